This is an optimization exercise on Yosys and OpenROAD, whose aim is small area, a short achievable clock period and few clock cycles per item, not a production implementation. In this exercise RTL edits were held to simulation tests only and were not proved equivalent to the original. The runs stand in the order in which they began. Some may have run side by side, so a run need not build on the results above it, and the first need not be the original design. Not every run is shown, and edits may drop behaviour that the tests do not exercise.

===== design.v =====
`timescale 1ns / 1ps
module msdap (
	input         clk,
	input         rst_n,
	input         in_valid,
	output        in_ready,
	input  [15:0] in_l,
	input  [15:0] in_r,
	input         flush,
	output        out_valid,
	output [39:0] out_l,
	output [39:0] out_r
);
wire        rj_write_en, h_write_en, x_write_en;
wire [3:0]  rj_write_val;
wire [6:0]  h_write_val;
wire [6:0]  x_newest;
wire [7:0]  x_count;
wire        alu_start, alu_abort;
wire        doneL, doneR;
wire [39:0] yL, yR;
wire [3:0]  rjL_rd_addr, rjR_rd_addr;
wire [7:0]  rjL_data, rjR_data;
wire [6:0]  hL_rd_addr, hR_rd_addr;
wire [7:0]  hL_data, hR_data;
wire [6:0]  xL_rd_addr, xR_rd_addr;
wire [15:0] xL_data, xR_data;
main_controller msdap_main (
	.clk(clk), .rst_n(rst_n), .in_valid(in_valid), .in_ready(in_ready), .flush(flush),
	.rj_write_en(rj_write_en), .rj_write_val(rj_write_val),
	.h_write_en(h_write_en), .h_write_val(h_write_val),
	.x_write_en(x_write_en), .x_newest(x_newest), .x_count(x_count),
	.alu_start(alu_start), .alu_abort(alu_abort),
	.doneL(doneL), .doneR(doneR), .yL(yL), .yR(yR),
	.out_valid(out_valid), .out_l(out_l), .out_r(out_r));
rj_memory rjL (.clk(clk), .write_en(rj_write_en), .write(rj_write_val), .data_in(in_l[7:0]),
	.read(rjL_rd_addr), .rj_data(rjL_data));
rj_memory rjR (.clk(clk), .write_en(rj_write_en), .write(rj_write_val), .data_in(in_r[7:0]),
	.read(rjR_rd_addr), .rj_data(rjR_data));
hcoeff_memory hL (.clk(clk), .write_en(h_write_en), .write(h_write_val), .data_in({in_l[8], in_l[6:0]}),
	.read(hL_rd_addr), .h_data(hL_data));
hcoeff_memory hR (.clk(clk), .write_en(h_write_en), .write(h_write_val), .data_in({in_r[8], in_r[6:0]}),
	.read(hR_rd_addr), .h_data(hR_data));
x_memory xL (.clk(clk), .write_en(x_write_en), .write(x_newest + 7'd1), .data_in(in_l),
	.read(xL_rd_addr), .x_data(xL_data));
x_memory xR (.clk(clk), .write_en(x_write_en), .write(x_newest + 7'd1), .data_in(in_r),
	.read(xR_rd_addr), .x_data(xR_data));
alu_channel aluL (.clk(clk), .rst_n(rst_n), .start(alu_start), .abort(alu_abort),
	.x_newest(x_newest), .x_count(x_count),
	.rj_addr(rjL_rd_addr), .rj_in(rjL_data), .h_addr(hL_rd_addr), .h_in(hL_data),
	.x_addr(xL_rd_addr), .x_in(xL_data), .done(doneL), .y(yL));
alu_channel aluR (.clk(clk), .rst_n(rst_n), .start(alu_start), .abort(alu_abort),
	.x_newest(x_newest), .x_count(x_count),
	.rj_addr(rjR_rd_addr), .rj_in(rjR_data), .h_addr(hR_rd_addr), .h_in(hR_data),
	.x_addr(xR_rd_addr), .x_in(xR_data), .done(doneR), .y(yR));
endmodule
module rj_memory (clk, write_en, write, data_in, read, rj_data);
input        clk, write_en;
input  [3:0] write, read;
input  [7:0] data_in;
output [7:0] rj_data;
reg [7:0] rj_mem [15:0];
always @(posedge clk)
	if (write_en)
		rj_mem[write] <= data_in;
assign rj_data = rj_mem[read];
endmodule
module hcoeff_memory (clk, write_en, write, data_in, read, h_data);
input        clk, write_en;
input  [6:0] write, read;
input  [7:0] data_in;
output [7:0] h_data;
reg [7:0] h_mem [127:0];
always @(posedge clk)
	if (write_en)
		h_mem[write] <= data_in;
assign h_data = h_mem[read];
endmodule
module x_memory (clk, write_en, write, data_in, read, x_data);
input         clk, write_en;
input  [6:0]  write, read;
input  [15:0] data_in;
output [15:0] x_data;
reg [15:0] x_mem [127:0];
always @(posedge clk)
	if (write_en)
		x_mem[write] <= data_in;
assign x_data = x_mem[read];
endmodule
module sign_extender (xin_data, xout_data);
input  [15:0] xin_data;
output [39:0] xout_data;
assign xout_data = {{8{xin_data[15]}}, xin_data, 16'h0000};
endmodule
module adder (clk, clr, add_sub_flag, self_add, shifted_add, x1, x2, y);
input             clk, clr, add_sub_flag, self_add, shifted_add;
input      [39:0] x1, x2;
output reg [39:0] y;
reg [39:0] temp;
always @(posedge clk)
begin
	if (clr)
	begin
		temp <= 40'b0;
		y    <= 40'b0;
	end
	else if (self_add && !add_sub_flag)
		temp <= temp + x1;
	else if (self_add && add_sub_flag)
		temp <= temp + (~x1 + 40'd1);
	else if (shifted_add)
	begin
		y    <= temp + x2;
		temp <= 40'b0;
	end
end
endmodule
module shifter (clk, clr, shift_en, shift_in, shift_out);
input             clk, clr, shift_en;
input      [39:0] shift_in;
output reg [39:0] shift_out;
always @(posedge clk)
begin
	if (clr)
		shift_out <= 40'b0;
	else if (shift_en)
		shift_out <= {shift_in[39], shift_in[39:1]};
end
endmodule
module alu_channel (clk, rst_n, start, abort, x_newest, x_count,
	rj_addr, rj_in, h_addr, h_in, x_addr, x_in, done, y);
input             clk, rst_n, start, abort;
input      [6:0]  x_newest;
input      [7:0]  x_count;
output reg [3:0]  rj_addr;
input      [7:0]  rj_in;
output reg [6:0]  h_addr;
input      [7:0]  h_in;
output     [6:0]  x_addr;
input      [15:0] x_in;
output reg        done;
output     [39:0] y;
localparam S_IDLE  = 3'b111;
localparam S_WAIT  = 3'b000;
localparam S_RJ    = 3'b001;
localparam S_H     = 3'b010;
localparam S_ADD   = 3'b011;
localparam S_SHIFT = 3'b100;
reg [2:0] compState;
reg [1:0] cnt;
reg [4:0] k;
reg [7:0] i, j;
reg       clr, self_add, add_sub_flag, shifted_add, shift_en;
reg [15:0] x_term;
wire [39:0] x_ext, sum, shifted;
wire term_ok = ({1'b0, h_in[6:0]} < x_count);
assign x_addr = x_newest - h_in[6:0];
sign_extender s_ext (.xin_data(x_term), .xout_data(x_ext));
adder add (.clk(clk), .clr(clr), .add_sub_flag(add_sub_flag), .self_add(self_add),
	.shifted_add(shifted_add), .x1(x_ext), .x2(shifted), .y(sum));
shifter shift (.clk(clk), .clr(clr), .shift_en(shift_en), .shift_in(sum), .shift_out(shifted));
assign y = shifted;
always @(*)
begin
	h_addr = i[6:0];
	rj_addr = k[3:0];
end
always @(posedge clk)
begin
	if (!rst_n || abort)
	begin
		compState    <= S_IDLE;
		cnt          <= 2'd0;
		k            <= 5'd0;
		i            <= 8'd0;
		j            <= 8'd0;
		clr          <= 1'b1;
		self_add     <= 1'b0;
		add_sub_flag <= 1'b0;
		shifted_add  <= 1'b0;
		shift_en     <= 1'b0;
		done         <= 1'b0;
	end
	else
	begin
		self_add    <= 1'b0;
		shifted_add <= 1'b0;
		shift_en    <= 1'b0;
		done        <= 1'b0;
		case (compState)
		S_IDLE:
		begin
			if (start)
			begin
				cnt       <= 2'd0;
				compState <= S_WAIT;
			end
		end
		S_WAIT:
		begin
			clr <= 1'b1;
			i   <= 8'd0;
			j   <= 8'd0;
			k   <= 5'd0;
			cnt <= cnt + 2'd1;
			if (cnt == 2'd3)
				compState <= S_RJ;
		end
		S_RJ:
		begin
			clr <= 1'b0;
			if (k < 5'd16)
			begin
				j         <= j + rj_in;
				compState <= S_H;
			end
			else
			begin
				done      <= 1'b1;
				compState <= S_IDLE;
			end
		end
		S_H:
		begin
			if (i < j)
			begin
				if (term_ok)
				begin
					self_add     <= 1'b1;
					add_sub_flag <= h_in[7];
					x_term       <= x_in;
				end
				i <= i + 8'd1;
			end
			else
				compState <= S_ADD;
		end
		S_ADD:
		begin
			shifted_add <= 1'b1;
			compState   <= S_SHIFT;
		end
		S_SHIFT:
		begin
			shift_en  <= 1'b1;
			k         <= k + 5'd1;
			compState <= S_RJ;
		end
		default:
			compState <= S_IDLE;
		endcase
	end
end
endmodule
module main_controller (clk, rst_n, in_valid, in_ready, flush,
	rj_write_en, rj_write_val, h_write_en, h_write_val,
	x_write_en, x_newest, x_count, alu_start, alu_abort,
	doneL, doneR, yL, yR, out_valid, out_l, out_r);
input             clk, rst_n, in_valid, flush;
output            in_ready;
output            rj_write_en;
output     [3:0]  rj_write_val;
output            h_write_en;
output     [6:0]  h_write_val;
output            x_write_en;
output reg [6:0]  x_newest;
output reg [7:0]  x_count;
output            alu_start;
output            alu_abort;
input             doneL, doneR;
input      [39:0] yL, yR;
output reg        out_valid;
output reg [39:0] out_l, out_r;
localparam ST_RJ   = 2'd0;
localparam ST_H    = 2'd1;
localparam ST_WAIT = 2'd2;
localparam ST_CALC = 2'd3;
reg [1:0] state;
reg [6:0] load_count;
reg       yReadyL, yReadyR;
wire load_phase = (state == ST_RJ) || (state == ST_H);
wire accept     = in_valid && in_ready && !(flush && !load_phase);
assign in_ready     = (state != ST_CALC);
assign rj_write_en  = accept && (state == ST_RJ);
assign rj_write_val = load_count[3:0];
assign h_write_en   = accept && (state == ST_H);
assign h_write_val  = load_count;
assign x_write_en   = accept && (state == ST_WAIT);
assign alu_start    = x_write_en;
assign alu_abort    = flush && !load_phase;
wire doneL_all = yReadyL || doneL;
wire doneR_all = yReadyR || doneR;
always @(posedge clk)
begin
	if (!rst_n)
	begin
		state      <= ST_RJ;
		load_count <= 7'd0;
		x_newest   <= 7'd0;
		x_count    <= 8'd0;
		yReadyL    <= 1'b0;
		yReadyR    <= 1'b0;
		out_valid  <= 1'b0;
	end
	else
	begin
		out_valid <= 1'b0;
		case (state)
		ST_RJ:
		begin
			if (accept)
			begin
				load_count <= load_count + 7'd1;
				if (load_count == 7'd15)
				begin
					load_count <= 7'd0;
					state      <= ST_H;
				end
			end
		end
		ST_H:
		begin
			if (accept)
			begin
				load_count <= load_count + 7'd1;
				if (load_count == 7'd127)
					state <= ST_WAIT;
			end
		end
		ST_WAIT:
		begin
			if (flush)
				x_count <= 8'd0;
			else if (accept)
			begin
				x_newest <= x_newest + 7'd1;
				if (x_count != 8'd128)
					x_count <= x_count + 8'd1;
				yReadyL <= 1'b0;
				yReadyR <= 1'b0;
				state   <= ST_CALC;
			end
		end
		ST_CALC:
		begin
			if (flush)
			begin
				x_count <= 8'd0;
				yReadyL <= 1'b0;
				yReadyR <= 1'b0;
				state   <= ST_WAIT;
			end
			else
			begin
				if (doneL)
				begin
					yReadyL <= 1'b1;
					out_l   <= yL;
				end
				if (doneR)
				begin
					yReadyR <= 1'b1;
					out_r   <= yR;
				end
				if (doneL_all && doneR_all)
				begin
					out_valid <= 1'b1;
					state     <= ST_WAIT;
				end
			end
		end
		endcase
	end
end
endmodule

===== run.sh =====
#!/bin/bash
# synth_recipe.tcl (not shown) runs the flow's synth.tcl, then flattens the netlist and writes it again
# the make line also repeats each setting of config.mk as NAME=value (left out here)
make -C /OpenROAD-flow-scripts/flow DESIGN_CONFIG=/design/flow/config.mk WORK_HOME=/design/flow/orfs CLKGATE_MAP_FILE= SYNTH_SCRIPT=/design/flow/synth_recipe.tcl finish

===== config.mk =====
export PLATFORM = sky130hd
export DESIGN_NAME = msdap
export DESIGN_NICKNAME = msdap
export VERILOG_FILES = /design/flow/design.v
export SDC_FILE = /design/flow/constraint.sdc
export NUM_CORES = 4
export LEC_CHECK = 0
export CAP_MARGIN = 20
export CORE_MARGIN = 2
export CORE_UTILIZATION = 40
export PLACE_DENSITY = 0.6
export SLEW_MARGIN = 20

===== constraint.sdc =====
create_clock -name core_clock -period 10.0 [get_ports {clk}]
set_input_delay 2.0000 -clock core_clock [delete_from_list [all_inputs] [get_ports {clk}]]
set_output_delay 2.0000 -clock core_clock [all_outputs]
set_load 0.01 [all_outputs]

==> results of run 1 <==
## logic make-up (layout without fill, tap and decap cells)
family / Yosys count / count (layout)
buffers and inverters: 827 / 2069
muxes: 2082 / 2082
other: 1 / 39
xor gates and xnor gates: 151 / 151
DFF: 6827 / 6827
and+or+nand+nor: 1644 / 1644
AOI/OAI and AO/OA: 969 / 969
adders and majority gates: 215 / 215
## per-stage QoR
stage / cells / util (%) / hold WS, ps / worst slack (ps)
final: 22900 / 45.8 / 432 / 1500
after global routing: 22900 / 45.8 / 459 / 1420
after CTS: 22900 / 45.7 / 438 / 1440
after detailed placement: 21600 / 42.5 / 422 / 1440
after global placement: 21600 / 42.5 / 419 / 797
after floorplan: 12700 / - / 408 / 3680
## cells in the final DEF, fill, tap and decap left out, types with 20 or more instances in the layout
cell and n:
sky130_fd_sc_hd__nor2_1 461, sky130_fd_sc_hd__nand4_1 22, sky130_fd_sc_hd__xor2_1 48, sky130_fd_sc_hd__nand2_1 572
sky130_fd_sc_hd__inv_1 140, sky130_fd_sc_hd__clkbuf_1 154, sky130_fd_sc_hd__and2_1 24, sky130_fd_sc_hd__xnor2_1 99
sky130_fd_sc_hd__inv_6 20, sky130_fd_sc_hd__dfxtp_1 298, sky130_fd_sc_hd__a211oi_1 42, sky130_fd_sc_hd__nor4_1 34
sky130_fd_sc_hd__a221o_1 32, sky130_fd_sc_hd__buf_4 518, sky130_fd_sc_hd__ha_1 205, sky130_fd_sc_hd__a31o_1 32
sky130_fd_sc_hd__diode_2 37, sky130_fd_sc_hd__nand2b_1 29, sky130_fd_sc_hd__nor3b_1 37, sky130_fd_sc_hd__o21ai_0 130
sky130_fd_sc_hd__o21bai_1 25, sky130_fd_sc_hd__clkdlybuf4s50_1 85, sky130_fd_sc_hd__nor2b_1 41, sky130_fd_sc_hd__edfxtp_1 6510
sky130_fd_sc_hd__bufinv_16 41, sky130_fd_sc_hd__o21ai_1 29, sky130_fd_sc_hd__nor3_1 44, sky130_fd_sc_hd__clkinv_1 158
sky130_fd_sc_hd__a221oi_1 30, sky130_fd_sc_hd__a21o_1 50, sky130_fd_sc_hd__a21oi_1 220, sky130_fd_sc_hd__nand3_1 122
sky130_fd_sc_hd__and3_1 20, sky130_fd_sc_hd__o22ai_1 201, sky130_fd_sc_hd__clkinv_2 112, sky130_fd_sc_hd__nor2_4 133
sky130_fd_sc_hd__clkbuf_16 688, sky130_fd_sc_hd__buf_12 58, sky130_fd_sc_hd__mux4_2 1962, sky130_fd_sc_hd__mux2i_1 114
## critical path: stages, from the launching register on
cell	delay [ps]
sky130_fd_sc_hd__dfxtp_4	870
sky130_fd_sc_hd__buf_4	480
sky130_fd_sc_hd__mux4_2	560
sky130_fd_sc_hd__mux4_2	480
sky130_fd_sc_hd__mux4_2	580
sky130_fd_sc_hd__mux2i_1	640
sky130_fd_sc_hd__inv_1	190
sky130_fd_sc_hd__fa_4	1420
sky130_fd_sc_hd__buf_12	370
sky130_fd_sc_hd__mux4_2	360
sky130_fd_sc_hd__nand2_1	80
sky130_fd_sc_hd__nand2_1	100
sky130_fd_sc_hd__o21ai_0	850
sky130_fd_sc_hd__a221o_1	800
sky130_fd_sc_hd__nor4_1	100
sky130_fd_sc_hd__a31o_1	210
## area by class of cell
| cell class | count | share of cell area, % |
|---|---|---|
| diodes | 37 | 0.0303 |
| flip-flops and latches | 6827 | 66.1 |
| clock buffers | 854 | 5.88 |
| well taps | 8909 | 3.65 |
| multi-input cells | 5063 | 21.1 |
| inverters | 142 | 0.174 |
| repair buffers | 685 | 2.05 |
| clock inverters | 388 | 1.11 |
## flip-flops by register name (all words and copies together), names as in the netlist, 16 cells and up, named ones only
signal / flops
rjR.rj_mem: 128
xL.x_mem: 2048
aluR.add.temp: 24
xR.x_mem: 2048
rjL.rj_mem: 128
aluL.x_term: 16
aluL.shift.shift_out: 39
aluR.add.y: 39
aluR.x_term: 16
aluL.add.y: 39
hR.h_mem: 1024
hL.h_mem: 1024
aluR.shift.shift_out: 39
aluL.add.temp: 24
msdap_main.out_l: 39
msdap_main.out_r: 39
## Yosys cell counts, types with 11 or more instances
library cell and number:
sky130_fd_sc_hd__edfxtp_1 6510, sky130_fd_sc_hd__mux4_2 1962, sky130_fd_sc_hd__nor2_1 601, sky130_fd_sc_hd__nand2_1 578, sky130_fd_sc_hd__clkbuf_1 444, sky130_fd_sc_hd__dfxtp_1 317
sky130_fd_sc_hd__a21oi_1 220, sky130_fd_sc_hd__ha_1 207, sky130_fd_sc_hd__o22ai_1 201, sky130_fd_sc_hd__o21ai_0 155, sky130_fd_sc_hd__inv_1 140, sky130_fd_sc_hd__nand3_1 127
sky130_fd_sc_hd__mux2i_1 114, sky130_fd_sc_hd__buf_1 111, sky130_fd_sc_hd__buf_2 111, sky130_fd_sc_hd__xnor2_1 101, sky130_fd_sc_hd__a21o_1 50, sky130_fd_sc_hd__xor2_1 50
sky130_fd_sc_hd__nor3_1 46, sky130_fd_sc_hd__a211oi_1 42, sky130_fd_sc_hd__nor2b_1 41, sky130_fd_sc_hd__nor3b_1 37, sky130_fd_sc_hd__a221oi_1 35, sky130_fd_sc_hd__nor4_1 34
sky130_fd_sc_hd__a221o_1 32, sky130_fd_sc_hd__a31o_1 32, sky130_fd_sc_hd__nand2b_1 29, sky130_fd_sc_hd__and2_1 27, sky130_fd_sc_hd__o21bai_1 25, sky130_fd_sc_hd__nand4_1 22
sky130_fd_sc_hd__and3_1 21, sky130_fd_sc_hd__o21a_1 18, sky130_fd_sc_hd__o211ai_1 17, sky130_fd_sc_hd__a22oi_1 16, sky130_fd_sc_hd__a31oi_1 16, sky130_fd_sc_hd__or3_1 16
sky130_fd_sc_hd__o31ai_1 14, sky130_fd_sc_hd__or2_2 14, sky130_fd_sc_hd__a22o_1 12, sky130_fd_sc_hd__buf_4 12, sky130_fd_sc_hd__o21ai_1 12, sky130_fd_sc_hd__nand3b_1 11
## worst max-delay path by stage
stage	endpoint	cells past startpoint
floorplan	aluR.x_term[5]	20
global placement	aluL.x_term[5]	14
detailed placement	aluL.x_term[5]	16
CTS	aluL.x_term[6]	16
global route	aluL.x_term[5]	16
finish	aluL.x_term[5]	15
## per-layer routing
metal / part of all wire [%] / vias to the layer above / GRT usage [%]
li1: - / 54500 / -
met1: 42 / 72800 / 31.2
met2: 47 / 6435 / 33.4
met3: 9.0 / 996 / 3.59
met4: 2.8 / 20 / 5.41
met5: 0.018 / - / 0
==> Implementation_results.wiki, run 1 <==
{| class="wikitable"
! Metric !! Value
|-
| Type of origin of the critical path || flip-flop
|-
| Cell types occupying the most area after synthesis || sky130_fd_sc_hd__edfxtp_1, sky130_fd_sc_hd__mux4_2, sky130_fd_sc_hd__dfxtp_1, sky130_fd_sc_hd__ha_1, sky130_fd_sc_hd__nor2_1
|-
| Global placer's final weighted congestion || ~0.84
|-
| Final hold viol count || 0
|-
| Compound-cell area share of the yosys netlist || 2.35%
|-
| Die area || 0.677 mm^2
|-
| Data required time of the worst path || ~11000 ps
|-
| Area occupied by multi-input gates || 0.0643 mm^2
|-
| Setup crit end kind || flip-flop
|-
| Clk_skew || 120 ps
|-
| FF-to-FF End || aluL.x_term[5]
|-
| CORE AREA || about 0.67 mm^2
|-
| Number of different library cells in the post-synthesis netlist || between 80 and 90
|-
| DP Area || 0.284 mm^2
|-
| Startpoint of the worst hold path || aluL.shift.shift_out[0]
|-
| Proportion of synthesized chip area in sequential cells || 75.2%
|-
| Synthesized area per cell || between 20 and 25 um^2
|-
| Synthesized netlist cell count || 12700
|-
| Antenna violations before repair || 52
|-
| Via count of the first global-routing pass || 132000
|-
| Instance count along the most critical hold path || 0
|-
| Total half-perimeter wirelength after legalization and detailed placement || 430000 um
|-
| Number of instances resized during post-cts repair || 0
|-
| Transition at the pin with the smallest max-transition slack || around 1300 ps
|-
| Length of the first detailed-routing pass in iterations || 8
|-
| H-tree depth || 6
|-
| Layout filler cell count || 55300
|-
| Classification of the worst-slack hold path || reg -> reg
|-
| Maximum buffer depth of the clock tree || 4
|-
| Post-layout instance area || roughly 0.31 mm^2
|-
| Master cell of the clock root buffer || sky130_fd_sc_hd__clkbuf_16
|-
| Relative slew slack || 16.4%
|-
| Unrepaired setup endpoints after global routing || no
|-
| Mux contribution to synthesized area || roughly 17%
|-
| Period Utilization, post-route || 85.0%
|-
| Routed wirelength normalized by instance count || 32.2 um
|-
| Net total in the final layout || between 10000 and 15000
|-
| Number of buffers added for setup after CTS || 0
|-
| Synth Register Bits || 6827
|-
| Combinational family with the most area after synthesis || multiplexers
|-
| Number of synthesized flops with an enable pin || about 6500
|-
| Share of the synthesized netlist area taken by xor and xnor gates || 0.493%
|-
| Status || finished clean
|-
| Die width || between 800 and 900 um
|-
| Critical-path maximum fanout || 56
|-
| Hold Buf Count CTS || 0
|-
| Area taken by flip-flops and latches || between 0.2 and 0.25 mm^2
|-
| Number of clock sinks seen by CTS || 6827
|-
| Number of input and output port buffers inserted || 117
|-
| TritonCTS Buffers || between 600 and 700
|-
| Async SR Flop Fraction || 0%
|-
| Mapped Area || 0.268 mm^2
|-
| Count of max-cap constraint violations || 0
|-
| Sum of negative setup slack || 0 ps
|-
| Grt ovf || 0
|-
| Largest net degree at the start of global routing || 164
|-
| Post-synthesis to final-layout area growth || 13.9%
|-
| Total wirelength of the detailed-routed design || 739000 um
|-
| Max-slew violations || 0
|-
| Number of design rule violations left after detail routing || 0
|-
| Count of cells along the worst register-to-register path || 15
|-
| Simple-Gate Fraction of Synth Area || 2.73%
|-
| Vertical die dimension || about 820 um
|-
| Top Ports || between 100 and 150
|-
| Row count || 300
|-
| CTS tree || built
|-
| Initial DRC Count || 18800
|-
| YS warnings || 7
|-
| Worst endpoint data arrival time || between 9000 and 10000 ps
|-
| Fraction of final layout cells with drive strength greater than 1 || 26.7%
|-
| Detailed-route via count || ~130k
|-
| Highest clock rate || 118 MHz
|-
| Antenna violation net count after detailed routing || 0
|-
| Proportion of netlist area held by the largest area contributor || 72.9%
|-
| Slack of the worst reg-to-reg path || 1500 ps
|-
| Predominant post-synthesis flop cell || sky130_fd_sc_hd__edfxtp_1
|-
| Critical path start-end classification || reg -> reg
|-
| Final number of setup-violating endpoints || 0
|-
| Clock latency on the worst-skew pair || 1160 ps
|-
| Clock-pin slew reported for the worst setup and hold paths after clock tree synthesis || 60 ps
|-
| Overall routing resource usage || 21.3%
|-
| Global-route wire length before repair || 1030000 um
|-
| Adder and majority cell fraction of the synthesized area || 1.03%
|-
| Time the final worst path needs with I/O delays and setup || roughly 8500 ps
|-
| Cell type with the largest total area after synthesis || sky130_fd_sc_hd__edfxtp_1
|-
| Starting density of the core || 40.2%
|-
| Per-cell via count in the routed design || roughly 5.9
|-
| End point of the most critical hold path || msdap_main.out_l[0]
|}
Testbench counts, summed over its fixed seeds: cycles 192,200, samples 960.
Power of run 1 is not shown: the default activity estimate is doubtful for this run.
==> run 2: changes to the inputs <==
==> design.v (replaced) <==
`timescale 1ns / 1ps
module msdap (
	input         clk,
	input         rst_n,
	input         in_valid,
	output        in_ready,
	input  [15:0] in_l,
	input  [15:0] in_r,
	input         flush,
	output        out_valid,
	output [39:0] out_l,
	output [39:0] out_r
);
localparam LT = 4;             
localparam LP = 7 - LT;        
localparam T  = 1 << LT;
localparam PH_RJ = 2'd0;
localparam PH_H  = 2'd1;
localparam PH_X  = 2'd2;
reg  [1:0]  phase;
reg  [6:0]  widx;        
reg  [6:0]  cnt;         
reg  [6:0]  pc;          
reg  [6:0]  p_cur;       
reg  [7:0]  xcount;      
reg  [31:0] hold;        
reg         ready;
reg         rj_wr, h_wr, x_wr;
reg  [6:0]  c_wr;
reg  [LT-1:0] x_wa;
reg         actA, actB, actC, actD, actE;
reg  [LT-1:0] kB, kC, kD;
reg         out_v;
wire flushing = flush && (phase == PH_X);
assign in_ready = ready;
wire accept   = in_valid && ready && !flushing;
wire x_acc    = accept && (phase == PH_X);
wire aligned  = (cnt[LT-1:0] == {LT{1'b0}});
wire [LT-1:0] kA = cnt[LT-1:0] - 1'b1;
wire [6:0] pA1    = aligned ? pc : p_cur;
wire [7:0] xc_inc = (xcount == 8'd128) ? xcount : xcount + 8'd1;
wire [7:0] cA1    = aligned ? xc_inc : xcount;
reg  [1:0] phase_n;
reg  [6:0] widx_n;
wire [6:0] pc_n  = pc + {6'd0, x_acc};
wire [6:0] cnt_n = cnt + 7'd1;
always @(*)
begin
	phase_n = phase;
	widx_n  = widx;
	if (accept && (phase != PH_X))
	begin
		widx_n = widx + 7'd1;
		if (phase == PH_RJ && widx == 7'd15)
		begin
			widx_n  = 7'd0;
			phase_n = PH_H;
		end
		if (phase == PH_H && widx == 7'd127)
			phase_n = PH_X;
	end
end
wire ready_n = (phase_n == PH_RJ) || ((phase_n == PH_H) && (cnt_n == widx_n)) ||
               ((phase_n == PH_X) && (cnt_n == {pc_n[LP-1:0], {LT{1'b0}}}));
always @(posedge clk)
begin
	hold  <= {in_r, in_l};
	c_wr  <= widx;
	x_wa  <= pc[6:LP];
	rj_wr <= 1'b0;
	h_wr  <= 1'b0;
	x_wr  <= 1'b0;
	kB    <= kA;
	kC    <= kB;
	kD    <= kC;
	cnt   <= cnt_n;
	if (!rst_n)
	begin
		phase  <= PH_RJ;
		widx   <= 7'd0;
		cnt    <= 7'd112;
		ready  <= 1'b1;
		pc     <= 7'd0;
		xcount <= 8'd0;
		actA   <= 1'b0;
		actB   <= 1'b0;
		actC   <= 1'b0;
		actD   <= 1'b0;
		actE   <= 1'b0;
		out_v  <= 1'b0;
	end
	else
	begin
		rj_wr <= accept && (phase == PH_RJ);
		h_wr  <= accept && (phase == PH_H);
		x_wr  <= x_acc;
		phase <= phase_n;
		widx  <= widx_n;
		ready <= ready_n;
		pc    <= pc_n;
		if (x_acc)
		begin
			p_cur  <= pc;
			xcount <= xc_inc;
		end
		if (flushing)
			xcount <= 8'd0;
		actA  <= !flushing && (x_acc || (actA && !aligned));
		actB  <= !flushing && actA;
		actC  <= !flushing && actB;
		actD  <= !flushing && actC;
		actE  <= !flushing && actD && (kD == T-1);
		out_v <= !flushing && actE;
	end
end
assign out_valid = out_v;
msdap_channel chL (.clk(clk), .rst_n(rst_n), .rj_wr(rj_wr), .h_wr(h_wr), .x_wr(x_wr),
	.c_wr(c_wr), .x_wa(x_wa), .din(hold[15:0]), .pA1(pA1), .cA1(cA1), .kA(kA),
	.kD(kD), .endD(actD && (kD == T-1)), .endE(actE), .y(out_l));
msdap_channel chR (.clk(clk), .rst_n(rst_n), .rj_wr(rj_wr), .h_wr(h_wr), .x_wr(x_wr),
	.c_wr(c_wr), .x_wa(x_wa), .din(hold[31:16]), .pA1(pA1), .cA1(cA1), .kA(kA),
	.kD(kD), .endD(actD && (kD == T-1)), .endE(actE), .y(out_r));
endmodule
module msdap_channel (
	input             clk,
	input             rst_n,
	input             rj_wr,
	input             h_wr,
	input             x_wr,
	input      [6:0]  c_wr,
	input      [3:0]  x_wa,
	input      [15:0] din,
	input      [6:0]  pA1,
	input      [7:0]  cA1,
	input      [3:0]  kA,
	input      [3:0]  kD,
	input             endD,
	input             endE,
	output reg [39:0] y
);
localparam LT = 4;
localparam LP = 7 - LT;
localparam T  = 1 << LT;
localparam P  = 1 << LP;
reg [7:0]   rsum;
reg [7:0]   nneg;        
reg [127:0] bnd;         
always @(posedge clk)
begin
	if (!rst_n)
		rsum <= 8'd0;
	else if (rj_wr)
	begin
		rsum <= rsum + din[7:0];
		bnd  <= {rsum + din[7:0], bnd[127:8]};
	end
end
wire [14:0] th;
genvar j;
generate
	for (j = 0; j < 15; j = j + 1)
	begin : g_th
		assign th[j] = ({1'b0, c_wr} >= bnd[8*j +: 8]);
	end
endgenerate
wire       g3 = th[7];
wire       g2 = g3 ? th[11] : th[3];
wire       g1 = th[{g3, g2, 2'b01}];
wire       g0 = th[{g3, g2, g1, 1'b0}];
wire       used = ({1'b0, c_wr} < bnd[127:120]);
wire       neg  = used && din[8];
wire [12:0] cword = {used, g3, g2, g1, g0, neg, din[6:0]};
always @(posedge clk)
begin
	if (!rst_n)
		nneg <= 8'd0;
	else if (h_wr && neg)
		nneg <= nneg + 8'd1;
end
reg  [128*13-1:0] cr;
wire [128*13-1:0] cr_rot = {cr[12:0], cr[128*13-1:13]};
always @(posedge clk)
begin
	cr <= cr_rot;
	if (h_wr)
		cr[126*13 +: 13] <= cword;
end
reg  [128*16-1:0] xr;
wire [128*16-1:0] xr_rot = {xr[15:0], xr[128*16-1:16]};
integer a;
always @(posedge clk)
begin
	xr <= xr_rot;
	for (a = 0; a < T; a = a + 1)
		if (x_wr && x_wa == a)
			xr[(126-a)*16 +: 16] <= din;
end
wire [P*40-1:0] terms;
genvar i;
generate
	for (i = 0; i < P; i = i + 1)
	begin : g_tap
		wire [12:0] cw1 = cr[((T*i + 128) % 128)*13 +: 13];
		wire [6:0]  q1  = pA1 - cw1[6:0];
		reg  [LT-1:0] qhA;
		reg         okA;
		always @(posedge clk)
		begin
			qhA <= q1[6:LP];
			okA <= cw1[12] && ({1'b0, cw1[6:0]} < cA1);
		end
		wire [12:0] cw  = cr[((T*i + 127) % 128)*13 +: 13];
		reg  [6:0]  posB;
		reg         okB;
		reg         sB;
		reg  [3:0]  gB;
		always @(posedge clk)
		begin
			posB <= ~({cw[LP-1:0], qhA} + {4'd0, kA} + 7'd1);
			okB  <= okA;
			sB   <= cw[7];
			gB   <= cw[11:8];
		end
		wire [15:0] xv = xr[posB*16 +: 16];
		reg [15:0] xC;
		reg        sC;
		reg [3:0]  gC;
		always @(posedge clk)
		begin
			xC <= (xv & {16{okB}}) ^ {16{sB}};
			sC <= sB;
			gC <= gB;
		end
		wire [45:0] ext = {{15{xC[15]}}, xC, {15{sC}}};
		wire [45:0] sh  = ext >> (4'd15 - gC);
		assign terms[i*40 +: 40] = {9'd0, ~sh[30], sh[29:0]};
	end
endgenerate
wire [39:0] u0 = terms[39:0];
wire [39:0] u1 = terms[79:40];
wire [39:0] u2 = terms[119:80];
wire [39:0] u3 = terms[159:120];
wire [39:0] u4 = terms[199:160];
wire [39:0] u5 = terms[239:200];
wire [39:0] u6 = terms[279:240];
wire [39:0] u7 = terms[319:280];
wire [39:0] cc_s0 = u0 ^ u1 ^ u2;
wire [39:0] cc_m0 = (u0 & u1) | (u0 & u2) | (u1 & u2);
wire [39:0] cc_c0 = {cc_m0[38:0], 1'b0};
wire [39:0] cc_s1 = u3 ^ u4 ^ u5;
wire [39:0] cc_m1 = (u3 & u4) | (u3 & u5) | (u4 & u5);
wire [39:0] cc_c1 = {cc_m1[38:0], 1'b0};
wire [39:0] cc_s2 = cc_s0 ^ cc_c0 ^ cc_s1;
wire [39:0] cc_m2 = (cc_s0 & cc_c0) | (cc_s0 & cc_s1) | (cc_c0 & cc_s1);
wire [39:0] cc_c2 = {cc_m2[38:0], 1'b0};
wire [39:0] cc_s3 = cc_c1 ^ u6 ^ u7;
wire [39:0] cc_m3 = (cc_c1 & u6) | (cc_c1 & u7) | (u6 & u7);
wire [39:0] cc_c3 = {cc_m3[38:0], 1'b0};
reg  [39:0] vD0;
reg  [39:0] vD1;
reg  [39:0] vD2;
reg  [39:0] vD3;
always @(posedge clk)
begin
	vD0 <= cc_s2;
	vD1 <= cc_c2;
	vD2 <= cc_s3;
	vD3 <= cc_c3;
end
reg  [39:0] acc_s, acc_c;
wire        first = (kD == 0);
wire [39:0] acc_s0 = first ? {8'hE0, 24'd0, nneg} : acc_s;
wire [39:0] acc_c0 = first ? 40'd0 : acc_c;
wire [39:0] dd_s0 = vD0 ^ vD1 ^ vD2;
wire [39:0] dd_m0 = (vD0 & vD1) | (vD0 & vD2) | (vD1 & vD2);
wire [39:0] dd_c0 = {dd_m0[38:0], 1'b0};
wire [39:0] dd_s1 = vD3 ^ acc_s0 ^ acc_c0;
wire [39:0] dd_m1 = (vD3 & acc_s0) | (vD3 & acc_c0) | (acc_s0 & acc_c0);
wire [39:0] dd_c1 = {dd_m1[38:0], 1'b0};
wire [39:0] dd_s2 = dd_s0 ^ dd_c0 ^ dd_s1;
wire [39:0] dd_m2 = (dd_s0 & dd_c0) | (dd_s0 & dd_s1) | (dd_c0 & dd_s1);
wire [39:0] dd_c2 = {dd_m2[38:0], 1'b0};
wire [39:0] dd_s3 = dd_s2 ^ dd_c2 ^ dd_c1;
wire [39:0] dd_m3 = (dd_s2 & dd_c2) | (dd_s2 & dd_c1) | (dd_c2 & dd_c1);
wire [39:0] dd_c3 = {dd_m3[38:0], 1'b0};
reg  [39:0] yE_s, yE_c;
always @(posedge clk)
begin
	acc_s <= dd_s3;
	acc_c <= dd_c3;
	if (endD)
	begin
		yE_s <= dd_s3;
		yE_c <= dd_c3;
	end
end
always @(posedge clk)
	if (endE)
		y <= yE_s + yE_c;
endmodule
--- a/config.mk
+++ b/config.mk
@@ -10,3 +10,3 @@
 export CORE_UTILIZATION = 40
-export PLACE_DENSITY = 0.6
+export PLACE_DENSITY = 0.5
 export SLEW_MARGIN = 20
==> Implementation_results.wiki, run 2 <==
{| class="wikitable"
! Metric !! Value
|-
| Synthesized area per cell || 16.8 um^2 (-21%)
|-
| Cell types occupying the most area after synthesis || sky130_fd_sc_hd__mux4_2, sky130_fd_sc_hd__dfxtp_1, sky130_fd_sc_hd__edfxtp_1, sky130_fd_sc_hd__fa_1, sky130_fd_sc_hd__mux2_2
|-
| Unrepaired setup endpoints after global routing || no
|-
| Maximum buffer depth of the clock tree || 6 (+2)
|-
| Proportion of synthesized chip area in sequential cells || 37.2% (-38 points)
|-
| Highest clock rate || 201 MHz (+70%)
|-
| Global-route wire length before repair || 2650000 um (+160%)
|-
| Number of synthesized flops with an enable pin || 499 (-92%)
|-
| Placed Instances || 44000 (+100%)
|-
| Total wirelength of the detailed-routed design || 1900000 um (+160%)
|-
| Final number of setup-violating endpoints || 0 (unchanged)
|-
| Master cell of the clock root buffer || sky130_fd_sc_hd__clkbuf_16
|-
| Data required time of the worst path || 11090 ps (+190 ps)
|-
| Routed wirelength normalized by instance count || 41.3 um (+28%)
|-
| Setup crit end kind || flip-flop
|-
| Initial DRC Count || 40700 (+120%)
|-
| Starting density of the core || 40.1% (-0.053 points)
|-
| Delay of the slowest critical-path stage || 920 ps (-500 ps)
|-
| Count of cells along the worst register-to-register path || 8 (-7)
|-
| Total half-perimeter wirelength after legalization and detailed placement || 1230000 um (+190%)
|-
| Clock-pin slew reported for the worst setup and hold paths after clock tree synthesis || 60 ps (about the same)
|-
| Max-slew violations || 0 (unchanged)
|-
| Largest registers ranked by flip-flop count || chL.xr (2048), chR.xr (2048)
|-
| Number of clock sinks seen by CTS || 8943 (+31%)
|-
| Count of max-cap constraint violations || 0 (unchanged)
|-
| Cell type with the largest total area after synthesis || sky130_fd_sc_hd__mux4_2
|-
| Cell seen most often among critical-path stages || sky130_fd_sc_hd__mux4_2
|-
| Number of input and output port buffers inserted || 117 (unchanged)
|-
| Leading cell types in the layout, fill and taps excluded || sky130_fd_sc_hd__mux4_2, sky130_fd_sc_hd__dfxtp_1, sky130_fd_sc_hd__clkbuf_16
|-
| Time the final worst path needs with I/O delays and setup || 4980 ps (-3510 ps)
|-
| Row count || 408 (+36%)
|-
| Via count of the first global-routing pass || 315000 (+140%)
|-
| Mapped Area || 0.495 mm^2 (+85%)
|-
| End point of the most critical hold path || chR.cr[1472]
|-
| CORE AREA || 1.23 mm^2 (+85%)
|-
| Per-cell via count in the routed design || 6.90 (+17%)
|-
| Number of buffers added for setup after CTS || 0 (unchanged)
|-
| CTS tree || built
|-
| Classification of the worst-slack hold path || reg -> reg
|-
| Async SR Flop Fraction || 0% (unchanged)
|-
| H-tree depth || 7 (+1)
|-
| Area occupied by multi-input gates || 0.297 mm^2 (+360%)
|-
| Critical-path maximum fanout || 53 (-5.4%)
|-
| Die area || 1.25 mm^2 (+84%)
|-
| Clk_skew || 97.6 ps (-22.4 ps)
|-
| Cell-by-cell listing of the critical path || buf_4, buf_4, mux4_2, mux4_2, mux4_2, mux2_2, nand2_1, xnor2_1
|-
| Final hold viol count || 0 (unchanged)
|-
| Relative slew slack || 12.3% (-4.2 points)
|-
| Grt ovf || 0 (unchanged)
|-
| Clock latency on the worst-skew pair || 1310 ps (+150 ps)
|-
| Largest net degree at the start of global routing || 117 (-29%)
|-
| Startpoint of the worst hold path || chR.cr[1485]
|-
| Net total in the final layout || 29900 (+120%)
|-
| Slack of the worst reg-to-reg path || 5020 ps (+3510 ps)
|-
| Max stage delay cell, worst path || sky130_fd_sc_hd__dfxtp_4
|-
| Hold Buf Count CTS || 0 (unchanged)
|-
| Fraction of final layout cells with drive strength greater than 1 || 48.7% (+22 points)
|-
| Number of standard cells in the layout, taps in and fillers out || 46200 (+100%)
|-
| Synth Register Bits || 8943 (+31%)
|-
| Layout filler cell count || 106000 (+91%)
|-
| TritonCTS Buffers || 1115 (+64%)
|-
| Transition at the pin with the smallest max-transition slack || 1310 ps (+60.6 ps)
|-
| Proportion of netlist area held by the largest area contributor || 49.0% (-24 points)
|-
| Die width || 1120 um (+36%)
|-
| Antenna violations before repair || 194 (+270%)
|-
| Predominant post-synthesis flop cell || sky130_fd_sc_hd__dfxtp_1
|-
| FF-to-FF End || chR.g_tap[1].xC[13]
|-
| Synthesized netlist cell count || 29500 (+130%)
|-
| Antenna violation net count after detailed routing || 0 (unchanged)
|-
| Number of instances resized during post-cts repair || 0 (unchanged)
|-
| Vertical die dimension || 1120 um (+36%)
|-
| Worst reg2reg startpoint || chR.g_tap[1].posB[1]
|-
| Type of origin of the critical path || flip-flop
|-
| Number of different library cells in the post-synthesis netlist || 68 (-16%)
|-
| YS warnings || 2 (-5)
|-
| Overall routing resource usage || 30.2% (+8.9 points)
|-
| Post-Route Hold Slack || 261 ps (-171 ps)
|-
| Most common cell in the synthesized netlist || sky130_fd_sc_hd__mux4_2
|-
| Period Utilization, post-route || 49.8% (-35 points)
|-
| Area taken by flip-flops and latches || 0.185 mm^2 (-8.6%)
|-
| Top Ports || 118 (unchanged)
|-
| Sum of negative setup slack || 0 ps (unchanged)
|-
| Worst endpoint data arrival time || 6080 ps (-3320 ps)
|-
| Instance count along the most critical hold path || 0 (unchanged)
|-
| Length of the first detailed-routing pass in iterations || 6 (-2)
|-
| Global placer's final weighted congestion || 0.922 (+10%)
|-
| Detailed-route via count || 319000 (+140%)
|-
| Final core area utilization || 44.6% (-1.1 points)
|-
| Number of design rule violations left after detail routing || 0 (unchanged)
|-
| Post-synthesis to final-layout area growth || 11.2%
|-
| Critical path start-end classification || reg -> reg
|-
| Status || finished clean
|-
| Most common cell after layout, fill and taps aside || sky130_fd_sc_hd__mux4_2
|-
| Top cells by instance count after synthesis || sky130_fd_sc_hd__mux4_2, sky130_fd_sc_hd__dfxtp_1, sky130_fd_sc_hd__clkbuf_1
|}
==> run 2: final cells by class <==
| class | instances | share of cell area (%) |
|---|---|---|
| clock inverter | 340 | 0.727 |
| multi-input combinational | 17000 | 53.9 |
| clock buffer | 1553 | 5.89 |
| timing repair buffer | 890 | 1.63 |
| sequential | 8943 | 33.5 |
| tap | 16400 | 3.73 |
| inverter | 753 | 0.513 |
| antenna | 252 | 0.115 |
==> run 2: through the flow <==
stage	worst slack, ps	area, um^2
after global placement	4430	513000
after CTS	5070	550000
after global routing	4870	550000
after detailed placement	4600	513000
final	5020	551000
after floorplan	970	495000
==> run 2: cells by family after synthesis <==
family	synth area share, %
AOI/OAI and AO/OA	1.83
xor gates and xnor gates	0.872
adders and majority gates	3.58
buffers and inverters	2.97
DFF	37.2
muxes	52.0
and+or+nand+nor	1.62
==> run 2: worst max-delay path by stage <==
stage | from | end | slack (ps) | cells after the start
2_1_floorplan | rst_n | chL.bnd[0] | 970 | 3
3_3_place_gp | in_valid | ready | 4430 | 10
3_5_place_dp | in_valid | ready | 4600 | 10
4_1_cts | chR.g_tap[0].posB[0] | chR.g_tap[0].xC[11] | 5070 | 8
5_1_grt | chR.g_tap[5].posB[0] | chR.g_tap[5].xC[13] | 4870 | 8
6_report | chR.g_tap[1].posB[1] | chR.g_tap[1].xC[13] | 5020 | 8
==> run 2: layer usage <==
layer	vias up	global-route usage, %	wire length (um)
li1	122000	-	-
met1	170000	41.1	736000
met2	22000	42.4	811000
met3	4354	12.9	262000
met4	132	12.9	94400
met5	-	0.0953	868
==> run 2: critical path: cells and delay by family (launching register included) <==
kind	cells	cell delay [ps]
simple gates	1	100
mux	4	1790
flops	1	920
xor+xnor	1	70
buf+inv	2	1690
Testbench counts for the RTL of run 2, summed over its fixed seeds: cycles 16,560, samples 960.
Power of run 2 is not shown: the default activity estimate is doubtful for this run.
==> run 3: changes to the inputs <==
--- a/design.v
+++ b/design.v
@@ -13,3 +13,3 @@
 );
-localparam LT = 4;             
+localparam LT = 5;             
 localparam LP = 7 - LT;        
@@ -130,3 +130,3 @@
 	input      [6:0]  c_wr,
-	input      [3:0]  x_wa,
+	input      [4:0]  x_wa,
 	input      [15:0] din,
@@ -134,4 +134,4 @@
 	input      [7:0]  cA1,
-	input      [3:0]  kA,
-	input      [3:0]  kD,
+	input      [4:0]  kA,
+	input      [4:0]  kD,
 	input             endD,
@@ -140,3 +140,3 @@
 );
-localparam LT = 4;
+localparam LT = 5;
 localparam LP = 7 - LT;
@@ -242,6 +242,2 @@
 wire [39:0] u3 = terms[159:120];
-wire [39:0] u4 = terms[199:160];
-wire [39:0] u5 = terms[239:200];
-wire [39:0] u6 = terms[279:240];
-wire [39:0] u7 = terms[319:280];
 wire [39:0] cc_s0 = u0 ^ u1 ^ u2;
@@ -249,21 +245,11 @@
 wire [39:0] cc_c0 = {cc_m0[38:0], 1'b0};
-wire [39:0] cc_s1 = u3 ^ u4 ^ u5;
-wire [39:0] cc_m1 = (u3 & u4) | (u3 & u5) | (u4 & u5);
+wire [39:0] cc_s1 = cc_s0 ^ cc_c0 ^ u3;
+wire [39:0] cc_m1 = (cc_s0 & cc_c0) | (cc_s0 & u3) | (cc_c0 & u3);
 wire [39:0] cc_c1 = {cc_m1[38:0], 1'b0};
-wire [39:0] cc_s2 = cc_s0 ^ cc_c0 ^ cc_s1;
-wire [39:0] cc_m2 = (cc_s0 & cc_c0) | (cc_s0 & cc_s1) | (cc_c0 & cc_s1);
-wire [39:0] cc_c2 = {cc_m2[38:0], 1'b0};
-wire [39:0] cc_s3 = cc_c1 ^ u6 ^ u7;
-wire [39:0] cc_m3 = (cc_c1 & u6) | (cc_c1 & u7) | (u6 & u7);
-wire [39:0] cc_c3 = {cc_m3[38:0], 1'b0};
 reg  [39:0] vD0;
 reg  [39:0] vD1;
-reg  [39:0] vD2;
-reg  [39:0] vD3;
-always @(posedge clk)
-begin
-	vD0 <= cc_s2;
-	vD1 <= cc_c2;
-	vD2 <= cc_s3;
-	vD3 <= cc_c3;
+always @(posedge clk)
+begin
+	vD0 <= cc_s1;
+	vD1 <= cc_c1;
 end
@@ -273,14 +259,8 @@
 wire [39:0] acc_c0 = first ? 40'd0 : acc_c;
-wire [39:0] dd_s0 = vD0 ^ vD1 ^ vD2;
-wire [39:0] dd_m0 = (vD0 & vD1) | (vD0 & vD2) | (vD1 & vD2);
+wire [39:0] dd_s0 = vD0 ^ vD1 ^ acc_s0;
+wire [39:0] dd_m0 = (vD0 & vD1) | (vD0 & acc_s0) | (vD1 & acc_s0);
 wire [39:0] dd_c0 = {dd_m0[38:0], 1'b0};
-wire [39:0] dd_s1 = vD3 ^ acc_s0 ^ acc_c0;
-wire [39:0] dd_m1 = (vD3 & acc_s0) | (vD3 & acc_c0) | (acc_s0 & acc_c0);
+wire [39:0] dd_s1 = dd_s0 ^ dd_c0 ^ acc_c0;
+wire [39:0] dd_m1 = (dd_s0 & dd_c0) | (dd_s0 & acc_c0) | (dd_c0 & acc_c0);
 wire [39:0] dd_c1 = {dd_m1[38:0], 1'b0};
-wire [39:0] dd_s2 = dd_s0 ^ dd_c0 ^ dd_s1;
-wire [39:0] dd_m2 = (dd_s0 & dd_c0) | (dd_s0 & dd_s1) | (dd_c0 & dd_s1);
-wire [39:0] dd_c2 = {dd_m2[38:0], 1'b0};
-wire [39:0] dd_s3 = dd_s2 ^ dd_c2 ^ dd_c1;
-wire [39:0] dd_m3 = (dd_s2 & dd_c2) | (dd_s2 & dd_c1) | (dd_c2 & dd_c1);
-wire [39:0] dd_c3 = {dd_m3[38:0], 1'b0};
 reg  [39:0] yE_s, yE_c;
@@ -288,8 +268,8 @@
 begin
-	acc_s <= dd_s3;
-	acc_c <= dd_c3;
+	acc_s <= dd_s1;
+	acc_c <= dd_c1;
 	if (endD)
 	begin
-		yE_s <= dd_s3;
-		yE_c <= dd_c3;
+		yE_s <= dd_s1;
+		yE_c <= dd_c1;
 	end
==> Implementation_results.wiki, run 3 <==
{| class="wikitable"
! Metric !! Value
|-
| Synthesized netlist cell count || 20800 (-30%)
|-
| Layout filler cell count || 74600 (-30%)
|-
| Global placer's final weighted congestion || 0.859 (-6.8%)
|-
| Synthesized area per cell || 16.8 um^2 (+0.15%)
|-
| Vertical die dimension || 938 um (-16%)
|-
| Top Ports || 118 (unchanged)
|-
| Number of buffers added for setup after CTS || 0 (unchanged)
|-
| Final hold viol count || 0 (unchanged)
|-
| Async SR Flop Fraction || 0% (unchanged)
|-
| Antenna violations before repair || 56 (-71%)
|-
| Share of the synthesized netlist area taken by xor and xnor gates || 0.802% (-0.071 points)
|-
| Adder and majority cell fraction of the synthesized area || 3.16% (-0.43 points)
|-
| Simple-Gate Fraction of Synth Area || 1.61% (-0.0058 points)
|-
| Count of cells along the worst register-to-register path || 8 (unchanged)
|-
| Number of clock sinks seen by CTS || 8597 (-3.9%)
|-
| Type of origin of the critical path || flip-flop
|-
| Largest registers ranked by flip-flop count || chL.xr (2048), chR.xr (2048)
|-
| Die width || 938 um (-16%)
|-
| Top cells by instance count after synthesis || sky130_fd_sc_hd__dfxtp_1, sky130_fd_sc_hd__mux4_2, sky130_fd_sc_hd__mux2_2
|-
| Largest net degree at the start of global routing || 131 (+12%)
|-
| Routed wirelength normalized by instance count || 31.2 um (-24%)
|-
| DP Area || 0.362 mm^2 (-30%)
|-
| Clock-pin slew reported for the worst setup and hold paths after clock tree synthesis || 60 ps (about the same)
|-
| Leading cell types in the layout, fill and taps excluded || sky130_fd_sc_hd__dfxtp_1, sky130_fd_sc_hd__mux4_2, sky130_fd_sc_hd__mux2_2
|-
| Status || finished clean
|-
| Area taken by flip-flops and latches || 0.177 mm^2 (-3.9%)
|-
| Overall routing resource usage || 23.1% (-7.1 points)
|-
| Most common cell in the synthesized netlist || sky130_fd_sc_hd__dfxtp_1
|-
| Via count of the first global-routing pass || 198000 (-37%)
|-
| Mux contribution to synthesized area || 39.4% (-13 points)
|-
| Instance count along the most critical hold path || 0 (unchanged)
|-
| Transition at the pin with the smallest max-transition slack || 1140 ps (-173 ps)
|-
| Maximum buffer depth of the clock tree || 4 (-2)
|-
| Mapped Area || 0.349 mm^2 (-30%)
|-
| Hold Buf Count CTS || 0 (unchanged)
|-
| Die area || 0.879 mm^2 (-29%)
|-
| Proportion of netlist area held by the largest area contributor || 46.5% (-2.5 points)
|-
| Final number of setup-violating endpoints || 0 (unchanged)
|-
| Clk_skew || 130 ps (+32.0 ps)
|-
| Compound-cell area share of the yosys netlist || 1.83% (+0.0035 points)
|-
| Time the final worst path needs with I/O delays and setup || 4900 ps (-84.3 ps)
|-
| Relative slew slack || 23.2% (+11 points)
|-
| Number of synthesized flops with an enable pin || 499 (unchanged)
|-
| Proportion of synthesized chip area in sequential cells || 50.8% (+14 points)
|-
| Row count || 342 (-16%)
|-
| Worst endpoint data arrival time || 5890 ps (-190 ps)
|-
| Most common cell after layout, fill and taps aside || sky130_fd_sc_hd__dfxtp_1
|-
| Number of different library cells in the post-synthesis netlist || 71 (+4.4%)
|-
| Per-cell via count in the routed design || 5.82 (-16%)
|-
| Data required time of the worst path || 10990 ps (-100 ps)
|-
| Critical path start-end classification || reg -> reg
|-
| H-tree depth || 6 (-1)
|-
| Combinational family with the most area after synthesis || multiplexers
|-
| Area occupied by multi-input gates || 0.163 mm^2 (-45%)
|-
| Max-slew violations || 0 (unchanged)
|-
| Period Utilization, post-route || 49.0% (-0.84 points)
|-
| Grt ovf || 0 (unchanged)
|-
| Initial DRC Count || 15800 (-61%)
|-
| Unrepaired setup endpoints after global routing || no
|-
| Classification of the worst-slack hold path || reg -> reg
|-
| Cell type with the largest total area after synthesis || sky130_fd_sc_hd__dfxtp_1
|-
| Length of the first detailed-routing pass in iterations || 8 (+2)
|-
| Global-route wire length before repair || 1480000 um (-44%)
|-
| Detailed-route via count || 191000 (-40%)
|-
| Number of design rule violations left after detail routing || 0 (unchanged)
|-
| Clock latency on the worst-skew pair || 1220 ps (-90 ps)
|-
| Critical-path maximum fanout || 75 (+42%)
|-
| TritonCTS Buffers || 892 (-20%)
|-
| CTS tree || built
|-
| Net total in the final layout || 21300 (-29%)
|-
| Fraction of final layout cells with drive strength greater than 1 || 40.3% (-8.4 points)
|-
| Starting density of the core || 40.2% (+0.046 points)
|-
| Highest clock rate || 204 MHz (+1.7%)
|-
| Count of max-cap constraint violations || 0 (unchanged)
|-
| Total wirelength of the detailed-routed design || 1030000 um (-46%)
|-
| Predominant post-synthesis flop cell || sky130_fd_sc_hd__dfxtp_1
|-
| Total half-perimeter wirelength after legalization and detailed placement || 638000 um (-48%)
|-
| Antenna violation net count after detailed routing || 0 (unchanged)
|-
| Cell types occupying the most area after synthesis || sky130_fd_sc_hd__dfxtp_1, sky130_fd_sc_hd__mux4_2, sky130_fd_sc_hd__edfxtp_1, sky130_fd_sc_hd__mux2_2, sky130_fd_sc_hd__ha_1
|-
| Synth Register Bits || 8597 (-3.9%)
|-
| Number of input and output port buffers inserted || 117 (unchanged)
|-
| Sum of negative setup slack || 0 ps (unchanged)
|-
| Number of instances resized during post-cts repair || 0 (unchanged)
|-
| Setup crit end kind || flip-flop
|-
| Post-layout instance area || 0.393 mm^2 (-29%)
|-
| Master cell of the clock root buffer || sky130_fd_sc_hd__clkbuf_16
|-
| Post-synthesis to final-layout area growth || 12.8%
|-
| CORE AREA || 0.868 mm^2 (-30%)
|-
| YS warnings || 2 (unchanged)
|}
run 3: critical path, cell delays in order, from the launching register on:
cell                      delay [ps]
sky130_fd_sc_hd__dfxtp_4         890
sky130_fd_sc_hd__buf_12          520
sky130_fd_sc_hd__buf_4           690
sky130_fd_sc_hd__mux4_2          590
sky130_fd_sc_hd__mux4_2          520
sky130_fd_sc_hd__mux4_2          640
sky130_fd_sc_hd__mux2_2          310
sky130_fd_sc_hd__nand2_1          80
sky130_fd_sc_hd__xnor2_1          70
run 3: path summary, 6_finish.rpt:
kind,slack (ps),startpoint,endpoint
max,5100,chL.g_tap[2].posB[0],chL.g_tap[2].xC[7]
min,250,chL.cr[1539],chL.cr[1526]
max reg2reg,5100,chL.g_tap[2].posB[0],chL.g_tap[2].xC[7]
min reg2reg,250,chL.cr[1539],chL.cr[1526]
run 3: final cells by class:
| type | count | area share [%] |
|---|---|---|
| clock buffer | 1255 | 6.58 |
| sequential | 8597 | 45.1 |
| multi-input combinational | 10100 | 41.6 |
| inverter | 456 | 0.435 |
| tap | 11500 | 3.67 |
| antenna | 38 | 0.0242 |
| clock inverter | 405 | 1.42 |
| timing repair buffer | 483 | 1.23 |
run 3: logic make-up after synthesis:
kind of cell	count (synthesis)
muxes	6843
and+or+nand+nor	1209
buffers and inverters	2052
adders and majority gates	725
AOI/OAI and AO/OA	1027
DFF	8597
xor gates and xnor gates	319
run 3: routing by layer:
metal	vias up	part of all wire [%]	GRT usage, %
li1	81600	-	-
met1	102000	43	31.9
met2	6031	47	36.8
met3	1695	5.7	3.74
met4	8	4.7	9.17
met5	-	0.0052	0
run 3: through the flow:
stage               worst slack [ps]  hold slack [ps]  instances  utilization [%]
floorplan                       1250              310      20800                -
global placement                4480              310      31200             41.7
detailed placement              4560              312      31200             41.7
CTS                             5030              230      32800             45.3
global route                    4840              251      32900             45.3
finish                          5100              251      32900             45.3
Testbench counts for the RTL of run 3, summed over its fixed seeds: cycles 31,920, samples 960.
Power of run 3 is not shown: the default activity estimate is doubtful for this run.
==> run 4: changes to the inputs <==
--- a/design.v
+++ b/design.v
@@ -13,3 +13,3 @@
 );
-localparam LT = 5;             
+localparam LT = 4;             
 localparam LP = 7 - LT;        
@@ -25,2 +25,3 @@
 reg  [7:0]  xcount;      
+reg  [7:0]  xcp1;        
 reg  [31:0] hold;        
@@ -39,5 +40,4 @@
 wire [LT-1:0] kA = cnt[LT-1:0] - 1'b1;
-wire [6:0] pA1    = aligned ? pc : p_cur;
-wire [7:0] xc_inc = (xcount == 8'd128) ? xcount : xcount + 8'd1;
-wire [7:0] cA1    = aligned ? xc_inc : xcount;
+reg  [6:0] pA1;         
+reg  [7:0] cA1;         
 reg  [1:0] phase_n;
@@ -62,2 +62,6 @@
 end
+wire       aligned_n = (cnt_n[LT-1:0] == {LT{1'b0}});
+wire [6:0] p_cur_n   = x_acc ? pc : p_cur;
+wire [7:0] xcount_n  = flushing ? 8'd0 : x_acc ? xcp1 : xcount;
+wire [7:0] xcp1_n    = flushing ? 8'd1 : (x_acc && xcp1 != 8'd128) ? xcp1 + 8'd1 : xcp1;
 wire ready_n = (phase_n == PH_RJ) || ((phase_n == PH_H) && (cnt_n == widx_n)) ||
@@ -84,2 +88,5 @@
 		xcount <= 8'd0;
+		xcp1   <= 8'd1;
+		pA1    <= 7'd0;
+		cA1    <= 8'd1;
 		actA   <= 1'b0;
@@ -100,2 +107,4 @@
 		pc    <= pc_n;
+		pA1   <= aligned_n ? pc_n : p_cur_n;
+		cA1   <= aligned_n ? xcp1_n : xcount_n;
 		if (x_acc)
@@ -103,6 +112,11 @@
 			p_cur  <= pc;
-			xcount <= xc_inc;
+			xcount <= xcp1;
+			if (xcp1 != 8'd128)
+				xcp1 <= xcp1 + 8'd1;
 		end
 		if (flushing)
+		begin
 			xcount <= 8'd0;
+			xcp1   <= 8'd1;
+		end
 		actA  <= !flushing && (x_acc || (actA && !aligned));
@@ -130,3 +144,3 @@
 	input      [6:0]  c_wr,
-	input      [4:0]  x_wa,
+	input      [3:0]  x_wa,
 	input      [15:0] din,
@@ -134,4 +148,4 @@
 	input      [7:0]  cA1,
-	input      [4:0]  kA,
-	input      [4:0]  kD,
+	input      [3:0]  kA,
+	input      [3:0]  kD,
 	input             endD,
@@ -140,3 +154,3 @@
 );
-localparam LT = 5;
+localparam LT = 4;
 localparam LP = 7 - LT;
@@ -212,3 +226,4 @@
 		wire [12:0] cw  = cr[((T*i + 127) % 128)*13 +: 13];
-		reg  [6:0]  posB;
+		reg  [6:2]  posB;
+		reg  [7:0]  posBq;
 		reg         okB;
@@ -216,10 +231,22 @@
 		reg  [3:0]  gB;
+		wire [6:0]  posA = ~({cw[LP-1:0], qhA} + {4'd0, kA} + 7'd1);
 		always @(posedge clk)
 		begin
-			posB <= ~({cw[LP-1:0], qhA} + {4'd0, kA} + 7'd1);
-			okB  <= okA;
-			sB   <= cw[7];
-			gB   <= cw[11:8];
+			posB  <= posA[6:2];
+			posBq <= {posA[1:0] ^ 2'd3, posA[1:0] ^ 2'd2, posA[1:0] ^ 2'd1, posA[1:0]};
+			okB   <= okA;
+			sB    <= cw[7];
+			gB    <= cw[11:8];
+		end
+		wire [15:0] xv;
+		genvar q, e;
+		for (q = 0; q < 4; q = q + 1)
+		begin : g_q
+			wire [128*4-1:0] xq;
+			for (e = 0; e < 128; e = e + 1)
+			begin : g_e
+				assign xq[e*4 +: 4] = xr[(e ^ q)*16 + 4*q +: 4];
+			end
+			assign xv[4*q +: 4] = xq[{posB, posBq[2*q +: 2]}*4 +: 4];
 		end
-		wire [15:0] xv = xr[posB*16 +: 16];
 		reg [15:0] xC;
@@ -242,2 +269,6 @@
 wire [39:0] u3 = terms[159:120];
+wire [39:0] u4 = terms[199:160];
+wire [39:0] u5 = terms[239:200];
+wire [39:0] u6 = terms[279:240];
+wire [39:0] u7 = terms[319:280];
 wire [39:0] cc_s0 = u0 ^ u1 ^ u2;
@@ -245,11 +276,21 @@
 wire [39:0] cc_c0 = {cc_m0[38:0], 1'b0};
-wire [39:0] cc_s1 = cc_s0 ^ cc_c0 ^ u3;
-wire [39:0] cc_m1 = (cc_s0 & cc_c0) | (cc_s0 & u3) | (cc_c0 & u3);
+wire [39:0] cc_s1 = u3 ^ u4 ^ u5;
+wire [39:0] cc_m1 = (u3 & u4) | (u3 & u5) | (u4 & u5);
 wire [39:0] cc_c1 = {cc_m1[38:0], 1'b0};
+wire [39:0] cc_s2 = cc_s0 ^ cc_c0 ^ cc_s1;
+wire [39:0] cc_m2 = (cc_s0 & cc_c0) | (cc_s0 & cc_s1) | (cc_c0 & cc_s1);
+wire [39:0] cc_c2 = {cc_m2[38:0], 1'b0};
+wire [39:0] cc_s3 = cc_c1 ^ u6 ^ u7;
+wire [39:0] cc_m3 = (cc_c1 & u6) | (cc_c1 & u7) | (u6 & u7);
+wire [39:0] cc_c3 = {cc_m3[38:0], 1'b0};
 reg  [39:0] vD0;
 reg  [39:0] vD1;
+reg  [39:0] vD2;
+reg  [39:0] vD3;
 always @(posedge clk)
 begin
-	vD0 <= cc_s1;
-	vD1 <= cc_c1;
+	vD0 <= cc_s2;
+	vD1 <= cc_c2;
+	vD2 <= cc_s3;
+	vD3 <= cc_c3;
 end
@@ -259,8 +300,14 @@
 wire [39:0] acc_c0 = first ? 40'd0 : acc_c;
-wire [39:0] dd_s0 = vD0 ^ vD1 ^ acc_s0;
-wire [39:0] dd_m0 = (vD0 & vD1) | (vD0 & acc_s0) | (vD1 & acc_s0);
+wire [39:0] dd_s0 = vD0 ^ vD1 ^ vD2;
+wire [39:0] dd_m0 = (vD0 & vD1) | (vD0 & vD2) | (vD1 & vD2);
 wire [39:0] dd_c0 = {dd_m0[38:0], 1'b0};
-wire [39:0] dd_s1 = dd_s0 ^ dd_c0 ^ acc_c0;
-wire [39:0] dd_m1 = (dd_s0 & dd_c0) | (dd_s0 & acc_c0) | (dd_c0 & acc_c0);
+wire [39:0] dd_s1 = vD3 ^ acc_s0 ^ acc_c0;
+wire [39:0] dd_m1 = (vD3 & acc_s0) | (vD3 & acc_c0) | (acc_s0 & acc_c0);
 wire [39:0] dd_c1 = {dd_m1[38:0], 1'b0};
+wire [39:0] dd_s2 = dd_s0 ^ dd_c0 ^ dd_s1;
+wire [39:0] dd_m2 = (dd_s0 & dd_c0) | (dd_s0 & dd_s1) | (dd_c0 & dd_s1);
+wire [39:0] dd_c2 = {dd_m2[38:0], 1'b0};
+wire [39:0] dd_s3 = dd_s2 ^ dd_c2 ^ dd_c1;
+wire [39:0] dd_m3 = (dd_s2 & dd_c2) | (dd_s2 & dd_c1) | (dd_c2 & dd_c1);
+wire [39:0] dd_c3 = {dd_m3[38:0], 1'b0};
 reg  [39:0] yE_s, yE_c;
@@ -268,8 +315,8 @@
 begin
-	acc_s <= dd_s1;
-	acc_c <= dd_c1;
+	acc_s <= dd_s3;
+	acc_c <= dd_c3;
 	if (endD)
 	begin
-		yE_s <= dd_s1;
-		yE_c <= dd_c1;
+		yE_s <= dd_s3;
+		yE_c <= dd_c3;
 	end
--- a/config.mk
+++ b/config.mk
@@ -9,4 +9,4 @@
 export CORE_MARGIN = 2
-export CORE_UTILIZATION = 40
-export PLACE_DENSITY = 0.5
+export CORE_UTILIZATION = 35
+export PLACE_DENSITY = 0.38
 export SLEW_MARGIN = 20
==> Implementation_results.wiki, run 4 <==
{| class="wikitable"
! Metric !! Value
|-
| Largest registers ranked by flip-flop count || chL.xr (2048), chR.xr (2048)
|-
| Total half-perimeter wirelength after legalization and detailed placement || 1350000 um (+110%)
|-
| Area occupied by multi-input gates || 0.297 mm^2 (+82%)
|-
| Top routing layer used || met5
|-
| Classification of the worst-slack hold path || reg -> reg
|-
| Period Utilization, post-route || 50.4% (+1.4 points)
|-
| Initial DRC Count || 35800 (+130%)
|-
| Clock latency on the worst-skew pair || 1320 ps (+100 ps)
|-
| Highest clock rate || 199 MHz (-2.7%)
|-
| Mux contribution to synthesized area || 51.7% (+12 points)
|-
| Total wirelength of the detailed-routed design || 2090000 um (+100%)
|-
| Fraction of final layout cells with drive strength greater than 1 || 48.5% (+8.2 points)
|-
| Net total in the final layout || 30000 (+41%)
|-
| Type of origin of the critical path || flip-flop
|-
| Global-route wire length before repair || 2870000 um (+93%)
|-
| Cell types occupying the most area after synthesis || sky130_fd_sc_hd__mux4_2, sky130_fd_sc_hd__dfxtp_1, sky130_fd_sc_hd__edfxtp_1, sky130_fd_sc_hd__fa_1, sky130_fd_sc_hd__mux2_2
|-
| Startpoint of the worst hold path || chL.cr[348]
|-
| Max-slew violations || 0 (unchanged)
|-
| Layout filler cell count || 128000 (+72%)
|-
| Async SR Flop Fraction || 0% (unchanged)
|-
| Per-cell via count in the routed design || 6.51 (+12%)
|-
| Setup slack after layout || 4960 ps (-138 ps)
|-
| Vertical die dimension || 1200 um (+28%)
|-
| Row count || 437 (+28%)
|-
| Number of instances resized during post-cts repair || 0 (unchanged)
|-
| Combinational family with the most area after synthesis || multiplexers
|-
| TritonCTS Buffers || 1175 (+32%)
|-
| Most common cell in the synthesized netlist || sky130_fd_sc_hd__mux4_2
|-
| Global placer's final weighted congestion || 0.853 (-0.71%)
|-
| Synthesized area per cell || 16.7 um^2 (-0.20%)
|-
| Via count of the first global-routing pass || 320000 (+62%)
|-
| Simple-Gate Fraction of Synth Area || 1.74% (+0.13 points)
|-
| Largest net degree at the start of global routing || 135 (+3.1%)
|-
| Slack of the worst reg-to-reg path || 4960 ps (-140 ps)
|-
| CORE AREA || 1.42 mm^2 (+63%)
|-
| Transition at the pin with the smallest max-transition slack || 1360 ps (+223 ps)
|-
| Top Ports || 118 (unchanged)
|-
| Area taken by flip-flops and latches || 0.186 mm^2 (+4.7%)
|-
| Worst setup slack before clock tree synthesis || 4160 ps (-392 ps)
|-
| Count of max-cap constraint violations || 0 (unchanged)
|-
| Clock-pin slew reported for the worst setup and hold paths after clock tree synthesis || 60 ps (about the same)
|-
| Time the final worst path needs with I/O delays and setup || 5040 ps (+138 ps)
|-
| Compound-cell area share of the yosys netlist || 1.80% (-0.034 points)
|-
| Status || finished clean
|-
| Metal3 WL || 225000 um (+290%)
|-
| Adder and majority cell fraction of the synthesized area || 3.57% (+0.41 points)
|-
| Worst reg2reg startpoint || chL.g_tap[4].posBq[4]
|-
| Setup crit end kind || flip-flop
|-
| Count of cells along the worst register-to-register path || 8 (unchanged)
|-
| Metal-1 WL || 896000 um (+100%)
|-
| Antenna violations before repair || 204 (+260%)
|-
| Number of buffers added for setup after CTS || 0 (unchanged)
|-
| Data required time of the worst path || 11110 ps (+120 ps)
|-
| Cell type with the largest total area after synthesis || sky130_fd_sc_hd__mux4_2
|-
| Overall routing resource usage || 28.8% (+5.7 points)
|-
| Final hold viol count || 0 (unchanged)
|-
| Final number of setup-violating endpoints || 0 (unchanged)
|-
| Number of clock sinks seen by CTS || 8998 (+4.7%)
|-
| Worst endpoint data arrival time || 6140 ps (+250 ps)
|-
| CTS tree || built
|-
| Antenna violation net count after detailed routing || 0 (unchanged)
|-
| Die width || 1200 um (+28%)
|-
| Number of synthesized flops with an enable pin || 499 (unchanged)
|-
| Post-synthesis to final-layout area growth || 11.8%
|-
| Synthesized netlist cell count || 29700 (+43%)
|-
| Mapped Area || 0.497 mm^2 (+43%)
|-
| Routed wirelength normalized by instance count || 43.0 um (+38%)
|-
| Grt ovf || 0 (unchanged)
|-
| Starting density of the core || 35.1% (-5.1 points)
|-
| Master cell of the clock root buffer || sky130_fd_sc_hd__clkbuf_16
|-
| Most common cell after layout, fill and taps aside || sky130_fd_sc_hd__mux4_2
|-
| Length of the first detailed-routing pass in iterations || 6 (-2)
|-
| Wire length on met2 || 902000 um (+88%)
|-
| FF-to-FF End || chL.g_tap[4].xC[9]
|-
| Number of design rule violations left after detail routing || 0 (unchanged)
|-
| Leading cell types in the layout, fill and taps excluded || sky130_fd_sc_hd__mux4_2, sky130_fd_sc_hd__dfxtp_1, sky130_fd_sc_hd__clkbuf_16
|-
| Instance count along the most critical hold path || 0 (unchanged)
|-
| Maximum buffer depth of the clock tree || 6 (+2)
|-
| Sum of negative setup slack || 0 ps (unchanged)
|-
| Hold Buf Count CTS || 0 (unchanged)
|-
| Detailed-route via count || 317000 (+66%)
|-
| H-tree depth || 7 (+1)
|-
| Unrepaired setup endpoints after global routing || no
|-
| YS warnings || 2 (unchanged)
|-
| Clk_skew || 102 ps (-27.6 ps)
|-
| Proportion of netlist area held by the largest area contributor || 48.7% (+2.2 points)
|-
| Proportion of synthesized chip area in sequential cells || 37.2% (-14 points)
|-
| Critical-path maximum fanout || 35 (-53%)
|-
| Number of different library cells in the post-synthesis netlist || 66 (-7.0%)
|-
| Synth Register Bits || 8998 (+4.7%)
|-
| Predominant post-synthesis flop cell || sky130_fd_sc_hd__dfxtp_1
|-
| Share of the synthesized netlist area taken by xor and xnor gates || 0.854% (+0.053 points)
|-
| Die area || 1.43 mm^2 (+63%)
|-
| Relative slew slack || 9.08% (-14 points)
|-
| Top cells by instance count after synthesis || sky130_fd_sc_hd__mux4_2, sky130_fd_sc_hd__dfxtp_1, sky130_fd_sc_hd__clkbuf_1
|-
| End point of the most critical hold path || chL.cr[335]
|-
| Critical path start-end classification || reg -> reg
|-
| Number of input and output port buffers inserted || 117 (unchanged)
|}
## run 4: cell types whose count changed in the layout (fill, tap and decap cells not counted), moves of 165 or more
cell	delta
sky130_fd_sc_hd__a21oi_1	+214
sky130_fd_sc_hd__buf_4	+310
sky130_fd_sc_hd__clkbuf_16	+297
sky130_fd_sc_hd__dfxtp_1	+280
sky130_fd_sc_hd__fa_1	+254
sky130_fd_sc_hd__inv_1	+290
sky130_fd_sc_hd__mux2_2	-318
sky130_fd_sc_hd__mux2i_1	+207
sky130_fd_sc_hd__mux4_2	+5382
sky130_fd_sc_hd__nand2_1	+326
sky130_fd_sc_hd__xnor2_1	+165
## run 4: routing by layer
metal,global-route usage (%),vias to the layer above
met3,10.3,3344
met5,0,-
met1,40.9,174000
li1,-,123000
met4,8.59,152
met2,41.4,17400
## run 4: critical path, cell delays in order, from the launching register on
cell and delay (ps):
sky130_fd_sc_hd__dfxtp_4 890, sky130_fd_sc_hd__buf_4 790, sky130_fd_sc_hd__buf_4 540, sky130_fd_sc_hd__mux4_2 560, sky130_fd_sc_hd__mux4_2 540, sky130_fd_sc_hd__mux4_2 510
sky130_fd_sc_hd__mux2_2 580, sky130_fd_sc_hd__nand2_1 240, sky130_fd_sc_hd__xnor2_1 100
## run 4: how the worst max path moves through the flow
stage	start	to	slack, ps
2_1_floorplan	rst_n	chL.bnd[0]	740
3_3_place_gp	flush	ready	3960
3_5_place_dp	flush	ready	4160
4_1_cts	chR.g_tap[0].posBq[6]	chR.g_tap[0].xC[5]	4880
5_1_grt	chL.g_tap[4].posBq[4]	chL.g_tap[4].xC[9]	4700
6_report	chL.g_tap[4].posBq[4]	chL.g_tap[4].xC[9]	4960
## run 4: final cells by class
| type | count | area share (%) |
|---|---|---|
| Clock buffer | 1641 | 6.12 |
| Tap cell | 18900 | 4.25 |
| Multi-Input combinational cell | 17100 | 53.4 |
| Sequential cell | 8998 | 33.4 |
| Timing Repair Buffer | 851 | 1.50 |
| Antenna cell | 125 | 0.0562 |
| Clock inverter | 367 | 0.805 |
| Inverter | 760 | 0.513 |
## run 4: stage by stage
step	hold slack, ps	std cells	cell area [um^2]	utilization, %
floorplan	310	29700	497000	-
global placement	310	46600	517000	36.5
detailed placement	312	46600	517000	36.5
CTS	233	48600	556000	39.2
global route	243	48600	556000	39.3
finish	249	48700	556000	39.3
## run 4: kinds of logic (layout without fill, tap and decap cells)
group,after synthesis,after routing
mux,12100,12100
other cells,0,125
simple gates,1905,1905
compound gates,1485,1485
xor+xnor,485,485
buf+inv,3600,3619
flops,8998,8998
fa+ha+maj,1110,1110
Testbench counts for the RTL of run 4, summed over its fixed seeds: cycles 16,560, samples 960.
Power of run 4 is not shown: the default activity estimate is doubtful for this run.
==> run 5: changes to the inputs <==
--- a/design.v
+++ b/design.v
@@ -13,3 +13,3 @@
 );
-localparam LT = 4;             
+localparam LT = 5;             
 localparam LP = 7 - LT;        
@@ -144,3 +144,3 @@
 	input      [6:0]  c_wr,
-	input      [3:0]  x_wa,
+	input      [4:0]  x_wa,
 	input      [15:0] din,
@@ -148,4 +148,4 @@
 	input      [7:0]  cA1,
-	input      [3:0]  kA,
-	input      [3:0]  kD,
+	input      [4:0]  kA,
+	input      [4:0]  kD,
 	input             endD,
@@ -154,3 +154,3 @@
 );
-localparam LT = 4;
+localparam LT = 5;
 localparam LP = 7 - LT;
@@ -269,6 +269,2 @@
 wire [39:0] u3 = terms[159:120];
-wire [39:0] u4 = terms[199:160];
-wire [39:0] u5 = terms[239:200];
-wire [39:0] u6 = terms[279:240];
-wire [39:0] u7 = terms[319:280];
 wire [39:0] cc_s0 = u0 ^ u1 ^ u2;
@@ -276,21 +272,11 @@
 wire [39:0] cc_c0 = {cc_m0[38:0], 1'b0};
-wire [39:0] cc_s1 = u3 ^ u4 ^ u5;
-wire [39:0] cc_m1 = (u3 & u4) | (u3 & u5) | (u4 & u5);
+wire [39:0] cc_s1 = cc_s0 ^ cc_c0 ^ u3;
+wire [39:0] cc_m1 = (cc_s0 & cc_c0) | (cc_s0 & u3) | (cc_c0 & u3);
 wire [39:0] cc_c1 = {cc_m1[38:0], 1'b0};
-wire [39:0] cc_s2 = cc_s0 ^ cc_c0 ^ cc_s1;
-wire [39:0] cc_m2 = (cc_s0 & cc_c0) | (cc_s0 & cc_s1) | (cc_c0 & cc_s1);
-wire [39:0] cc_c2 = {cc_m2[38:0], 1'b0};
-wire [39:0] cc_s3 = cc_c1 ^ u6 ^ u7;
-wire [39:0] cc_m3 = (cc_c1 & u6) | (cc_c1 & u7) | (u6 & u7);
-wire [39:0] cc_c3 = {cc_m3[38:0], 1'b0};
 reg  [39:0] vD0;
 reg  [39:0] vD1;
-reg  [39:0] vD2;
-reg  [39:0] vD3;
 always @(posedge clk)
 begin
-	vD0 <= cc_s2;
-	vD1 <= cc_c2;
-	vD2 <= cc_s3;
-	vD3 <= cc_c3;
+	vD0 <= cc_s1;
+	vD1 <= cc_c1;
 end
@@ -300,14 +286,8 @@
 wire [39:0] acc_c0 = first ? 40'd0 : acc_c;
-wire [39:0] dd_s0 = vD0 ^ vD1 ^ vD2;
-wire [39:0] dd_m0 = (vD0 & vD1) | (vD0 & vD2) | (vD1 & vD2);
+wire [39:0] dd_s0 = vD0 ^ vD1 ^ acc_s0;
+wire [39:0] dd_m0 = (vD0 & vD1) | (vD0 & acc_s0) | (vD1 & acc_s0);
 wire [39:0] dd_c0 = {dd_m0[38:0], 1'b0};
-wire [39:0] dd_s1 = vD3 ^ acc_s0 ^ acc_c0;
-wire [39:0] dd_m1 = (vD3 & acc_s0) | (vD3 & acc_c0) | (acc_s0 & acc_c0);
+wire [39:0] dd_s1 = dd_s0 ^ dd_c0 ^ acc_c0;
+wire [39:0] dd_m1 = (dd_s0 & dd_c0) | (dd_s0 & acc_c0) | (dd_c0 & acc_c0);
 wire [39:0] dd_c1 = {dd_m1[38:0], 1'b0};
-wire [39:0] dd_s2 = dd_s0 ^ dd_c0 ^ dd_s1;
-wire [39:0] dd_m2 = (dd_s0 & dd_c0) | (dd_s0 & dd_s1) | (dd_c0 & dd_s1);
-wire [39:0] dd_c2 = {dd_m2[38:0], 1'b0};
-wire [39:0] dd_s3 = dd_s2 ^ dd_c2 ^ dd_c1;
-wire [39:0] dd_m3 = (dd_s2 & dd_c2) | (dd_s2 & dd_c1) | (dd_c2 & dd_c1);
-wire [39:0] dd_c3 = {dd_m3[38:0], 1'b0};
 reg  [39:0] yE_s, yE_c;
@@ -315,8 +295,8 @@
 begin
-	acc_s <= dd_s3;
-	acc_c <= dd_c3;
+	acc_s <= dd_s1;
+	acc_c <= dd_c1;
 	if (endD)
 	begin
-		yE_s <= dd_s3;
-		yE_c <= dd_c3;
+		yE_s <= dd_s1;
+		yE_c <= dd_c1;
 	end
--- a/config.mk
+++ b/config.mk
@@ -9,4 +9,4 @@
 export CORE_MARGIN = 2
-export CORE_UTILIZATION = 35
-export PLACE_DENSITY = 0.38
+export CORE_UTILIZATION = 40
+export PLACE_DENSITY = 0.5
 export SLEW_MARGIN = 20
==> Implementation_results.wiki, run 5 <==
{| class="wikitable"
! Metric !! Value
|-
| Highest clock rate || 215 MHz (+8.1%)
|-
| CTS tree || built
|-
| Number of standard cells in the layout, taps in and fillers out || 33100 (-32%)
|-
| Routed wirelength normalized by instance count || 31.3 um (-27%)
|-
| Grt ovf || 0 (unchanged)
|-
| Mapped Area || 0.350 mm^2 (-30%)
|-
| Number of instances resized during post-cts repair || 0 (unchanged)
|-
| Synthesized netlist cell count || 20900 (-30%)
|-
| Initial DRC Count || 15300 (-57%)
|-
| Unrepaired setup endpoints after global routing || no
|-
| Antenna violations before repair || 75 (-63%)
|-
| Most common cell after layout, fill and taps aside || sky130_fd_sc_hd__dfxtp_1
|-
| Predominant post-synthesis flop cell || sky130_fd_sc_hd__dfxtp_1
|-
| Synthesized area per cell || 16.7 um^2 (about the same)
|-
| Async SR Flop Fraction || 0% (unchanged)
|-
| Leading cell types in the layout, fill and taps excluded || sky130_fd_sc_hd__dfxtp_1, sky130_fd_sc_hd__mux4_2, sky130_fd_sc_hd__mux2_2
|-
| Worst endpoint data arrival time || 5630 ps (-510 ps)
|-
| Number of buffers added for setup after CTS || 0 (unchanged)
|-
| Status || finished clean
|-
| Synth Register Bits || 8636 (-4.0%)
|-
| H-tree depth || 6 (-1)
|-
| Period Utilization, post-route || 46.6% (-3.8 points)
|-
| Fraction of final layout cells with drive strength greater than 1 || 40.1% (-8.4 points)
|-
| Overall routing resource usage || 23.1% (-5.7 points)
|-
| Critical path start-end classification || reg -> reg
|-
| Detailed-route via count || 193000 (-39%)
|-
| Proportion of synthesized chip area in sequential cells || 50.8% (+14 points)
|-
| Largest net degree at the start of global routing || 127 (-5.9%)
|-
| Most common cell in the synthesized netlist || sky130_fd_sc_hd__dfxtp_1
|-
| Top Ports || 118 (unchanged)
|-
| Master cell of the clock root buffer || sky130_fd_sc_hd__clkbuf_16
|-
| Global-route wire length before repair || 1500000 um (-48%)
|-
| Cell type with the largest total area after synthesis || sky130_fd_sc_hd__dfxtp_1
|-
| Time the final worst path needs with I/O delays and setup || 4660 ps (-375 ps)
|-
| Clock-pin slew reported for the worst setup and hold paths after clock tree synthesis || 60 ps (about the same)
|-
| Classification of the worst-slack hold path || reg -> reg
|-
| CORE AREA || 0.872 mm^2 (-38%)
|-
| Row count || 343 (-22%)
|-
| Number of input and output port buffers inserted || 117 (unchanged)
|-
| Length of the first detailed-routing pass in iterations || 8 (+2)
|-
| Hold Buf Count CTS || 0 (unchanged)
|-
| Total half-perimeter wirelength after legalization and detailed placement || 639000 um (-53%)
|-
| Number of synthesized flops with an enable pin || 499 (unchanged)
|-
| Sum of negative setup slack || 0 ps (unchanged)
|-
| Die width || 940 um (-21%)
|-
| Placed Instances || 31300 (-33%)
|-
| Net total in the final layout || 21400 (-29%)
|-
| Via count of the first global-routing pass || 200000 (-38%)
|-
| Count of max-cap constraint violations || 0 (unchanged)
|-
| Setup crit end kind || flip-flop
|-
| Area taken by flip-flops and latches || 0.178 mm^2 (-4.1%)
|-
| Post-synthesis to final-layout area growth || 12.7%
|-
| Largest registers ranked by flip-flop count || chL.xr (2048), chR.xr (2048)
|-
| Clock latency on the worst-skew pair || 1220 ps (-100 ps)
|-
| Antenna violation net count after detailed routing || 0 (unchanged)
|-
| YS warnings || 2 (unchanged)
|-
| Final hold viol count || 0 (unchanged)
|-
| Clk_skew || 146 ps (+43.5 ps)
|-
| Top cells by instance count after synthesis || sky130_fd_sc_hd__dfxtp_1, sky130_fd_sc_hd__mux4_2, sky130_fd_sc_hd__mux2_2
|-
| Final number of setup-violating endpoints || 0 (unchanged)
|-
| Number of design rule violations left after detail routing || 0 (unchanged)
|-
| Vertical die dimension || 940 um (-21%)
|-
| Cell types occupying the most area after synthesis || sky130_fd_sc_hd__dfxtp_1, sky130_fd_sc_hd__mux4_2, sky130_fd_sc_hd__edfxtp_1, sky130_fd_sc_hd__mux2_2, sky130_fd_sc_hd__ha_1
|-
| Total wirelength of the detailed-routed design || 1030000 um (-51%)
|-
| Relative slew slack || 16.2% (+7.1 points)
|-
| Area occupied by multi-input gates || 0.164 mm^2 (-45%)
|-
| Type of origin of the critical path || flip-flop
|-
| Per-cell via count in the routed design || 5.85 (-10%)
|-
| Critical-path maximum fanout || 38 (+8.6%)
|-
| Data required time of the worst path || 10970 ps (-140 ps)
|-
| Layout filler cell count || 75200 (-41%)
|-
| Proportion of netlist area held by the largest area contributor || 46.5% (-2.2 points)
|-
| Number of clock sinks seen by CTS || 8636 (-4.0%)
|-
| Transition at the pin with the smallest max-transition slack || 1260 ps (-107 ps)
|-
| Maximum buffer depth of the clock tree || 4 (-2)
|-
| Die area || 0.883 mm^2 (-38%)
|-
| Global placer's final weighted congestion || 0.832 (-2.4%)
|-
| Number of different library cells in the post-synthesis netlist || 65 (-1.5%)
|-
| TritonCTS Buffers || 880 (-25%)
|-
| Starting density of the core || 40.1% (+5.0 points)
|-
| Max-slew violations || 0 (unchanged)
|}
## run 5: cell count changes after synthesis, sizes merged, moves of 197 or more
cell and delta:
a21oi -197, buf -719, clkbuf -522, dfxtp -362, fa -254, inv -262, mux2 +324, mux2i -221
mux4 -5380, nand2 -262
## run 5: critical path, stage by stage, from the launching register on
cell and delay, ps:
sky130_fd_sc_hd__dfxtp_4 810, sky130_fd_sc_hd__buf_4 780, sky130_fd_sc_hd__buf_4 760, sky130_fd_sc_hd__mux4_2 590
sky130_fd_sc_hd__mux4_2 480, sky130_fd_sc_hd__mux4_2 520, sky130_fd_sc_hd__mux2_2 290, sky130_fd_sc_hd__nand2_1 100
sky130_fd_sc_hd__xnor2_1 70
## run 5: cell families after synthesis
logic type / count (synthesis) / share of synthesized area [%]
compound gates: 1019 / 1.78
buf+inv: 2088 / 2.52
xor+xnor: 320 / 0.801
flops: 8636 / 50.8
mux: 6835 / 39.2
fa+ha+maj: 725 / 3.14
simple gates: 1289 / 1.71
## run 5: final timing paths
path / startpoint / to / slack (ps) / cells past startpoint
worst max register to register: chL.g_tap[2].posBq[6] / chL.g_tap[2].xC[4] / 5340 / 8
worst max-delay path: chL.g_tap[2].posBq[6] / chL.g_tap[2].xC[4] / 5340 / 8
worst min-delay path: chR.cr[1171] / chR.cr[1158] / 270 / 0
worst min register to register: chR.cr[1171] / chR.cr[1158] / 270 / 0
## run 5: area by class of cell
class | instances | area share (%)
clock inverters | 435 | 1.55
repair buffers | 475 | 1.17
diodes | 54 | 0.0343
clock buffers | 1220 | 6.47
inverters | 489 | 0.465
well taps | 11600 | 3.67
flip-flops and latches | 8636 | 45.2
multi-input cells | 10200 | 41.5
## run 5: per-layer routing
metal	routed length [um]	vias to the layer above	track usage, %
li1	-	81900	-
met3	62500	1848	3.96
met2	485000	6749	36.9
met4	45200	24	8.64
met1	442000	103000	31.9
met5	158	-	0
## run 5: through the flow
step | utilization, % | cell area (um^2) | setup slack, ps | hold WS, ps
after floorplan | - | 350000 | 1020 | 310
after global placement | 41.6 | 363000 | 4620 | 310
after detailed placement | 41.6 | 363000 | 4640 | 312
after CTS | 45.2 | 394000 | 5200 | 269
after global routing | 45.2 | 394000 | 5000 | 271
final | 45.2 | 394000 | 5340 | 271
Testbench counts for the RTL of run 5, summed over its fixed seeds: cycles 31,920, samples 960.
Power of run 5 is not shown: the default activity estimate is doubtful for this run.

==> static timing again, ports no longer ideal <==
No port has a modelled driver above. Below, the same layouts with a new extraction and two added sets of constraints.
Step 1, drivers: a clkbuf_16 drives clk and a buf_2 each remaining input, both assumed.
Step 2, shift: input delay + t, output delay - t, t = (earliest + latest rising clock arrival at the registers) / 2. This alone moves slack from input paths to output paths.
Slacks: ideal / step 1 / step 2; pairs: ideal / step 1.
| run | shift t [ns] | slack for setup (ns) | hold slack, ns |
|---|---|---|---|
| run 1 | 1.250 | 1.504 / 1.504 / 1.504 | 0.432 / 0.432 / 0.432 |
| run 2 | 1.438 | 5.017 / 5.017 / 4.915 | 0.261 / 0.261 / 0.261 |
| run 3 | 1.298 | 5.102 / 5.102 / 4.752 | 0.251 / 0.251 / 0.251 |
| run 4 | 1.438 | 4.964 / 4.964 / 4.146 | 0.249 / 0.249 / 0.249 |
| run 5 | 1.290 | 5.339 / 5.339 / 4.652 | 0.271 / 0.271 / 0.271 |
After both steps setup and hold are still met in every run listed. The setup slack of run 4, which loses most, moves by 0.000 ns with the drivers and by -0.818 ns with both steps.
